Background: an optimization exercise with open tools, aiming at small area and a short achievable clock period. Do not read the settings as production practice. At most, simulation tests tie the RTL to the original design; equivalence was not proved. Runs are listed by start time; runs that overlapped did not see each other's results, and the first one shown may already differ from the original design. The series may have gaps, and a smaller design here may also do less where the tests do not look. For runs 2 to 9, only the layout was checked, not whether the RTL still works. Power and IR drop assume default switching activity.

`design/flow/constraint.sdc`:
```
create_clock -name core_clock -period 32.0 [get_ports {clk_p_i}]
set_input_delay 6.4000 -clock core_clock [delete_from_list [all_inputs] [get_ports {clk_p_i}]]
set_output_delay 6.4000 -clock core_clock [all_outputs]
set_load 0.01 [all_outputs]
```
`design/flow/design.v`:
```
module alu(
             clk_p_i,
             reset_n_i,
             data_a_i,
             data_b_i,
             inst_i,
             data_o
             );
      input           clk_p_i;
      input           reset_n_i;
      input   [7:0]   data_a_i;
      input   [7:0]   data_b_i;
      input   [2:0]   inst_i;
      output reg  [15:0]  data_o;
      reg     [15:0]   ALU_d2_w;
      reg     [7:0]    data_a_d1_r;
      reg     [7:0]    data_b_d1_r;
      reg     [2:0]    inst_d1_r;
      always@ (*)
      begin
          case(inst_d1_r)
            3'b000:    ALU_d2_w = {{8{data_a_d1_r[7]}},data_a_d1_r}+{{8{data_b_d1_r[7]}},data_b_d1_r};
            3'b001:    ALU_d2_w = {{8{data_b_d1_r[7]}},data_b_d1_r}+~{{8{data_a_d1_r[7]}},data_a_d1_r}+1;
            3'b010:    ALU_d2_w = data_a_d1_r*data_b_d1_r;
            3'b011:    ALU_d2_w = data_a_d1_r&data_b_d1_r;
            3'b100:    ALU_d2_w = data_a_d1_r^data_b_d1_r;
            3'b101:begin 
				if(data_a_d1_r[7]) ALU_d2_w = {8'd0,~data_a_d1_r}+1;
				else ALU_d2_w = data_a_d1_r;
			end
            3'b110:    ALU_d2_w = (data_a_d1_r+data_b_d1_r)>>1;
            3'b111:begin
				if(data_a_d1_r == 8'd0) ALU_d2_w = {8'd0,data_b_d1_r};
				else ALU_d2_w = data_b_d1_r%data_a_d1_r;
			end
            default:   ALU_d2_w = 0;
          endcase
      end
      always@(posedge clk_p_i or negedge reset_n_i)
      begin
          if (reset_n_i == 1'b0)
          begin
			data_a_d1_r <= 0;
			data_b_d1_r <= 0;
			inst_d1_r <= 0;
            data_o <= 0;
          end
          else
          begin
			data_a_d1_r <= data_a_i;
			data_b_d1_r <= data_b_i;
			inst_d1_r <= inst_i;
            data_o <= ALU_d2_w;
          end
      end
endmodule
```
`design/flow/run.sh`:
```
#!/bin/bash
# synth_recipe.tcl (not shown) runs the flow's synth.tcl, then flattens the netlist and writes it again
# the make line also repeats each setting of config.mk as NAME=value (left out here)
make -C /OpenROAD-flow-scripts/flow DESIGN_CONFIG=/design/flow/config.mk WORK_HOME=/design/flow/orfs CLKGATE_MAP_FILE= SYNTH_SCRIPT=/design/flow/synth_recipe.tcl finish
```
`design/flow/config.mk`:
```
export PLATFORM = sky130hd
export DESIGN_NAME = alu
export DESIGN_NICKNAME = alu
export VERILOG_FILES = /design/flow/design.v
export SDC_FILE = /design/flow/constraint.sdc
export NUM_CORES = 4
export LEC_CHECK = 0
export CAP_MARGIN = 20
export CORE_MARGIN = 2
export CORE_UTILIZATION = 35
export SLEW_MARGIN = 20
```
==> metrics.md, run 1 <==
| Metric | Value |
|---|---|
| Core Util, Final | 0.4037 |
| Clk root buf | clkbuf_16 |
| Layout cell share with drive strength beyond 1 | 0.1255 |
| Drt wl/cell | 17.59 microns |
| Critical path launch point type | flop |
| Port buffer count | 36 |
| Die area | 31070 sq um |
| Top Layer Used | met4 |
| Most common cell on crit path | o21a_1 |
| Number of routed nets with antenna violations | 0 |
| Most frequent cell after synthesis | ha_1 |
| TritonCTS clock tree | yes |
| Top post-synthesis cells by area | ha_1 19%, dfrtp_1 8.4%, fa_1 7.7% |
| Relative slew slack | 0.4142 |
| Max Buffers Root-to-Sink | 2 |
| DR WL met3 | 1.001 mm |
| XOR/XNOR Fraction of Synth Area | 0.05818 |
| Max-Cap Viols | 0 |
| Placer Congestion | 0.9074 |
| Initial antenna violation count | 1 |
| Post-synth top cells | 155 x ha_1, 114 x nor2_1, 113 x nand2_1, 95 x inv_1, 89 x a21oi_1 |
| Total GRT Usage | 0.1971 |
| CTS Hold Buffers Added | 0 |
| Fillers | 2995 |
| GR Overflow Total | 0 |
| Most used DFF post-synth | dfrtp_1 |
| Largest family of logic cells by synthesized area | compound AO/OA/AOI/OAI gates |
| Clock-pin slew on the worst setup and hold paths | 60 ps |
| Seq cells post-synth | 35 |
| FP Rows | 63 |
| Largest net degree at the start of global routing | 36 |
| DR vias/cell | 5.679 |
| Synth Area in Compound Gates | 0.2749 |
| Period utilization | 0.9390 |
| Pre-antenna DRT Iters | 6 |
| Worst R2R Setup Slack | 1950 ps |
| RR Startpoint | data_a_d1_r[0] |
| Measured slew at the worst slew-check pin | 877.7 ps |
| Status | no timing/DRC/antenna violations |
| Remaining DRCs | 0 |
| Total CTS buffers | 5 |
| Post-Synthesis Cell Area | 10390 sq um |
| Die Y | 176.3 microns |
| Synth area leader | ha_1 |
| Highest clock rate | 0.03328 GHz |
| Hold Path Class | flop to flop |
| Synth top area share | 0.1867 |
| CP max stage delay | 520 ps |
| M1 WL | 14.63 mm |
| Clock latency reported for the late side of the worst-skew pair | 300 ps |
| Reg2reg path depth | 137 |
| Mux share of post-synthesis cell area | 0.05457 |
| Initial Util | 0.3533 |
| Starting DRT DRC Count | 647 |
| Critical Path Sink | data_o[10] |
| Slowest cell on crit path | or4_1 |
| Yosys warns | 1 |
| Reg-to-Reg End | data_o[10] |
| Min cycle time layout | 30050 ps |
| Worst EP arrival | 30230 ps |
| Simple-Gate Fraction of Synth Area | 0.2121 |
| Met2 WL | 15.12 mm |
| Final Hold Viols | 0 |
| Setup crit end kind | flop |
| First-pass GRT wire length | 49.66 mm |
| Critical-path maximum fanout | 10 |
| Number of flops mapped to enable cells by yosys | 0 |
| Total routed wirelength | 31.28 mm |
| Htree depth | 2 |
| Number of global-route vias before repair | 9519 |
| Worst setup startpoint | data_a_d1_r[0] |
| # clock sinks | 35 |
| Post-Synth Adder-Cell Area | 0.2638 |
| Crit path kind | flop to flop |
| Area of the multi-input gates | 9269 sq um |
| Vias | 10100 |
| Critical path data required time | 32180 ps |
| Slew Limit Fails | 0 |
| Synthesized instance count | 1329 |
| Worst Skew | 4.282 ps |
| Seq/Total Area, Yosys | 0.08432 |
| Final HPWL DP | 24.17 mm |
| Core area | 29400 sq um |
| Asr flop ratio synth | 1.000 |
| Die W | 176.3 microns |
| # setup viols final | 0 |
| Count of boundary I/O pins | 37 |
| Syn Area/Cell | 7.816 sq um |
| Nets | 1602 |
| FF+latch area | 880.8 sq um |
| Syn-to-layout area delta | 14.26% |
| Cell variety after synth | 98 |
## cell type report
class | instances | share of cell area
Clock inverter | 3 | 0.003900
Inverter | 95 | 0.03004
Sequential cell | 35 | 0.07421
Tap cell | 390 | 0.04111
Antenna cell | 1 | 0.0002108
Timing Repair Buffer | 82 | 0.05903
Multi-Input combinational cell | 1167 | 0.7809
Clock buffer | 5 | 0.01054
## cells in the final DEF, fill, tap and decap left out, types with 10 or more instances in the layout
cell type,Yosys,routed
fa_1,40,40
and2_1,24,24
or3_1,16,16
ha_1,155,155
o211ai_1,17,17
nand3_1,30,30
o31ai_1,25,25
or2_2,11,11
nand4_1,11,11
o21a_1,51,51
xnor2_1,47,47
nand2b_1,17,17
dfrtp_1,35,31
clkdlybuf4s50_1,0,35
nor3_1,62,57
a21o_1,27,27
inv_1,95,95
nor2b_1,12,11
mux2i_1,15,11
o21bai_1,11,10
o21ai_0,60,57
nor2_1,114,109
a21oi_1,89,80
buf_4,0,46
xor2_1,22,22
nand2_1,113,113
mux2_2,25,25
## registers in the layout, indices dropped and copies added (netlist names)
| signal | cells |
|---|---|
| inst_d1_r | 3 |
| data_o | 16 |
| data_b_d1_r | 8 |
| data_a_d1_r | 8 |
## cell families (layout without fill, tap and decap cells)
group | after synthesis | in the layout
AOI/OAI and AO/OA | 396 | 396
buffers and inverters | 135 | 185
muxes | 49 | 49
xor gates and xnor gates | 69 | 69
DFF | 35 | 35
and+or+nand+nor | 449 | 450
other | 1 | 9
adders and majority gates | 195 | 195
## what timing repair did
item | 4_1_cts | 5_1_grt
setup endpoints to repair | 16 | 16
pin swaps | 0 | 13
hold endpoints to repair | 0 | 0
gates cloned | 0 | 1
resized for setup | 3 | 58
setup buffers | 2 | 21
## metal layers
layer / vias to the layer above / GRT usage
met2: 196 / 0.3475
met5: - / 0
met3: 41 / 0.01206
li1: 4991 / -
met4: 0 / 0.04442
met1: 4870 / 0.2641
## stage by stage
step	TNS, ps	instances	hold WS (ps)	worst slack, ps	instance area (sq um)
2_1_floorplan	0	1336	635.6	2740	10410
3_3_place_gp	0	1745	803.6	314.6	11250
3_5_place_dp	-3913	1745	805.5	-379.0	11250
4_1_cts	0	1755	828.7	50.62	11450
5_1_grt	-1081	1777	840.2	-186.9	11870
6_report	0	1778	834.0	1951	11870
## critical path, delay by kind of cell (launching register included)
family,cells,cell delay [ps]
AO/OA/AOI/OAI,76,15520
adder cells (fa/ha/maj),15,4340
buffers and inverters,5,580
flip-flops,1,510
multiplexers,5,1560
AND/OR/NAND/NOR,36,7310
## how the worst min path moves through the flow
| stage | end | cells after the start | slack, ps | from |
|---|---|---|---|---|
| detailed placement | data_o[5] | 3 | 810 | data_b_d1_r[5] |
| global route | data_o[1] | 3 | 840 | data_b_d1_r[1] |
| finish | data_o[1] | 3 | 830 | data_b_d1_r[1] |
| CTS | data_o[1] | 3 | 830 | data_b_d1_r[1] |
| global placement | data_o[5] | 3 | 800 | data_b_d1_r[5] |
| floorplan | data_o[0] | 2 | 640 | data_b_d1_r[0] |
Power of run 1 is not shown: default switching activity piles up to over one toggle a cycle in this logic, so the estimate is an artifact.
==> run 2, diff against run 1 <==
==> design/flow/design.v (replaced) <==
module alu(
             clk_p_i,
             reset_n_i,
             data_a_i,
             data_b_i,
             inst_i,
             data_o
             );
      input           clk_p_i;
      input           reset_n_i;
      input   [7:0]   data_a_i;
      input   [7:0]   data_b_i;
      input   [2:0]   inst_i;
      output reg  [15:0]  data_o;
      reg     [7:0]    data_a_d1_r;
      reg     [7:0]    data_b_d1_r;
      reg     [2:0]    inst_d1_r;
      reg              valid_d1_r;
      wire    [7:0]    a = data_a_d1_r;
      wire    [7:0]    b = data_b_d1_r;
      wire    [2:0]    op = inst_d1_r;
      wire             inv_a = (op == 3'b001) | ((op == 3'b101) & a[7]);
      wire             use_b = (op != 3'b101);
      wire    [7:0]    x = a ^ {8{inv_a}};
      wire    [7:0]    y = b & {8{use_b}};
      wire    [8:0]    s = {1'b0, x} + {1'b0, y} + {8'd0, inv_a};
      wire             s8 = x[7] ^ y[7] ^ s[8];
      wire    [15:0]   prod = a * b;
      wire    [7:0]    r [0:8];
      assign r[0] = 8'd0;
      genvar k;
      generate
        for (k = 1; k <= 8; k = k + 1) begin : g_div
          wire [k-1:0] t;
          if (k == 1) begin : g_t1
            assign t = b[7];
          end else begin : g_tn
            assign t = {r[k-1][k-2:0], b[8-k]};
          end
          wire [k:0] d = {1'b0, t} - {1'b0, a[k-1:0]};
          wire hz;
          if (k == 8) begin : g_hz8
            assign hz = 1'b1;
          end else begin : g_hzn
            assign hz = ~|a[7:k];
          end
          wire ge = hz & ~d[k];
          if (k == 8) begin : g_r8
            assign r[k] = ge ? d[k-1:0] : t;
          end else begin : g_rn
            assign r[k] = {{(8-k){1'b0}}, (ge ? d[k-1:0] : t)};
          end
        end
      endgenerate
      wire    [7:0]    rem = r[8];
      reg     [15:0]   res;
      always @(*)
      begin
          case (op)
            3'b000,
            3'b001:  res = {{8{s8}}, s[7:0]};
            3'b010:  res = prod;
            3'b011:  res = {8'd0, a & b};
            3'b100:  res = {8'd0, a ^ b};
            3'b101:  res = {8'd0, s[7:0]};
            3'b110:  res = {8'd0, s[8:1]};
            default: res = {8'd0, rem};
          endcase
      end
      always @(posedge clk_p_i)
      begin
          data_a_d1_r <= data_a_i;
          data_b_d1_r <= data_b_i;
          inst_d1_r <= inst_i;
      end
      always @(posedge clk_p_i or negedge reset_n_i)
      begin
          if (reset_n_i == 1'b0)
          begin
              valid_d1_r <= 1'b0;
              data_o <= 16'd0;
          end
          else
          begin
              valid_d1_r <= 1'b1;
              data_o <= valid_d1_r ? res : 16'd0;
          end
      end
endmodule
==> metrics.md, run 2 <==
| Metric | Value |
|---|---|
| Cell variety after synth | 68 (-31%) |
| Slew Limit Fails | 0 (unchanged) |
| Critical-path maximum fanout | 13 (+3) |
| Seq cells post-synth | 36 (+2.9%) |
| Largest register FFs | 16 (unchanged) |
| Period utilization | 0.3740 (-0.5650) |
| Number of global-route vias before repair | 5015 (-47%) |
| Placed insts | 935 (-46%) |
| Nets | 880 (-45%) |
| Clock latency reported for the late side of the worst-skew pair | 300 ps (about the same) |
| Total routed wirelength | 16.33 mm (-48%) |
| Status | no timing/DRC/antenna violations |
| Final Hold Viols | 0 (unchanged) |
| Seq/Total Area, Yosys | 0.1384 (+0.05406) |
| GR Overflow Total | 0 (unchanged) |
| Worst Skew | 5.903 ps (+1.621 ps) |
| Setup WS post-layout | 20030 ps (+18080 ps) |
| Critical path data required time | 32190 ps (about the same) |
| Placer Congestion | 0.9906 (+9.2%) |
| Post-CTS Setup Inserts | 0 (-2) |
| Highest clock rate | 0.08355 GHz (+150%) |
| Max VDD drop | 33.56 uV |
| Fin cells | 943 (-47%) |
| # setup viols final | 0 (unchanged) |
| Relative slew slack | 0.3305 (-0.08372) |
| Hold depth | 1 (-2) |
| First-pass GRT wire length | 26.59 mm (-46%) |
| Number of routed nets with antenna violations | 0 (unchanged) |
| CP bufs+invs | 4 (-1) |
| Worst path depth | 42 (-69%) |
| Die W | 133.0 microns (-25%) |
| Port buffer count | 36 (unchanged) |
| # clock sinks | 36 (+2.9%) |
| CP max stage delay | 810 ps (+290 ps) |
| Die Y | 133.0 microns (-25%) |
| Starting DRT DRC Count | 311 (-52%) |
| Max Buffers Root-to-Sink | 2 (unchanged) |
| Total GRT Usage | 0.1919 (-0.005229) |
| Synth top area share | 0.1998 (+0.01313) |
| Initial antenna violation count | 0 (-1) |
| Critical path launch point type | flop |
| Yosys warns | 1 (unchanged) |
| Largest net degree at the start of global routing | 27 (-25%) |
| Post-synth top cells | 93 x ha_1, 88 x inv_1, 62 x nor2_1, 55 x nand2_1, 47 x a21oi_1 |
| Max-Cap Viols | 0 (unchanged) |
| Initial Util | 0.3549 (+0.001623) |
| Drt wl/cell | 17.31 microns (-1.6%) |
| P per Cell Area | 44.29 nW/um^2 |
| Crit path kind | flop to flop |
| Asr flop ratio synth | 0.4722 (-0.5278) |
| Post-Synthesis Cell Area | 5823 sq um (-44%) |
| Pre-antenna DRT Iters | 5 (-1) |
| Measured slew at the worst slew-check pin | 993.4 ps (+115.7 ps) |
| CTS Hold Buffers Added | 0 (unchanged) |
| Most common cell after layout, fill and taps aside | ha_1 |
| Reg2reg path depth | 42 (-69%) |
| Setup crit end kind | flop |
| Syn Area/Cell | 8.427 sq um (+7.8%) |
| Layout cell share with drive strength beyond 1 | 0.05256 (-0.07289) |
| Synthesized instance count | 691 (-48%) |
| Total CTS buffers | 5 (unchanged) |
| Placed cell area | 6422 sq um (-43%) |
| Most frequent cell after synthesis | ha_1 |
| Design area | 6573 sq um (-45%) |
| Clock-pin slew on the worst setup and hold paths | 60 ps (about the same) |
| Critical path's top delay family | compound AO/OA/AOI/OAI gates |
| Top library cells by usage in the layout, fill and taps aside | 93 x ha_1, 88 x inv_1, 62 x nor2_1 |
| # diodes | 0 (-1) |
| Hold Path Class | flop to flop |
| Core area | 16410 sq um (-44%) |
| TritonCTS clock tree | yes |
| Top post-synthesis cells by area | ha_1 20%, fa_1 15%, dfrtp_1 7.3% |
| Synth area leader | ha_1 |
| Remaining DRCs | 0 (unchanged) |
| Number of flops mapped to enable cells by yosys | 0 (unchanged) |
| Top flop regs | data_o: 16 flops, data_a_d1_r: 8 flops, data_b_d1_r: 8 flops |
| Final HPWL DP | 12.83 mm (-47%) |
| RSZ-0062 raised after global routing | false |
| Worst EP arrival | 12160 ps (-18070 ps) |
| Total negative slack | 0 ps (unchanged) |
| FP Rows | 47 (-25%) |
| DR vias/cell | 5.439 (-4.2%) |
| Count of boundary I/O pins | 37 (unchanged) |
| Slowest cell on crit path | o41ai_2 |
| Top reg by flops | data_o |
| Min cycle time layout | 11970 ps (-18080 ps) |
| Most used DFF post-synth | dfxtp_1 |
| Syn-to-layout area delta | 12.87% |
| Clk root buf | clkbuf_16 |
| Die area | 17690 sq um (-43%) |
| CTS resizes | 0 (-3) |
| Vias | 5129 (-49%) |
| Most common cell on crit path | ha_1 |
| Pre-CTS setup slack | 20250 ps (+20630 ps) |
| Htree depth | 2 (unchanged) |
| Leakage | 3.080 nW |
run 2: final cells by class:
class	instances	area (sq um)
fill	1675	9834
multi-input combinational	548	4606
sequential	36	805.8
timing repair buffer	41	397.9
inverter	90	337.8
tap	220	275.3
clock buffer	7	142.6
clock inverter	1	7.507
run 2: worst paths after layout:
check	start	to	slack [ps]
setup / recovery	data_a_d1_r[6]	data_o[2]	20030
hold / removal	valid_d1_r	data_o[2]	610
setup reg to reg	data_a_d1_r[6]	data_o[2]	20030
hold reg to reg	valid_d1_r	data_o[2]	610
max in group asynchronous	reset_n_i	data_o[12]	24880
min in group asynchronous	reset_n_i	data_o[3]	6590
run 2: cells by family (layout without fill, tap and decap cells):
| family | after synthesis | after routing | share of synthesized area |
|---|---|---|---|
| xor gates and xnor gates | 36 | 36 | 0.05415 |
| adders and majority gates | 137 | 137 | 0.3511 |
| other | 1 | 1 | 0.0006440 |
| AOI/OAI and AO/OA | 172 | 172 | 0.2084 |
| DFF | 36 | 36 | 0.1384 |
| and+or+nand+nor | 188 | 188 | 0.1502 |
| muxes | 14 | 14 | 0.02643 |
| buffers and inverters | 107 | 139 | 0.07069 |
run 2: report_power, final:
group / leakage, nW / internal (mW) / switching [mW]
logic: 2.62 / 0.0811 / 0.102
clock network: 0.0701 / 0.0311 / 0.0227
registers: 0.386 / 0.0491 / 0.00507
run 2: through the flow:
step	hold WS [ps]	power (mW)	utilization
finish	609.9	0.2911	0.4006
global route	633.1	0.3186	0.4006
CTS	605.3	0.2937	0.4006
detailed placement	601.3	0.2373	0.3914
global placement	597.2	0.2384	0.3914
floorplan	540.7	0.1912	-
run 2: layer usage:
layer / up-vias / track usage / share of wire / routed length, microns
li1: 2472 / - / - / -
met1: 2463 / 0.2501 / 0.44 / 7259
met2: 157 / 0.3210 / 0.47 / 7746
met3: 37 / 0.03065 / 0.053 / 862
met4: 0 / 0.07049 / 0.028 / 457
met5: - / 0 / 0 / 0
==> run 3, diff against run 2 <==
--- a/design/flow/config.mk
+++ b/design/flow/config.mk
@@ -7,5 +7,6 @@
 export LEC_CHECK = 0
 export CAP_MARGIN = 20
 export CORE_MARGIN = 2
-export CORE_UTILIZATION = 35
+export CORE_UTILIZATION = 65
+export PLACE_DENSITY = 0.75
 export SLEW_MARGIN = 20
==> metrics.md, run 3 <==
| Metric | Value |
|---|---|
| Status | no timing/DRC/antenna violations |
| Hold Path Class | flop to flop |
| Syn Area/Cell | 8.427 sq um (unchanged) |
| Nets | 878 (-0.23%) |
| DR vias/cell | 6.326 (+16%) |
| Core area | 8721 sq um (-47%) |
| Slew Limit Fails | 0 (unchanged) |
| # clock sinks | 36 (unchanged) |
| Top library cells by usage in the layout, fill and taps aside | 93 x ha_1, 88 x inv_1, 62 x nor2_1 |
| Most used DFF post-synth | dfxtp_1 |
| Initial Util | 0.6677 (+0.3128) |
| Clk root buf | clkbuf_8 |
| Crit path kind | flop to flop |
| Total GRT Usage | 0.3342 (+0.1423) |
| Total negative slack | 0 ps (unchanged) |
| Post-Synthesis Cell Area | 5823 sq um (unchanged) |
| Slowest cell on crit path | o41ai_2 |
| Critical path data required time | 32190 ps (about the same) |
| Number of routed nets with antenna violations | 0 (unchanged) |
| Seq cells post-synth | 36 (unchanged) |
| Critical-path maximum fanout | 11 (-2) |
| Syn-to-layout area delta | 9.239% |
| Total routed wirelength | 15.49 mm (-5.1%) |
| Simple-Gate Fraction of Synth Area | 0.1502 (unchanged) |
| M1 WL | 6.392 mm (-12%) |
| Drt wl/cell | 18.68 microns (+7.9%) |
| Top Layer Used | met4 |
| Leakage | 3.045 nW (-1.2%) |
| Relative slew slack | 0.3267 (-0.003782) |
| Most common cell on crit path | a21oi_1 |
| Total CTS buffers | 5 (unchanged) |
| Count of boundary I/O pins | 37 (unchanged) |
| Max Buffers Root-to-Sink | 2 (unchanged) |
| Total power | 277.2 uW (-4.8%) |
| # setup viols final | 0 (unchanged) |
| Die area | 9732 sq um (-45%) |
| Largest register FFs | 16 (unchanged) |
| Die Y | 98.65 microns (-26%) |
| Synth Area in Compound Gates | 0.2084 (unchanged) |
| Worst EP arrival | 12720 ps (+560 ps) |
| Clock latency reported for the late side of the worst-skew pair | 290 ps (about the same) |
| Layout cell share with drive strength beyond 1 | 0.04993 (-0.002628) |
| Synthesized instance count | 691 (unchanged) |
| Placer Congestion | 0.9318 (-5.9%) |
| Period utilization | 0.3917 (+0.01767) |
| TritonCTS clock tree | yes |
| FP Rows | 34 (-28%) |
| CTS resizes | 0 (unchanged) |
| Htree depth | 2 (unchanged) |
| # diodes | 0 (unchanged) |
| Largest net degree at the start of global routing | 27 (unchanged) |
| Fillers | 705 (-58%) |
| CTS Hold Buffers Added | 0 (unchanged) |
| P per Cell Area | 43.58 nW/um^2 (-1.6%) |
| Initial antenna violation count | 0 (unchanged) |
| Synth top area share | 0.1998 (unchanged) |
| Setup crit end kind | flop |
| RSZ-0062 raised after global routing | false |
| Min cycle time layout | 12530 ps (+565.3 ps) |
| Critical path launch point type | flop |
| Mux share of post-synthesis cell area | 0.02643 (unchanged) |
| Measured slew at the worst slew-check pin | 999.0 ps (+5.611 ps) |
| First-pass GRT wire length | 26.11 mm (-1.8%) |
| Asr flop ratio synth | 0.4722 (unchanged) |
| Largest family of logic cells by synthesized area | adder cells |
| GR Overflow Total | 0 (unchanged) |
| Top flop regs | data_o: 16 flops, data_a_d1_r: 8 flops, data_b_d1_r: 8 flops |
| Number of flops mapped to enable cells by yosys | 0 (unchanged) |
| Final Hold Viols | 0 (unchanged) |
| Port buffer count | 36 (unchanged) |
| Max-Cap Viols | 0 (unchanged) |
| Top post-synthesis cells by area | ha_1 20%, fa_1 15%, dfrtp_1 7.3% |
| Post-synth top cells | 93 x ha_1, 88 x inv_1, 62 x nor2_1, 55 x nand2_1, 47 x a21oi_1 |
| Final HPWL DP | 12.52 mm (-2.4%) |
| CP max stage delay | 810 ps (about the same) |
| Post-CTS Setup Inserts | 0 (unchanged) |
| Vias | 5244 (+2.2%) |
| Highest clock rate | 0.07978 GHz (-4.5%) |
| Pre-antenna DRT Iters | 5 (unchanged) |
| Clock-pin slew on the worst setup and hold paths | 80 ps (+20 ps) |
| XOR/XNOR Fraction of Synth Area | 0.05415 (unchanged) |
| Met2 WL | 7.582 mm (-2.1%) |
| Cell variety after synth | 68 (unchanged) |
| Synth area leader | ha_1 |
| Max VDD drop | 59.52 uV (+77%) |
| Seq/Total Area, Yosys | 0.1384 (unchanged) |
| Most frequent cell after synthesis | ha_1 |
| Most common cell after layout, fill and taps aside | ha_1 |
| Number of global-route vias before repair | 5284 (+5.4%) |
| Worst Skew | 7.520 ps (+1.617 ps) |
| Post-Synth Adder-Cell Area | 0.3511 (unchanged) |
| Remaining DRCs | 0 (unchanged) |
| Die W | 98.65 microns (-26%) |
| Yosys warns | 1 (unchanged) |
| Top reg by flops | data_o |
| DR WL met3 | 1.034 mm (+20%) |
| Starting DRT DRC Count | 445 (+43%) |
[run 3: cell counts after synthesis]
Identical to the previous run, type by type.
[run 3: cells by family (layout without fill, tap and decap cells)]
family                     count (synthesis)  after routing
AOI/OAI and AO/OA                        172            172
xor gates and xnor gates                  36             36
adders and majority gates                137            137
buffers and inverters                    107            137
DFF                                       36             36
muxes                                     14             14
other                                      1              1
and+or+nand+nor                          188            188
[run 3: worst paths after layout]
check,slack (ps),from,cells after the start,endpoint
worst max-delay path,19470,data_a_d1_r[6],43,data_o[2]
worst min-delay path,610,valid_d1_r,1,data_o[2]
worst max register to register,19470,data_a_d1_r[6],43,data_o[2]
worst min register to register,610,valid_d1_r,1,data_o[2]
max in group asynchronous,24980,reset_n_i,1,data_o[5]
min in group asynchronous,6550,reset_n_i,1,data_o[11]
[run 3: area by class of cell]
type	count	area, sq um	share of cell area
repair buffers	39	382.9	0.06019
inverters	90	337.8	0.05311
clock inverters	1	7.507	0.001180
multi-input cells	548	4606	0.7240
well taps	108	135.1	0.02124
flip-flops and latches	36	805.8	0.1267
clock buffers	7	86.33	0.01357
[run 3: power by group]
| group | internal, mW | total, mW | switching (mW) |
|---|---|---|---|
| Clock | 0.0175 | 0.0349 | 0.0174 |
| Combinational | 0.0820 | 0.188 | 0.106 |
| Sequential | 0.0490 | 0.0539 | 0.00489 |
| Total | 0.149 | 0.277 | 0.129 |
[run 3: through the flow]
stage | setup slack, ps | utilization | cell area [sq um] | hold slack, ps | std cells
after global placement | 20270 | 0.7187 | 6267 | 591.3 | 821
final | 19470 | 0.7294 | 6361 | 612.1 | 829
after detailed placement | 19790 | 0.7187 | 6267 | 594.0 | 821
after global routing | 18530 | 0.7294 | 6361 | 630.5 | 829
after floorplan | 21340 | - | 5823 | 540.7 | 691
after CTS | 19740 | 0.7294 | 6361 | 604.1 | 829
[run 3: critical path: cells and delay by family (launching register included)]
kind / cells / cell delay (ps)
AOI/OAI and AO/OA: 15 / 4030
adders and majority gates: 7 / 2730
buffers and inverters: 4 / 790
DFF: 1 / 440
muxes: 5 / 1780
and+or+nand+nor: 12 / 2630
[run 3: layer usage]
layer | global-route usage | up-vias
met3 | 0.03191 | 42
met4 | 0.1191 | 0
met1 | 0.4429 | 2499
met2 | 0.5725 | 236
li1 | - | 2467
met5 | 0 | -
==> run 4, diff against run 3 <==
==> design/flow/design.v (replaced) <==
module alu(
             clk_p_i,
             reset_n_i,
             data_a_i,
             data_b_i,
             inst_i,
             data_o
             );
      input           clk_p_i;
      input           reset_n_i;
      input   [7:0]   data_a_i;
      input   [7:0]   data_b_i;
      input   [2:0]   inst_i;
      output reg  [15:0]  data_o;
      reg     [7:0]    data_a_d1_r;
      reg     [7:0]    data_b_d1_r;
      reg     [2:0]    inst_d1_r;
      reg              valid_d1_r;
  wire [7:0] b_p = data_b_i;
  wire [0:0] p1_t = b_p[7];
  wire [1:0] p1_d1 = {1'b0, p1_t} - {1'b0, data_a_i[0:0]};
  wire p1_c1 = ~|data_a_i[7:1] & ~p1_d1[1];
  wire [0:0] p1_r = p1_c1 ? p1_d1[0:0] : p1_t;
  wire [7:0] b_store = (inst_i == 3'b111) ? {p1_r, data_b_i[6:0]} : data_b_i;
      wire    [7:0]    a = data_a_d1_r;
      wire    [7:0]    b = data_b_d1_r;
      wire    [2:0]    op = inst_d1_r;
      wire             inv_a = (op == 3'b001) | ((op == 3'b101) & a[7]);
      wire             use_b = (op != 3'b101);
      wire    [7:0]    x = a ^ {8{inv_a}};
      wire    [7:0]    y = b & {8{use_b}};
      wire    [8:0]    s = {1'b0, x} + {1'b0, y} + {8'd0, inv_a};
      wire             s8 = x[7] ^ y[7] ^ s[8];
      wire    [15:0]   prod;
      mul8 u_mul(.a(a), .b(b), .p(prod));
  wire [7:0] b_q = b;
  wire [7:0] q_x1 = a;
  wire [8:0] q_x2 = {a, 1'b0};
  wire [9:0] q_x3 = {2'b0, a} + {1'b0, a, 1'b0};
  wire [1:0] q2_t = {b[7:7], b_q[6]};
  wire [2:0] q2_d1 = {1'b0, q2_t} - {1'b0, a[1:0]};
  wire q2_c1 = ~|a[7:2] & ~q2_d1[2];
  wire [1:0] q2_r = q2_c1 ? q2_d1[1:0] : q2_t;
  wire [3:0] q3_t = {q2_r, b_q[5:4]};
  wire [4:0] q3_d1 = {1'b0, q3_t} - {1'b0, q_x1[3:0]};
  wire q3_c1 = (a < 8'd16) & ~q3_d1[4];
  wire [4:0] q3_d2 = {1'b0, q3_t} - {1'b0, q_x2[3:0]};
  wire q3_c2 = (a < 8'd8) & ~q3_d2[4];
  wire [4:0] q3_d3 = {1'b0, q3_t} - {1'b0, q_x3[3:0]};
  wire q3_c3 = (a < 8'd6) & ~q3_d3[4];
  wire [3:0] q3_r = q3_c3 ? q3_d3[3:0] : q3_c2 ? q3_d2[3:0] : q3_c1 ? q3_d1[3:0] : q3_t;
  wire [5:0] q5_t = {q3_r, b_q[3:2]};
  wire [6:0] q5_d1 = {1'b0, q5_t} - {1'b0, q_x1[5:0]};
  wire q5_c1 = (a < 8'd64) & ~q5_d1[6];
  wire [6:0] q5_d2 = {1'b0, q5_t} - {1'b0, q_x2[5:0]};
  wire q5_c2 = (a < 8'd32) & ~q5_d2[6];
  wire [6:0] q5_d3 = {1'b0, q5_t} - {1'b0, q_x3[5:0]};
  wire q5_c3 = (a < 8'd22) & ~q5_d3[6];
  wire [5:0] q5_r = q5_c3 ? q5_d3[5:0] : q5_c2 ? q5_d2[5:0] : q5_c1 ? q5_d1[5:0] : q5_t;
  wire [7:0] q7_t = {q5_r, b_q[1:0]};
  wire [8:0] q7_d1 = {1'b0, q7_t} - {1'b0, q_x1[7:0]};
  wire q7_c1 = 1'b1 & ~q7_d1[8];
  wire [8:0] q7_d2 = {1'b0, q7_t} - {1'b0, q_x2[7:0]};
  wire q7_c2 = (a < 8'd128) & ~q7_d2[8];
  wire [8:0] q7_d3 = {1'b0, q7_t} - {1'b0, q_x3[7:0]};
  wire q7_c3 = (a < 8'd86) & ~q7_d3[8];
  wire [7:0] q7_r = q7_c3 ? q7_d3[7:0] : q7_c2 ? q7_d2[7:0] : q7_c1 ? q7_d1[7:0] : q7_t;
  wire [7:0] rem = q7_r;
      reg     [15:0]   res;
      always @(*)
      begin
          case (op)
            3'b000,
            3'b001:  res = {{8{s8}}, s[7:0]};
            3'b010:  res = prod;
            3'b011:  res = {8'd0, a & b};
            3'b100:  res = {8'd0, a ^ b};
            3'b101:  res = {8'd0, s[7:0]};
            3'b110:  res = {8'd0, s[8:1]};
            default: res = {8'd0, rem};
          endcase
      end
      always @(posedge clk_p_i)
      begin
          data_a_d1_r <= data_a_i;
          data_b_d1_r <= b_store;
          inst_d1_r <= inst_i;
      end
      always @(posedge clk_p_i or negedge reset_n_i)
      begin
          if (reset_n_i == 1'b0)
          begin
              valid_d1_r <= 1'b0;
              data_o <= 16'd0;
          end
          else
          begin
              valid_d1_r <= 1'b1;
              data_o <= valid_d1_r ? res : 16'd0;
          end
      end
endmodule
module mul8(input [7:0] a, input [7:0] b, output [15:0] p);
  wire pp1;
  wire pp2;
  wire pp3;
  wire pp4;
  wire pp5;
  wire pp6;
  wire pp7;
  wire pp8;
  wire pp9;
  wire pp10;
  wire pp11;
  wire pp12;
  wire pp13;
  wire pp14;
  wire pp15;
  wire pp16;
  wire pp17;
  wire pp18;
  wire pp19;
  wire pp20;
  wire pp21;
  wire pp22;
  wire pp23;
  wire pp24;
  wire pp25;
  wire pp26;
  wire pp27;
  wire pp28;
  wire pp29;
  wire pp30;
  wire pp31;
  wire pp32;
  wire pp33;
  wire pp34;
  wire pp35;
  wire pp36;
  wire pp37;
  wire pp38;
  wire pp39;
  wire pp40;
  wire pp41;
  wire pp42;
  wire pp43;
  wire pp44;
  wire pp45;
  wire pp46;
  wire pp47;
  wire pp48;
  wire pp49;
  wire pp50;
  wire pp51;
  wire pp52;
  wire pp53;
  wire pp54;
  wire pp55;
  wire pp56;
  wire pp57;
  wire pp58;
  wire pp59;
  wire pp60;
  wire pp61;
  wire pp62;
  wire pp63;
  wire pp64;
  wire s65;
  wire c66;
  wire s67;
  wire c68;
  wire s69;
  wire c70;
  wire s71;
  wire c72;
  wire s73;
  wire c74;
  wire s75;
  wire c76;
  wire s77;
  wire c78;
  wire s79;
  wire c80;
  wire s81;
  wire c82;
  wire s83;
  wire c84;
  wire s85;
  wire c86;
  wire s87;
  wire c88;
  wire s89;
  wire c90;
  wire s91;
  wire c92;
  wire s93;
  wire c94;
  wire s95;
  wire c96;
  wire s97;
  wire c98;
  wire s99;
  wire c100;
  wire s101;
  wire c102;
  wire s103;
  wire c104;
  wire s105;
  wire c106;
  wire s107;
  wire c108;
  wire s109;
  wire c110;
  wire s111;
  wire c112;
  wire s113;
  wire c114;
  wire s115;
  wire c116;
  wire s117;
  wire c118;
  wire s119;
  wire c120;
  wire s121;
  wire c122;
  wire s123;
  wire c124;
  wire s125;
  wire c126;
  wire s127;
  wire c128;
  wire s129;
  wire c130;
  wire s131;
  wire c132;
  wire s133;
  wire c134;
  wire s135;
  wire c136;
  wire s137;
  wire c138;
  wire s139;
  wire c140;
  wire s141;
  wire c142;
  wire s143;
  wire c144;
  wire s145;
  wire c146;
  wire s147;
  wire c148;
  wire s149;
  wire c150;
  wire s151;
  wire c152;
  wire s153;
  wire c154;
  wire s155;
  wire c156;
  wire s157;
  wire c158;
  wire s159;
  wire c160;
  wire s161;
  wire c162;
  wire s163;
  wire c164;
  wire s165;
  wire c166;
  wire s167;
  wire c168;
  wire s169;
  wire c170;
  wire s171;
  wire c172;
  wire s173;
  wire c174;
  wire s175;
  wire c176;
  wire s177;
  wire c178;
  assign pp1 = a[0] & b[0];
  assign pp2 = a[1] & b[0];
  assign pp3 = a[2] & b[0];
  assign pp4 = a[3] & b[0];
  assign pp5 = a[4] & b[0];
  assign pp6 = a[5] & b[0];
  assign pp7 = a[6] & b[0];
  assign pp8 = a[7] & b[0];
  assign pp9 = a[0] & b[1];
  assign pp10 = a[1] & b[1];
  assign pp11 = a[2] & b[1];
  assign pp12 = a[3] & b[1];
  assign pp13 = a[4] & b[1];
  assign pp14 = a[5] & b[1];
  assign pp15 = a[6] & b[1];
  assign pp16 = a[7] & b[1];
  assign pp17 = a[0] & b[2];
  assign pp18 = a[1] & b[2];
  assign pp19 = a[2] & b[2];
  assign pp20 = a[3] & b[2];
  assign pp21 = a[4] & b[2];
  assign pp22 = a[5] & b[2];
  assign pp23 = a[6] & b[2];
  assign pp24 = a[7] & b[2];
  assign pp25 = a[0] & b[3];
  assign pp26 = a[1] & b[3];
  assign pp27 = a[2] & b[3];
  assign pp28 = a[3] & b[3];
  assign pp29 = a[4] & b[3];
  assign pp30 = a[5] & b[3];
  assign pp31 = a[6] & b[3];
  assign pp32 = a[7] & b[3];
  assign pp33 = a[0] & b[4];
  assign pp34 = a[1] & b[4];
  assign pp35 = a[2] & b[4];
  assign pp36 = a[3] & b[4];
  assign pp37 = a[4] & b[4];
  assign pp38 = a[5] & b[4];
  assign pp39 = a[6] & b[4];
  assign pp40 = a[7] & b[4];
  assign pp41 = a[0] & b[5];
  assign pp42 = a[1] & b[5];
  assign pp43 = a[2] & b[5];
  assign pp44 = a[3] & b[5];
  assign pp45 = a[4] & b[5];
  assign pp46 = a[5] & b[5];
  assign pp47 = a[6] & b[5];
  assign pp48 = a[7] & b[5];
  assign pp49 = a[0] & b[6];
  assign pp50 = a[1] & b[6];
  assign pp51 = a[2] & b[6];
  assign pp52 = a[3] & b[6];
  assign pp53 = a[4] & b[6];
  assign pp54 = a[5] & b[6];
  assign pp55 = a[6] & b[6];
  assign pp56 = a[7] & b[6];
  assign pp57 = a[0] & b[7];
  assign pp58 = a[1] & b[7];
  assign pp59 = a[2] & b[7];
  assign pp60 = a[3] & b[7];
  assign pp61 = a[4] & b[7];
  assign pp62 = a[5] & b[7];
  assign pp63 = a[6] & b[7];
  assign pp64 = a[7] & b[7];
  assign s65 = pp7 ^ pp14;
  assign c66 = pp7 & pp14;
  assign s67 = pp8 ^ pp15 ^ pp22;
  assign c68 = (pp8 & pp15) | (pp8 & pp22) | (pp15 & pp22);
  assign s69 = pp29 ^ pp36;
  assign c70 = pp29 & pp36;
  assign s71 = pp16 ^ pp23 ^ pp30;
  assign c72 = (pp16 & pp23) | (pp16 & pp30) | (pp23 & pp30);
  assign s73 = pp37 ^ pp44;
  assign c74 = pp37 & pp44;
  assign s75 = pp24 ^ pp31 ^ pp38;
  assign c76 = (pp24 & pp31) | (pp24 & pp38) | (pp31 & pp38);
  assign s77 = pp5 ^ pp12;
  assign c78 = pp5 & pp12;
  assign s79 = pp6 ^ pp13 ^ pp20;
  assign c80 = (pp6 & pp13) | (pp6 & pp20) | (pp13 & pp20);
  assign s81 = pp27 ^ pp34;
  assign c82 = pp27 & pp34;
  assign s83 = pp21 ^ pp28 ^ pp35;
  assign c84 = (pp21 & pp28) | (pp21 & pp35) | (pp28 & pp35);
  assign s85 = pp42 ^ pp49 ^ s65;
  assign c86 = (pp42 & pp49) | (pp42 & s65) | (pp49 & s65);
  assign s87 = pp43 ^ pp50 ^ pp57;
  assign c88 = (pp43 & pp50) | (pp43 & pp57) | (pp50 & pp57);
  assign s89 = s67 ^ s69 ^ c66;
  assign c90 = (s67 & s69) | (s67 & c66) | (s69 & c66);
  assign s91 = pp51 ^ pp58 ^ s71;
  assign c92 = (pp51 & pp58) | (pp51 & s71) | (pp58 & s71);
  assign s93 = s73 ^ c68 ^ c70;
  assign c94 = (s73 & c68) | (s73 & c70) | (c68 & c70);
  assign s95 = pp45 ^ pp52 ^ pp59;
  assign c96 = (pp45 & pp52) | (pp45 & pp59) | (pp52 & pp59);
  assign s97 = s75 ^ c72 ^ c74;
  assign c98 = (s75 & c72) | (s75 & c74) | (c72 & c74);
  assign s99 = pp32 ^ pp39 ^ pp46;
  assign c100 = (pp32 & pp39) | (pp32 & pp46) | (pp39 & pp46);
  assign s101 = pp53 ^ pp60 ^ c76;
  assign c102 = (pp53 & pp60) | (pp53 & c76) | (pp60 & c76);
  assign s103 = pp40 ^ pp47 ^ pp54;
  assign c104 = (pp40 & pp47) | (pp40 & pp54) | (pp47 & pp54);
  assign s105 = pp4 ^ pp11;
  assign c106 = pp4 & pp11;
  assign s107 = pp19 ^ pp26 ^ pp33;
  assign c108 = (pp19 & pp26) | (pp19 & pp33) | (pp26 & pp33);
  assign s109 = pp41 ^ s79 ^ s81;
  assign c110 = (pp41 & s79) | (pp41 & s81) | (s79 & s81);
  assign s111 = s83 ^ s85 ^ c80;
  assign c112 = (s83 & s85) | (s83 & c80) | (s85 & c80);
  assign s113 = s87 ^ s89 ^ c84;
  assign c114 = (s87 & s89) | (s87 & c84) | (s89 & c84);
  assign s115 = s91 ^ s93 ^ c88;
  assign c116 = (s91 & s93) | (s91 & c88) | (s93 & c88);
  assign s117 = s95 ^ s97 ^ c92;
  assign c118 = (s95 & s97) | (s95 & c92) | (s97 & c92);
  assign s119 = s99 ^ s101 ^ c96;
  assign c120 = (s99 & s101) | (s99 & c96) | (s101 & c96);
  assign s121 = pp61 ^ s103 ^ c100;
  assign c122 = (pp61 & s103) | (pp61 & c100) | (s103 & c100);
  assign s123 = pp48 ^ pp55 ^ pp62;
  assign c124 = (pp48 & pp55) | (pp48 & pp62) | (pp55 & pp62);
  assign s125 = pp3 ^ pp10;
  assign c126 = pp3 & pp10;
  assign s127 = pp18 ^ pp25 ^ s105;
  assign c128 = (pp18 & pp25) | (pp18 & s105) | (pp25 & s105);
  assign s129 = s77 ^ s107 ^ c106;
  assign c130 = (s77 & s107) | (s77 & c106) | (s107 & c106);
  assign s131 = c78 ^ s109 ^ c108;
  assign c132 = (c78 & s109) | (c78 & c108) | (s109 & c108);
  assign s133 = c82 ^ s111 ^ c110;
  assign c134 = (c82 & s111) | (c82 & c110) | (s111 & c110);
  assign s135 = c86 ^ s113 ^ c112;
  assign c136 = (c86 & s113) | (c86 & c112) | (s113 & c112);
  assign s137 = c90 ^ s115 ^ c114;
  assign c138 = (c90 & s115) | (c90 & c114) | (s115 & c114);
  assign s139 = c94 ^ s117 ^ c116;
  assign c140 = (c94 & s117) | (c94 & c116) | (s117 & c116);
  assign s141 = c98 ^ s119 ^ c118;
  assign c142 = (c98 & s119) | (c98 & c118) | (s119 & c118);
  assign s143 = c102 ^ s121 ^ c120;
  assign c144 = (c102 & s121) | (c102 & c120) | (s121 & c120);
  assign s145 = c104 ^ s123 ^ c122;
  assign c146 = (c104 & s123) | (c104 & c122) | (s123 & c122);
  assign s147 = pp56 ^ pp63 ^ c124;
  assign c148 = (pp56 & pp63) | (pp56 & c124) | (pp63 & c124);
  assign p[0] = pp1;
  assign s149 = pp2 ^ pp9;
  assign c150 = pp2 & pp9;
  assign p[1] = s149;
  assign s151 = pp17 ^ s125 ^ c150;
  assign c152 = (pp17 & s125) | (pp17 & c150) | (s125 & c150);
  assign p[2] = s151;
  assign s153 = s127 ^ c126 ^ c152;
  assign c154 = (s127 & c126) | (s127 & c152) | (c126 & c152);
  assign p[3] = s153;
  assign s155 = s129 ^ c128 ^ c154;
  assign c156 = (s129 & c128) | (s129 & c154) | (c128 & c154);
  assign p[4] = s155;
  assign s157 = s131 ^ c130 ^ c156;
  assign c158 = (s131 & c130) | (s131 & c156) | (c130 & c156);
  assign p[5] = s157;
  assign s159 = s133 ^ c132 ^ c158;
  assign c160 = (s133 & c132) | (s133 & c158) | (c132 & c158);
  assign p[6] = s159;
  assign s161 = s135 ^ c134 ^ c160;
  assign c162 = (s135 & c134) | (s135 & c160) | (c134 & c160);
  assign p[7] = s161;
  assign s163 = s137 ^ c136 ^ c162;
  assign c164 = (s137 & c136) | (s137 & c162) | (c136 & c162);
  assign p[8] = s163;
  assign s165 = s139 ^ c138 ^ c164;
  assign c166 = (s139 & c138) | (s139 & c164) | (c138 & c164);
  assign p[9] = s165;
  assign s167 = s141 ^ c140 ^ c166;
  assign c168 = (s141 & c140) | (s141 & c166) | (c140 & c166);
  assign p[10] = s167;
  assign s169 = s143 ^ c142 ^ c168;
  assign c170 = (s143 & c142) | (s143 & c168) | (c142 & c168);
  assign p[11] = s169;
  assign s171 = s145 ^ c144 ^ c170;
  assign c172 = (s145 & c144) | (s145 & c170) | (c144 & c170);
  assign p[12] = s171;
  assign s173 = s147 ^ c146 ^ c172;
  assign c174 = (s147 & c146) | (s147 & c172) | (c146 & c172);
  assign p[13] = s173;
  assign s175 = pp64 ^ c148 ^ c174;
  assign c176 = (pp64 & c148) | (pp64 & c174) | (c148 & c174);
  assign p[14] = s175;
  assign s177 = 1'b0 ^ c176;
  assign c178 = 1'b0 & c176;
  assign p[15] = s177;
endmodule
--- a/design/flow/config.mk
+++ b/design/flow/config.mk
@@ -7,6 +7,5 @@
 export LEC_CHECK = 0
 export CAP_MARGIN = 20
 export CORE_MARGIN = 2
-export CORE_UTILIZATION = 65
-export PLACE_DENSITY = 0.75
+export CORE_UTILIZATION = 35
 export SLEW_MARGIN = 20
==> metrics.md, run 4 <==
| Metric | Value |
|---|---|
| Worst R2R Setup Slack | 23780 ps (+4310 ps) |
| Synth top area share | 0.1826 (-0.01718) |
| Starting DRT DRC Count | 440 (-1.1%) |
| P_sw | 161.3 uW (+25%) |
| Number of routed nets with antenna violations | 0 (unchanged) |
| Count of boundary I/O pins | 37 (unchanged) |
| First-pass GRT wire length | 30.36 mm (+16%) |
| Setup crit end kind | flop |
| Most used DFF post-synth | dfxtp_1 |
| # clock sinks | 36 (unchanged) |
| Slowest cell on crit path | dfxtp_1 |
| Fillers | 1902 (+170%) |
| Placer Congestion | 0.8936 (-4.1%) |
| GR Overflow Total | 0 (unchanged) |
| Layout cell share with drive strength beyond 1 | 0.04364 (-0.006294) |
| Most common cell on crit path | ha_1 |
| # diodes | 0 (unchanged) |
| Core area | 18580 sq um (+110%) |
| RR Startpoint | data_a_d1_r[1] |
| Worst EP arrival | 8450 ps (-4270 ps) |
| Critical path launch point type | flop |
| Pre-CTS setup slack | 23840 ps (+4051 ps) |
| Worst Skew | 23.17 ps (+15.65 ps) |
| Syn-to-layout area delta | 11.51% |
| Highest clock rate | 0.1216 GHz (+52%) |
| Origin of the worst min-delay path | valid_d1_r |
| Htree depth | 2 (unchanged) |
| Port buffer count | 36 (unchanged) |
| Clock-pin slew on the worst setup and hold paths | 80 ps (about the same) |
| Die area | 19900 sq um (+100%) |
| Switching share of total power | 0.4794 (+0.01516) |
| Top flop regs | data_o: 16 flops, data_a_d1_r: 8 flops, data_b_d1_r: 8 flops |
| P per Cell Area | 45.87 nW/um^2 (+5.3%) |
| Leakage | 3.335 nW (+9.5%) |
| CTS Hold Buffers Added | 0 (unchanged) |
| Top library cells by usage in the layout, fill and taps aside | 102 x inv_1, 95 x ha_1, 87 x nor2_1 |
| Initial antenna violation count | 0 (unchanged) |
| Cell variety after synth | 74 (+8.8%) |
| Critical-path maximum fanout | 16 (+5) |
| FP Rows | 50 (+47%) |
| Crit path kind | flop to flop |
| Number of flops mapped to enable cells by yosys | 0 (unchanged) |
| Most frequent cell after synthesis | inv_1 |
| Slew Limit Fails | 0 (unchanged) |
| Syn Area/Cell | 8.303 sq um (-1.5%) |
| Max VDD drop | 22.93 uV (-61%) |
| CTS resizes | 0 (unchanged) |
| Die W | 141.1 microns (+43%) |
| Nets | 1000 (+14%) |
| Final Hold Viols | 0 (unchanged) |
| Final HPWL DP | 14.77 mm (+18%) |
| Measured slew at the worst slew-check pin | 930.2 ps (-68.85 ps) |
| Synth area leader | fa_1 |
| Drt wl/cell | 17.72 microns (-5.2%) |
| Vias | 5786 (+10%) |
| Clk root buf | clkbuf_16 |
| Min cycle time layout | 8225 ps (-4309 ps) |
| Reg power frac | 0.160 (-0.034) |
| Worst setup startpoint | data_a_d1_r[1] |
| CP max stage delay | 750 ps (-60 ps) |
| TritonCTS clock tree | yes |
| Clock latency reported for the late side of the worst-skew pair | 320 ps (+30 ps) |
| Remaining DRCs | 0 (unchanged) |
| Total CTS buffers | 5 (unchanged) |
| Post-Synthesis Cell Area | 6576 sq um (+13%) |
| Number of global-route vias before repair | 5592 (+5.8%) |
| Clock Power Share | 0.157 (+0.031) |
| Seq cells post-synth | 36 (unchanged) |
| Cell internal pwr | 175.1 uW (+18%) |
| Relative slew slack | 0.3799 (+0.05318) |
| Post-synth top cells | 102 x inv_1, 95 x ha_1, 87 x nor2_1, 65 x a21oi_1, 60 x fa_1 |
| RSZ-0062 raised after global routing | false |
| Most common cell after layout, fill and taps aside | inv_1 |
| Critical path data required time | 32220 ps (+30 ps) |
| DR vias/cell | 5.464 (-14%) |
| Max Buffers Root-to-Sink | 2 (unchanged) |
| Largest net degree at the start of global routing | 27 (unchanged) |
| Hold Path Class | flop to flop |
| Synthesized instance count | 792 (+15%) |
| Total negative slack | 0 ps (unchanged) |
| Post-CTS Setup Inserts | 0 (unchanged) |
| Yosys warns | 1 (unchanged) |
| Top post-synthesis cells by area | fa_1 18%, ha_1 18%, dfrtp_1 6.5% |
| Initial Util | 0.3539 (-0.3138) |
| Status | no timing/DRC/antenna violations |
| Asr flop ratio synth | 0.4722 (unchanged) |
| Die Y | 141.1 microns (+43%) |
| Seq/Total Area, Yosys | 0.1225 (-0.01585) |
| Total GRT Usage | 0.1947 (-0.1395) |
| Period utilization | 0.2570 (-0.1346) |
| Top reg by flops | data_o |
| Pre-antenna DRT Iters | 6 (+1) |
| Total routed wirelength | 18.76 mm (+21%) |
| Largest register FFs | 16 (unchanged) |
| # setup viols final | 0 (unchanged) |
| Setup WS post-layout | 23780 ps (+4309 ps) |
| Max-Cap Viols | 0 (unchanged) |
| Comb power frac | 0.683 (+0.004) |
==> run 4: cell types whose count changed after synthesis, sizes merged, moves of 7 or more <==
| cell | delta |
|---|---|
| a211oi | -15 |
| a21oi | +19 |
| buf | +7 |
| clkbuf | -9 |
| fa | +16 |
| inv | +17 |
| nor2 | +25 |
| o21ai | +10 |
| o31a | +8 |
==> run 4: stage by stage <==
stage	cells	hold slack, ps	instance area [sq um]	total power, mW	utilization
floorplan	792	637.8	6576	0.2242	-
global placement	1051	637.9	7189	0.2823	0.3869
detailed placement	1051	641.2	7189	0.2819	0.3869
CTS	1059	651.2	7333	0.3373	0.3947
global route	1059	693.2	7333	0.3679	0.3947
finish	1059	659.9	7333	0.3364	0.3947
==> run 4: worst paths after layout <==
path | cells after the start | endpoint
max in group asynchronous | 1 | data_o[10]
hold reg to reg | 2 | data_o[0]
setup / recovery | 29 | data_o[7]
hold / removal | 2 | data_o[0]
min in group asynchronous | 1 | data_o[2]
setup reg to reg | 29 | data_o[7]
==> run 4: cells by family (layout without fill, tap and decap cells) <==
group                    after synthesis  after routing  synth area share
buffers and inverters                123            156           0.07230
flip-flops                            36             36            0.1225
AND/OR/NAND/NOR                      229            229            0.1631
other                                  1              1         0.0005702
XOR/XNOR                              31             31           0.04129
multiplexers                          14             14           0.02264
AO/OA/AOI/OAI                        203            203            0.2142
adder cells (fa/ha/maj)              155            155            0.3634
==> run 4: layout make-up <==
type	count	area (sq um)	area share
well taps	234	292.8	0.03992
inverters	108	405.4	0.05528
flip-flops and latches	36	805.8	0.1099
multi-input cells	633	5295	0.7221
clock buffers	5	125.1	0.01706
repair buffers	40	390.4	0.05323
clock inverters	3	18.77	0.002559
==> run 4: power groups by stage <==
stage	Combinational (mW)	Sequential, mW	Clock, mW
5_1_grt	0.257	0.0544	0.0560
3_5_place_dp	0.227	0.0546	0
2_1_floorplan	0.170	0.0542	0
6_report	0.230	0.0537	0.0529
3_3_place_gp	0.228	0.0548	0
4_1_cts	0.229	0.0538	0.0541
==> run 4: worst max-delay path: cells and delay by family, from the launching register on <==
family,cells,cell delay (ps)
buffers and inverters,3,870
AO/OA/AOI/OAI,16,3660
multiplexers,2,720
flip-flops,1,750
AND/OR/NAND/NOR,4,490
adder cells (fa/ha/maj),4,1610
==> run 4: metal layers <==
layer	global-route usage	share of wire	vias to the layer above
li1	-	-	2795
met1	0.2794	0.47	2775
met2	0.3051	0.45	178
met3	0.02853	0.061	38
met4	0.05474	0.024	0
met5	0	0	-
==> run 5, diff against run 4 <==
--- a/design/flow/design.v
+++ b/design/flow/design.v
@@ -17,11 +17,18 @@
       reg     [2:0]    inst_d1_r;
       reg              valid_d1_r;
   wire [7:0] b_p = data_b_i;
-  wire [0:0] p1_t = b_p[7];
-  wire [1:0] p1_d1 = {1'b0, p1_t} - {1'b0, data_a_i[0:0]};
-  wire p1_c1 = ~|data_a_i[7:1] & ~p1_d1[1];
-  wire [0:0] p1_r = p1_c1 ? p1_d1[0:0] : p1_t;
-  wire [7:0] b_store = (inst_i == 3'b111) ? {p1_r, data_b_i[6:0]} : data_b_i;
+  wire [7:0] p_x1 = data_a_i;
+  wire [8:0] p_x2 = {data_a_i, 1'b0};
+  wire [9:0] p_x3 = {2'b0, data_a_i} + {1'b0, data_a_i, 1'b0};
+  wire [1:0] p1_t = b_p[7:6];
+  wire [2:0] p1_d1 = {1'b0, p1_t} - {1'b0, p_x1[1:0]};
+  wire p1_c1 = (data_a_i < 8'd4) & ~p1_d1[2];
+  wire [2:0] p1_d2 = {1'b0, p1_t} - {1'b0, p_x2[1:0]};
+  wire p1_c2 = (data_a_i < 8'd2) & ~p1_d2[2];
+  wire [2:0] p1_d3 = {1'b0, p1_t} - {1'b0, p_x3[1:0]};
+  wire p1_c3 = (data_a_i < 8'd2) & ~p1_d3[2];
+  wire [1:0] p1_r = p1_c3 ? p1_d3[1:0] : p1_c2 ? p1_d2[1:0] : p1_c1 ? p1_d1[1:0] : p1_t;
+  wire [7:0] b_store = (inst_i == 3'b111) ? {p1_r, data_b_i[5:0]} : data_b_i;
       wire    [7:0]    a = data_a_d1_r;
       wire    [7:0]    b = data_b_d1_r;
       wire    [2:0]    op = inst_d1_r;
@@ -37,11 +44,7 @@
   wire [7:0] q_x1 = a;
   wire [8:0] q_x2 = {a, 1'b0};
   wire [9:0] q_x3 = {2'b0, a} + {1'b0, a, 1'b0};
-  wire [1:0] q2_t = {b[7:7], b_q[6]};
-  wire [2:0] q2_d1 = {1'b0, q2_t} - {1'b0, a[1:0]};
-  wire q2_c1 = ~|a[7:2] & ~q2_d1[2];
-  wire [1:0] q2_r = q2_c1 ? q2_d1[1:0] : q2_t;
-  wire [3:0] q3_t = {q2_r, b_q[5:4]};
+  wire [3:0] q3_t = {b[7:6], b_q[5:4]};
   wire [4:0] q3_d1 = {1'b0, q3_t} - {1'b0, q_x1[3:0]};
   wire q3_c1 = (a < 8'd16) & ~q3_d1[4];
   wire [4:0] q3_d2 = {1'b0, q3_t} - {1'b0, q_x2[3:0]};
==> metrics.md, run 5 <==
| Metric | Value |
|---|---|
| Placed insts | 1050 (-0.095%) |
| Cell variety after synth | 66 (-11%) |
| GR Overflow Total | 0 (unchanged) |
| Clock Power Share | 0.150 (-0.007) |
| Setup WS post-layout | 23820 ps (+41.30 ps) |
| Htree depth | 2 (unchanged) |
| Leakage | 3.323 nW (-0.37%) |
| P_sw | 153.5 uW (-4.8%) |
| Core area | 18520 sq um (-0.34%) |
| Die area | 19850 sq um (-0.28%) |
| Critical path data required time | 32220 ps (about the same) |
| Placed cell area | 7172 sq um (-0.24%) |
| Total CTS buffers | 5 (unchanged) |
| Initial antenna violation count | 0 (unchanged) |
| Nets | 1002 (+0.20%) |
| Highest clock rate | 0.1222 GHz (+0.51%) |
| WHS | 683.0 ps (+23.07 ps) |
| Measured slew at the worst slew-check pin | 902.0 ps (-28.23 ps) |
| Reg2reg path depth | 23 (-21%) |
| Largest net degree at the start of global routing | 25 (-7.4%) |
| Most common cell after layout, fill and taps aside | inv_1 |
| Max VDD drop | 22.62 uV (-1.4%) |
| Max Buffers Root-to-Sink | 2 (unchanged) |
| Worst Skew | 6.964 ps (-16.21 ps) |
| Top post-synthesis cells by area | fa_1 19%, ha_1 19%, dfrtp_1 6.5% |
| Clk root buf | clkbuf_16 |
| Setup crit end kind | flop |
| Switching share of total power | 0.4700 (-0.009408) |
| FP Rows | 50 (unchanged) |
| Max-Cap Viols | 0 (unchanged) |
| Hold depth | 1 (-1) |
| Asr flop ratio synth | 0.4722 (unchanged) |
| Drt wl/cell | 17.40 microns (-1.8%) |
| Top flop regs | data_o: 16 flops, data_a_d1_r: 8 flops, data_b_d1_r: 8 flops |
| Comb power frac | 0.681 (-0.002) |
| Min cycle time layout | 8184 ps (-41.30 ps) |
| Seq/Total Area, Yosys | 0.1229 (+0.0003507) |
| Number of global-route vias before repair | 5870 (+5.0%) |
| # setup viols final | 0 (unchanged) |
| Final Hold Viols | 0 (unchanged) |
| Reg power frac | 0.169 (+0.009) |
| Initial Util | 0.3541 (about the same) |
| Post-Synthesis Cell Area | 6558 sq um (-0.29%) |
| RSZ-0062 raised after global routing | false |
| # clock sinks | 36 (unchanged) |
| # diodes | 0 (unchanged) |
| Critical path launch point type | primary input |
| Design area | 7313 sq um (-0.27%) |
| Syn-to-layout area delta | 11.52% (about the same) |
| Total routed wirelength | 18.40 mm (-1.9%) |
| TritonCTS clock tree | yes |
| CTS Hold Buffers Added | 0 (unchanged) |
| Synth top area share | 0.1862 (+0.003576) |
| Fin cells | 1058 (-0.094%) |
| Clock latency reported for the late side of the worst-skew pair | 290 ps (-30 ps) |
| Yosys warns | 1 (unchanged) |
| Vias | 5809 (+0.40%) |
| Layout cell share with drive strength beyond 1 | 0.02913 (-0.01451) |
| Synthesized instance count | 791 (-0.13%) |
| Relative slew slack | 0.3965 (+0.01660) |
| Die Y | 140.9 microns (-0.14%) |
| Largest register FFs | 16 (unchanged) |
| Hold Path End | data_o[0] |
| Worst EP arrival | 8400 ps (-50 ps) |
| Hold Path Class | flop to flop |
| Worst R2R Setup Slack | 24200 ps (+430 ps) |
| DR vias/cell | 5.491 (+0.49%) |
| Clock-pin slew on the worst setup and hold paths | 60 ps (-20 ps) |
| Syn Area/Cell | 8.290 sq um (-0.16%) |
| Starting DRT DRC Count | 313 (-29%) |
| Die W | 140.9 microns (-0.14%) |
| Number of flops mapped to enable cells by yosys | 0 (unchanged) |
| Post-CTS Setup Inserts | 0 (unchanged) |
| RR Startpoint | data_a_d1_r[3] |
| Post-synth top cells | 98 x inv_1, 97 x ha_1, 80 x nor2_1, 62 x a21oi_1, 61 x fa_1 |
| Top reg by flops | data_o |
| Status | no timing/DRC/antenna violations |
| Cell internal pwr | 173.2 uW (-1.1%) |
| Period utilization | 0.2557 (-0.001291) |
| CTS resizes | 0 (unchanged) |
| P per Cell Area | 44.67 nW/um^2 (-2.6%) |
| Crit path kind | primary input to flop |
| Most frequent cell after synthesis | inv_1 |
| Synth area leader | fa_1 |
| Slew Limit Fails | 0 (unchanged) |
| Port buffer count | 36 (unchanged) |
| Pre-antenna DRT Iters | 5 (-1) |
| First-pass GRT wire length | 30.77 mm (+1.4%) |
| Count of boundary I/O pins | 37 (unchanged) |
| Final HPWL DP | 14.45 mm (-2.2%) |
| Reg-to-Reg End | data_o[7] |
| Number of routed nets with antenna violations | 0 (unchanged) |
| Total GRT Usage | 0.1954 (+0.0006944) |
| Top library cells by usage in the layout, fill and taps aside | 98 x inv_1, 97 x ha_1, 80 x nor2_1 |
| Total negative slack | 0 ps (unchanged) |
| Most used DFF post-synth | dfxtp_1 |
| Seq cells post-synth | 36 (unchanged) |
| Origin of the worst min-delay path | valid_d1_r |
| Critical-path maximum fanout | 4 (-12) |
| Remaining DRCs | 0 (unchanged) |
| Placer Congestion | 0.9223 (+3.2%) |
| Pre-CTS setup slack | 23520 ps (-325.2 ps) |
## run 5: cell types whose count changed after synthesis, sizes merged, moves of 5 or more
cell / delta
a21boi: -5
inv: -7
o31a: -6
o21ai: +10
a211oi: +11
xnor2: +5
a31oi: +5
nor2: -7
## run 5: final cells by class
cell class,instances,area (sq um)
fill,1922,11200
multi-input combinational,639,5308
sequential,36,805.8
timing repair buffer,39,382.9
inverter,102,382.9
tap,234,292.8
clock buffer,7,132.6
clock inverter,1,8.758
## run 5: worst max-delay path: stages
cell	delay, ps
clkdlybuf4s50_1	490
ha_1	270
fa_1	460
o311ai_0	340
a21oi_1	100
a21oi_1	120
o21ai_0	80
o21ai_0	130
## run 5: cells by family after synthesis
group	synth area share
XOR/XNOR	0.04808
buffers and inverters	0.06774
other	0.0005719
flip-flops	0.1229
AND/OR/NAND/NOR	0.1519
adder cells (fa/ha/maj)	0.3713
multiplexers	0.01736
AO/OA/AOI/OAI	0.2202
## run 5: how the worst max path moves through the flow
| stage | cells after the start | slack [ps] | startpoint | endpoint |
|---|---|---|---|---|
| final | 8 | 23820 | data_a_i[0] | data_b_d1_r[7] |
| after global routing | 9 | 23590 | data_a_i[0] | data_b_d1_r[7] |
| after CTS | 8 | 23810 | data_a_i[0] | data_b_d1_r[7] |
| after detailed placement | 8 | 23520 | data_a_i[0] | data_b_d1_r[7] |
| after global placement | 8 | 23530 | data_a_i[0] | data_b_d1_r[7] |
| after floorplan | 8 | 24170 | data_b_i[6] | data_b_d1_r[7] |
## run 5: power by group through the flow
stage / sequential [mW] / clock (mW) / combinational, mW
6_report: 0.0553 / 0.0489 / 0.223
5_1_grt: 0.0558 / 0.0522 / 0.255
4_1_cts: 0.0553 / 0.0496 / 0.222
3_5_place_dp: 0.0561 / 0 / 0.220
3_3_place_gp: 0.0560 / 0 / 0.220
2_1_floorplan: 0.0549 / 0 / 0.167
## run 5: layer usage
layer  track usage  part of all wire
met1        0.2756              0.47
met2        0.3209              0.46
met3       0.02446             0.050
met4       0.04474             0.023
met5             0                 0
## run 5: per-stage QoR
step | power, mW | utilization
after detailed placement | 0.2766 | 0.3873
after CTS | 0.3271 | 0.3949
final | 0.3267 | 0.3949
after global placement | 0.2757 | 0.3873
after floorplan | 0.2221 | -
after global routing | 0.3626 | 0.3949
==> run 6, diff against run 5 <==
==> design/flow/flow/run.sh (new file) <==
#!/bin/bash
set -euo pipefail
bash standard.sh BUFFER_PORTS_ARGS="-buffer_cell sky130_fd_sc_hd__buf_2" SETUP_SLACK_MARGIN=24 TNS_END_PERCENT=0 finish > make_finish.log 2>&1
==> design/flow/standard.sh (new file) <==
#!/bin/bash
# synth_recipe.tcl (not shown) runs the flow's synth.tcl, then flattens the netlist and writes it again
# the make line also repeats each setting of config.mk as NAME=value (left out here)
make -C /OpenROAD-flow-scripts/flow DESIGN_CONFIG=/design/flow/config.mk WORK_HOME=/design/flow/orfs CLKGATE_MAP_FILE= SYNTH_SCRIPT=/design/flow/synth_recipe.tcl "${@:-finish}"
removed: design/flow/run.sh
==> metrics.md, run 6 <==
| Metric | Value |
|---|---|
| Status | no timing/DRC/antenna violations |
| Total GRT Usage | 0.1883 (-0.007026) |
| Number of flops mapped to enable cells by yosys | 0 (unchanged) |
| Number of routed nets with antenna violations | 0 (unchanged) |
| Fin cells | 1061 (+0.28%) |
| Most used DFF post-synth | dfxtp_1 |
| Top library cells by usage in the layout, fill and taps aside | 97 x inv_1, 97 x ha_1, 80 x nor2_1 |
| Seq/Total Area, Yosys | 0.1229 (unchanged) |
| Pre-CTS setup slack | 23940 ps (+423.2 ps) |
| Pre-antenna DRT Iters | 5 (unchanged) |
| Relative slew slack | 0.4069 (+0.01043) |
| Final Hold Viols | 0 (unchanged) |
| Met2 WL | 8.163 mm (-3.3%) |
| Highest clock rate | 0.1285 GHz (+5.2%) |
| Largest register FFs | 16 (unchanged) |
| Htree depth | 2 (unchanged) |
| Max Buffers Root-to-Sink | 2 (unchanged) |
| Top flop regs | data_o: 16 flops, data_a_d1_r: 8 flops, data_b_d1_r: 8 flops |
| Remaining DRCs | 0 (unchanged) |
| Drt wl/cell | 17.23 microns (-0.97%) |
| Measured slew at the worst slew-check pin | 886.4 ps (-15.59 ps) |
| Design area | 7162 sq um (-2.1%) |
| Fillers | 1919 (-0.16%) |
| Post-Synthesis Cell Area | 6558 sq um (unchanged) |
| Synth top area share | 0.1862 (unchanged) |
| CTS Hold Buffers Added | 0 (unchanged) |
| Critical path launch point type | primary input |
| Area of the multi-input gates | 5308 sq um (unchanged) |
| Total power | 324.3 uW (-0.74%) |
| # setup viols final | 0 (unchanged) |
| Hold Path Class | flop to flop |
| Port buffer count | 36 (unchanged) |
| Max-Cap Viols | 0 (unchanged) |
| Total CTS buffers | 5 (unchanged) |
| TritonCTS clock tree | yes |
| Initial Util | 0.3541 (unchanged) |
| Largest net degree at the start of global routing | 25 (unchanged) |
| RSZ-0062 raised after global routing | false |
| Critical path data required time | 32220 ps (about the same) |
| Placed cell area | 6992 sq um (-2.5%) |
| Count of boundary I/O pins | 37 (unchanged) |
| Asr flop ratio synth | 0.4722 (unchanged) |
| Die area | 19850 sq um (unchanged) |
| Placed insts | 1050 (unchanged) |
| Comb power frac | 0.681 (about the same) |
| WHS | 680.2 ps (-2.811 ps) |
| Setup crit end kind | flop |
| Critical-path maximum fanout | 4 (unchanged) |
| Post-synth top cells | 98 x inv_1, 97 x ha_1, 80 x nor2_1, 62 x a21oi_1, 61 x fa_1 |
| Clk root buf | clkbuf_16 |
| Clock latency reported for the late side of the worst-skew pair | 290 ps (about the same) |
| Core Util, Final | 0.3868 (-0.008175) |
| M1 WL | 8.774 mm (+1.7%) |
| Period utilization | 0.2432 (-0.01255) |
| Syn-to-layout area delta | 9.216% |
| Crit path kind | primary input to flop |
| Nets | 1005 (+0.30%) |
| Leakage | 3.363 nW (+1.2%) |
| Min cycle time layout | 7782 ps (-401.6 ps) |
| # diodes | 0 (unchanged) |
| Vias | 5793 (-0.28%) |
| First-pass GRT wire length | 29.79 mm (-3.2%) |
| Clock Power Share | 0.150 (about the same) |
| GR Overflow Total | 0 (unchanged) |
| Syn Area/Cell | 8.290 sq um (unchanged) |
| Reg power frac | 0.169 (about the same) |
| DR WL met3 | 923 microns (+0.54%) |
| Most frequent cell after synthesis | inv_1 |
| Top Layer Used | met4 |
| Max VDD drop | 32.99 uV (+46%) |
| Cell internal pwr | 169.9 uW (-1.9%) |
| FF+latch area | 805.8 sq um (unchanged) |
| Setup WS post-layout | 24220 ps (+401.6 ps) |
| Synth area leader | fa_1 |
| Synthesized instance count | 791 (unchanged) |
| Total routed wirelength | 18.28 mm (-0.69%) |
| Starting DRT DRC Count | 381 (+22%) |
| Worst EP arrival | 8000 ps (-400 ps) |
| DR vias/cell | 5.460 (-0.56%) |
| Top reg by flops | data_o |
| Seq cells post-synth | 36 (unchanged) |
| Layout cell share with drive strength beyond 1 | 0.07981 (+0.05068) |
| Die W | 140.9 microns (unchanged) |
| FP Rows | 50 (unchanged) |
| P per Cell Area | 45.28 nW/um^2 (+1.4%) |
| Total negative slack | 0 ps (unchanged) |
| Die Y | 140.9 microns (unchanged) |
| Top post-synthesis cells by area | fa_1 19%, ha_1 19%, dfrtp_1 6.5% |
| Core area | 18520 sq um (unchanged) |
| Final HPWL DP | 14.34 mm (-0.79%) |
| Worst Skew | 4.452 ps (-2.512 ps) |
| Worst R2R Setup Slack | 24590 ps (+390 ps) |
| Yosys warns | 1 (unchanged) |
| Switching share of total power | 0.4760 (+0.005993) |
| Slew Limit Fails | 0 (unchanged) |
| Clock-pin slew on the worst setup and hold paths | 60 ps (about the same) |
| # clock sinks | 36 (unchanged) |
| Number of global-route vias before repair | 5798 (-1.2%) |
| Initial antenna violation count | 0 (unchanged) |
| Cell variety after synth | 66 (unchanged) |
| Placer Congestion | 0.9257 (+0.37%) |
| P_sw | 154.4 uW (+0.52%) |
-- run 6: cell counts after synthesis --
No cell type changed its count.
-- run 6: layout make-up --
class	count	share of cell area
multi-input cells	639	0.7411
flip-flops and latches	36	0.1125
inverters	102	0.05398
well taps	234	0.04088
repair buffers	42	0.03145
clock buffers	5	0.01747
clock inverters	3	0.002621
-- run 6: kinds of logic (layout without fill, tap and decap cells) --
group,count (synthesis),after routing,share of synthesized area
XOR/XNOR,36,36,0.04808
flip-flops,36,36,0.1229
AO/OA/AOI/OAI,215,215,0.2202
adder cells (fa/ha/maj),158,158,0.3713
buffers and inverters,116,152,0.06774
multiplexers,11,11,0.01736
other,1,1,0.0005719
AND/OR/NAND/NOR,218,218,0.1519
-- run 6: worst max-delay path, stage by stage --
cell	delay [ps]
buf_2	130
ha_1	220
fa_1	450
o311ai_0	350
a21oi_1	110
a21oi_1	120
o21ai_0	80
o21ai_0	130
-- run 6: path summary, 6_finish.rpt --
path,startpoint,to,cells past startpoint
max,data_a_i[0],data_b_d1_r[7],8
max reg2reg,data_a_d1_r[3],data_o[4],26
max in group asynchronous,reset_n_i,data_o[5],1
min in group asynchronous,reset_n_i,data_o[15],1
min reg2reg,valid_d1_r,data_o[0],1
min,valid_d1_r,data_o[0],1
-- run 6: power by group through the flow --
stage	combinational, mW	clock (mW)	sequential [mW]
after floorplan	0.167	0	0.0549
after global placement	0.216	0	0.0559
after detailed placement	0.218	0	0.0557
after CTS	0.220	0.0490	0.0549
after global routing	0.250	0.0511	0.0555
final	0.221	0.0485	0.0549
-- run 6: routing by layer --
metal	GRT usage	vias up
met1	0.2680	2800
met5	0	-
met3	0.02140	34
met2	0.3086	157
li1	-	2802
met4	0.04211	0
-- run 6: what timing repair did --
item / CTS / global route
buffers inserted: 0 / 3
resized for setup: 0 / 2
endpoints found under the setup margin: 0 / 3
endpoints found under the hold margin: 0 / 0
==> run 7, diff against run 6 <==
==> design/flow/flow/run.sh (replaced) <==
#!/bin/bash
set -euo pipefail
bash standard.sh BUFFER_PORTS_ARGS="-buffer_cell sky130_fd_sc_hd__buf_2" SETUP_SLACK_MARGIN=25 TNS_END_PERCENT=0 finish > make_finish.log 2>&1
==> metrics.md, run 7 <==
| Metric | Value |
|---|---|
| Status | no timing/DRC/antenna violations |
| Most used DFF post-synth | dfxtp_1 |
| Worst-path cell chain | buf_8, inv_12, ha_4, fa_2, o21ai_2, o311ai_2, a21oi_1, a21oi_1, o21ai_1, o21ai_1 |
| # diodes | 0 (unchanged) |
| Clk root buf | clkbuf_16 |
| TritonCTS clock tree | yes |
| Critical path launch point type | primary input |
| Drt wl/cell | 17.32 microns (+0.53%) |
| Fillers | 1918 (-0.052%) |
| Final HPWL DP | 14.35 mm (about the same) |
| CP max stage delay | 400 ps (-50 ps) |
| Nets | 1009 (+0.40%) |
| Hold depth | 1 (unchanged) |
| Fin cells | 1065 (+0.38%) |
| Top Layer Used | met4 |
| Placed insts | 1050 (unchanged) |
| Seq/Total Area, Yosys | 0.1229 (unchanged) |
| DR WL met3 | 1.101 mm (+19%) |
| Max VDD drop | 20.46 uV (-38%) |
| Number of flops mapped to enable cells by yosys | 0 (unchanged) |
| Cell variety after synth | 66 (unchanged) |
| Placer Congestion | 0.9418 (+1.7%) |
| Post-Synthesis Cell Area | 6558 sq um (unchanged) |
| M1 WL | 8.602 mm (-2.0%) |
| Setup WS post-layout | 24460 ps (+246.2 ps) |
| Total GRT Usage | 0.1914 (+0.003031) |
| Crit path kind | primary input to flop |
| CP bufs+invs | 2 (+1) |
| P per Cell Area | 44.73 nW/um^2 (-1.2%) |
| Setup crit end kind | flop |
| Post-synth top cells | 98 x inv_1, 97 x ha_1, 80 x nor2_1, 62 x a21oi_1, 61 x fa_1 |
| WHS | 674.0 ps (-6.195 ps) |
| Max-Cap Viols | 0 (unchanged) |
| Slowest cell on crit path | fa_2 |
| Pre-CTS setup slack | 24060 ps (+119.8 ps) |
| Worst R2R Setup Slack | 24800 ps (+210 ps) |
| Syn-to-layout area delta | 10.88% |
| RSZ-0062 raised after global routing | true |
| FP Rows | 50 (unchanged) |
| Port buffer count | 36 (unchanged) |
| Slew Limit Fails | 0 (unchanged) |
| # clock sinks | 36 (unchanged) |
| Worst path depth | 10 (+2) |
| # setup viols final | 0 (unchanged) |
| Most frequent cell after synthesis | inv_1 |
| Yosys warns | 1 (unchanged) |
| Die Y | 140.9 microns (unchanged) |
| Worst Skew | 4.919 ps (+0.4672 ps) |
| Top post-synthesis cells by area | fa_1 19%, ha_1 19%, dfrtp_1 6.5% |
| Critical path data required time | 32170 ps (-50 ps) |
| Layout cell share with drive strength beyond 1 | 0.09868 (+0.01887) |
| Highest clock rate | 0.1327 GHz (+3.3%) |
| Total negative slack | 0 ps (unchanged) |
| Clock-pin slew on the worst setup and hold paths | 60 ps (about the same) |
| Met2 WL | 8.455 mm (+3.6%) |
| Initial antenna violation count | 0 (unchanged) |
| Min cycle time layout | 7536 ps (-246.2 ps) |
| Htree depth | 2 (unchanged) |
| Initial Util | 0.3541 (unchanged) |
| Largest register FFs | 16 (unchanged) |
| Hold Path Class | flop to flop |
| Critical path's top delay family | compound AO/OA/AOI/OAI gates |
| Asr flop ratio synth | 0.4722 (unchanged) |
| Pre-antenna DRT Iters | 5 (unchanged) |
| Top library cells by usage in the layout, fill and taps aside | 96 x ha_1, 94 x inv_1, 80 x nor2_1 |
| Remaining DRCs | 0 (unchanged) |
| Largest net degree at the start of global routing | 25 (unchanged) |
| Total routed wirelength | 18.44 mm (+0.91%) |
| Top flop regs | data_o: 16 flops, data_a_d1_r: 8 flops, data_b_d1_r: 8 flops |
| Clock latency reported for the late side of the worst-skew pair | 290 ps (about the same) |
| Starting DRT DRC Count | 341 (-10%) |
| Most common cell after layout, fill and taps aside | ha_1 |
| GR Overflow Total | 0 (unchanged) |
| Total power | 325.2 uW (+0.28%) |
| Measured slew at the worst slew-check pin | 943.0 ps (+56.65 ps) |
| Vias | 5821 (+0.48%) |
| Number of routed nets with antenna violations | 0 (unchanged) |
| Leakage | 3.380 nW (+0.49%) |
| Critical-path maximum fanout | 4 (unchanged) |
| DR vias/cell | 5.466 (+0.11%) |
| Top reg by flops | data_o |
| Seq cells post-synth | 36 (unchanged) |
| Reg2reg path depth | 21 (-19%) |
| Period utilization | 0.2355 (-0.007694) |
| Die area | 19850 sq um (unchanged) |
| Die W | 140.9 microns (unchanged) |
| Total CTS buffers | 5 (unchanged) |
| Synth top area share | 0.1862 (unchanged) |
| Syn Area/Cell | 8.290 sq um (unchanged) |
| Final Hold Viols | 0 (unchanged) |
| Core area | 18520 sq um (unchanged) |
| Worst EP arrival | 7710 ps (-290 ps) |
| Synthesized instance count | 791 (unchanged) |
| First-pass GRT wire length | 30.06 mm (+0.88%) |
| Number of global-route vias before repair | 5691 (-1.8%) |
| Relative slew slack | 0.3690 (-0.03791) |
| Count of boundary I/O pins | 37 (unchanged) |
| Synth area leader | fa_1 |
| Max Buffers Root-to-Sink | 2 (unchanged) |
## run 7: worst reg2reg max path: stages (launching register included)
cell and delay, ps:
dfxtp_1 770, clkinvlp_4 330, buf_4 250, nor2_1 110, ha_1 250, fa_1 470, fa_1 450, fa_1 380
fa_1 390, fa_1 390, fa_1 390, fa_1 390, fa_1 390, fa_1 380, fa_1 400, fa_1 380
inv_1 90, fa_1 160, inv_1 50, fa_1 480, nand2_1 50, a21oi_1 170
## run 7: worst paths after layout
check                            endpoint            from
setup / recovery           data_b_d1_r[7]     data_b_i[6]
hold / removal                  data_o[0]      valid_d1_r
setup reg to reg               data_o[14]  data_a_d1_r[2]
hold reg to reg                 data_o[0]      valid_d1_r
max in group asynchronous       data_o[2]       reset_n_i
min in group asynchronous      data_o[13]       reset_n_i
## run 7: layout make-up
class | instances | area [sq um] | share of cell area
Tap cell | 234 | 292.8 | 0.04027
Clock inverter | 3 | 18.77 | 0.002581
Multi-Input combinational cell | 639 | 5351 | 0.7360
Sequential cell | 36 | 808.3 | 0.1112
Inverter | 102 | 402.9 | 0.05541
Timing Repair Buffer | 46 | 271.5 | 0.03734
Clock buffer | 5 | 125.1 | 0.01721
## run 7: metal layers
layer / track usage / vias to the layer above
met5: 0 / -
met4: 0.03526 / 0
met3: 0.02921 / 26
met2: 0.3163 / 161
met1: 0.2684 / 2816
li1: - / 2818
## run 7: cell families (layout without fill, tap and decap cells)
kind of cell / Yosys count / count (layout) / share of synthesized area
compound gates: 215 / 215 / 0.2202
xor+xnor: 36 / 36 / 0.04808
fa+ha+maj: 158 / 158 / 0.3713
buf+inv: 116 / 156 / 0.06774
flops: 36 / 36 / 0.1229
mux: 11 / 11 / 0.01736
other cells: 1 / 1 / 0.0005719
simple gates: 218 / 218 / 0.1519
## run 7: metrics by stage
stage,util,instance area (sq um)
after global placement,0.3791,7019
final,0.3926,7271
after detailed placement,0.3791,7019
after floorplan,-,6585
after CTS,0.3883,7191
after global routing,0.3926,7271
## run 7: report_power, final
| group | internal (mW) | switching [mW] | total (mW) | leakage [nW] |
|---|---|---|---|---|
| clock | 0.0287 | 0.0194 | 0.0481 | 0.0736 |
| sequential | 0.0493 | 0.00581 | 0.0551 | 0.386 |
| combinational | 0.0929 | 0.129 | 0.222 | 2.92 |
| total | 0.171 | 0.154 | 0.325 | 3.38 |
## run 7: timing repair
| action | 4_1_cts | 5_1_grt |
|---|---|---|
| resized for setup | 8 | 8 |
| hold buffers | 0 | 0 |
| pin swaps | 5 | 2 |
| setup buffers | 0 | 7 |
| endpoints found under the setup margin | 29 | 29 |
==> run 8, diff against run 7 <==
--- a/design/flow/config.mk
+++ b/design/flow/config.mk
@@ -7,5 +7,5 @@
 export LEC_CHECK = 0
 export CAP_MARGIN = 20
 export CORE_MARGIN = 2
-export CORE_UTILIZATION = 35
+export CORE_UTILIZATION = 60
 export SLEW_MARGIN = 20
==> metrics.md, run 8 <==
| Metric | Value |
|---|---|
| Met2 WL | 8.617 mm (+1.9%) |
| Clock latency reported for the late side of the worst-skew pair | 310 ps (+20 ps) |
| Core Util, Final | 0.6646 (+0.2720) |
| Reg-to-Reg End | data_o[0] |
| Initial antenna violation count | 0 (unchanged) |
| Reg power frac | 0.177 (+0.008) |
| Port buffer count | 36 (unchanged) |
| Pre-CTS setup slack | 23930 ps (-130.7 ps) |
| Worst EP arrival | 7810 ps (+100 ps) |
| Drt wl/cell | 18.59 microns (+7.3%) |
| Placer Congestion | 0.9717 (+3.2%) |
| RSZ-0062 raised after global routing | true |
| Die area | 11780 sq um (-41%) |
| Clock-pin slew on the worst setup and hold paths | 80 ps (+20 ps) |
| Top library cells by usage in the layout, fill and taps aside | 96 x ha_1, 94 x inv_1, 80 x nor2_1 |
| Most used DFF post-synth | dfxtp_1 |
| Period utilization | 0.2364 (+0.0008656) |
| Initial Util | 0.6103 (+0.2561) |
| Pre-antenna DRT Iters | 5 (unchanged) |
| Worst-path cell chain | buf_8, inv_12, ha_4, fa_2, o311ai_4, a21oi_2, a21oi_2, o21ai_1, o21ai_1 |
| Asr flop ratio synth | 0.4722 (unchanged) |
| M1 WL | 8.211 mm (-4.5%) |
| Max Buffers Root-to-Sink | 2 (unchanged) |
| Htree depth | 2 (unchanged) |
| Count of boundary I/O pins | 37 (unchanged) |
| Final HPWL DP | 14.10 mm (-1.7%) |
| Critical Path Sink | data_b_d1_r[7] |
| Critical path data required time | 32250 ps (+80 ps) |
| Post-synth top cells | 98 x inv_1, 97 x ha_1, 80 x nor2_1, 62 x a21oi_1, 61 x fa_1 |
| Largest net degree at the start of global routing | 25 (unchanged) |
| Worst Skew | 8.236 ps (+3.316 ps) |
| DR WL met3 | 997 microns (-9.4%) |
| # setup viols final | 0 (unchanged) |
| Leakage | 3.365 nW (-0.43%) |
| Post-Synthesis Cell Area | 6558 sq um (unchanged) |
| Synth top area share | 0.1862 (unchanged) |
| P per Cell Area | 43.59 nW/um^2 (-2.5%) |
| CP max stage delay | 480 ps (+80 ps) |
| Max VDD drop | 22.83 uV (+12%) |
| Total power | 311.3 uW (-4.3%) |
| Syn Area/Cell | 8.290 sq um (unchanged) |
| Total GRT Usage | 0.3263 (+0.1350) |
| Crit path kind | primary input to flop |
| Critical path launch point type | primary input |
| Syn-to-layout area delta | 8.911% |
| Total negative slack | 0 ps (unchanged) |
| Hold Path Class | flop to flop |
| Total CTS buffers | 5 (unchanged) |
| Origin of the worst min-delay path | valid_d1_r |
| Die Y | 108.5 microns (-23%) |
| DR vias/cell | 6.120 (+12%) |
| Highest clock rate | 0.1322 GHz (-0.37%) |
| RR Startpoint | data_a_d1_r[1] |
| Core area | 10750 sq um (-42%) |
| Synth area leader | fa_1 |
| Top post-synthesis cells by area | fa_1 19%, ha_1 19%, dfrtp_1 6.5% |
| Most common cell after layout, fill and taps aside | ha_1 |
| Critical-path maximum fanout | 2 (-2) |
| Worst setup startpoint | data_b_i[6] |
| Vias | 5949 (+2.2%) |
| Synthesized instance count | 791 (unchanged) |
| Clk root buf | clkbuf_8 |
| Status | no timing/DRC/antenna violations |
| Most frequent cell after synthesis | inv_1 |
| Top reg by flops | data_o |
| Reg2reg path depth | 25 (+19%) |
| Number of routed nets with antenna violations | 0 (unchanged) |
| P_sw | 153.7 uW (-0.40%) |
| Yosys warns | 1 (unchanged) |
| Seq cells post-synth | 36 (unchanged) |
| Setup WS post-layout | 24440 ps (-27.70 ps) |
| Total routed wirelength | 18.07 mm (-2.0%) |
| First-pass GRT wire length | 29.44 mm (-2.0%) |
| Cell internal pwr | 157.6 uW (-7.8%) |
| Seq/Total Area, Yosys | 0.1229 (unchanged) |
| Starting DRT DRC Count | 401 (+18%) |
| Max-Cap Viols | 0 (unchanged) |
| Worst R2R Setup Slack | 24790 ps (about the same) |
| Cell variety after synth | 66 (unchanged) |
| FP Rows | 38 (-24%) |
| Final Hold Viols | 0 (unchanged) |
| # diodes | 0 (unchanged) |
| Comb power frac | 0.713 (+0.030) |
| Setup crit end kind | flop |
| Largest register FFs | 16 (unchanged) |
| GR Overflow Total | 0 (unchanged) |
| Relative slew slack | 0.4270 (+0.05804) |
| Measured slew at the worst slew-check pin | 856.3 ps (-86.74 ps) |
| Clock Power Share | 0.110 (-0.038) |
| Layout cell share with drive strength beyond 1 | 0.1022 (+0.003487) |
| Remaining DRCs | 0 (unchanged) |
| Top Layer Used | met4 |
| Slowest cell on crit path | fa_2 |
| Number of global-route vias before repair | 5858 (+2.9%) |
| Min cycle time layout | 7564 ps (+27.70 ps) |
| Slew Limit Fails | 0 (unchanged) |
| Nets | 1010 (+0.099%) |
| Die W | 108.5 microns (-23%) |
| Switching share of total power | 0.4938 (+0.01917) |
| Top flop regs | data_o: 16 flops, data_a_d1_r: 8 flops, data_b_d1_r: 8 flops |
| # clock sinks | 36 (unchanged) |
| Number of flops mapped to enable cells by yosys | 0 (unchanged) |
| TritonCTS clock tree | yes |
run 8: cell counts after synthesis:
Identical to the previous run, type by type.
run 8: kinds of logic (layout without fill, tap and decap cells):
logic type,count (synthesis),after routing,synth area share
muxes,11,11,0.01736
and+or+nand+nor,218,218,0.1519
buffers and inverters,116,157,0.06774
other,1,1,0.0005719
DFF,36,36,0.1229
AOI/OAI and AO/OA,215,215,0.2202
adders and majority gates,158,158,0.3713
xor gates and xnor gates,36,36,0.04808
run 8: worst max-delay path: cells and delay by family:
kind            cells  cell delay, ps
buf+inv             2             120
compound gates      5             660
fa+ha+maj           2             630
run 8: timing repair:
action / CTS / global route
endpoints found under the hold margin: 0 / 0
pin swaps: 7 / 3
gates resized for setup: 13 / 10
hold buffers: 0 / 0
endpoints found under the setup margin: 29 / 29
buffers inserted: 4 / 6
run 8: area by class of cell:
cell class	count	area (sq um)
fill	958	3603
clock inverter	3	18.77
tap	140	175.2
inverter	102	402.9
timing repair buffer	47	281.5
multi-input combinational	639	5388
clock buffer	5	68.82
sequential	36	807.0
run 8: how the worst min path moves through the flow:
stage / to / slack, ps / cells past startpoint
global route: data_o[0] / 700 / 1
global placement: data_o[0] / 670 / 1
floorplan: data_o[0] / 540 / 1
CTS: data_o[0] / 680 / 1
detailed placement: data_o[0] / 670 / 1
finish: data_o[0] / 680 / 1
run 8: power groups by stage:
stage / clock network, mW / logic [mW] / registers (mW)
after detailed placement: 0 / 0.215 / 0.0561
after global routing: 0.0361 / 0.252 / 0.0559
after CTS: 0.0342 / 0.218 / 0.0551
after floorplan: 0 / 0.167 / 0.0549
after global placement: 0 / 0.211 / 0.0560
final: 0.0343 / 0.222 / 0.0552
run 8: metrics by stage:
step / cells / hold WS, ps / cell area [sq um]
global placement: 954 / 673.5 / 6887
finish: 972 / 683.9 / 7142
CTS: 966 / 680.0 / 7062
floorplan: 791 / 542.1 / 6585
global route: 972 / 699.2 / 7142
detailed placement: 954 / 668.3 / 6887
run 8: metal layers:
layer  vias to the layer above  global-route usage
met5                         -                   0
met4                         0             0.07784
met3                        21             0.03737
met2                       180              0.5402
met1                      2934              0.4567
li1                       2814                   -
==> run 9, diff against run 8 <==
==> design/flow/flow/run.sh (replaced) <==
#!/bin/bash
set -euo pipefail
bash standard.sh BUFFER_PORTS_ARGS="-buffer_cell sky130_fd_sc_hd__buf_2" SETUP_SLACK_MARGIN=26 TNS_END_PERCENT=0 finish > make_finish.log 2>&1
--- a/design/flow/config.mk
+++ b/design/flow/config.mk
@@ -7,5 +7,5 @@
 export LEC_CHECK = 0
 export CAP_MARGIN = 20
 export CORE_MARGIN = 2
-export CORE_UTILIZATION = 60
+export CORE_UTILIZATION = 35
 export SLEW_MARGIN = 20
==> metrics.md, run 9 <==
| Metric | Value |
|---|---|
| Status | no timing/DRC/antenna violations |
| Largest net degree at the start of global routing | 25 (unchanged) |
| Slew Limit Fails | 0 (unchanged) |
| Syn-to-layout area delta | 10.88% |
| Critical path data required time | 32170 ps (-80 ps) |
| Count of boundary I/O pins | 37 (unchanged) |
| DR WL met3 | 1.101 mm (+10%) |
| Worst R2R Setup Slack | 24800 ps (about the same) |
| Htree depth | 2 (unchanged) |
| Final HPWL DP | 14.35 mm (+1.7%) |
| Die Y | 140.9 microns (+30%) |
| Total CTS buffers | 5 (unchanged) |
| Origin of the worst min-delay path | valid_d1_r |
| M1 WL | 8.602 mm (+4.8%) |
| Die W | 140.9 microns (+30%) |
| Clock latency reported for the late side of the worst-skew pair | 290 ps (-20 ps) |
| Max-Cap Viols | 0 (unchanged) |
| Placed cell area | 7019 sq um (+1.9%) |
| Post-Synthesis Cell Area | 6558 sq um (unchanged) |
| Max Buffers Root-to-Sink | 2 (unchanged) |
| Asr flop ratio synth | 0.4722 (unchanged) |
| Placer Congestion | 0.9418 (-3.1%) |
| # diodes | 0 (unchanged) |
| Post-synth top cells | 98 x inv_1, 97 x ha_1, 80 x nor2_1, 62 x a21oi_1, 61 x fa_1 |
| Core Util, Final | 0.3926 (-0.2720) |
| GR Overflow Total | 0 (unchanged) |
| Initial antenna violation count | 0 (unchanged) |
| Setup WS post-layout | 24460 ps (+27.70 ps) |
| Number of routed nets with antenna violations | 0 (unchanged) |
| Top post-synthesis cells by area | fa_1 19%, ha_1 19%, dfrtp_1 6.5% |
| Core area | 18520 sq um (+72%) |
| DR vias/cell | 5.466 (-11%) |
| Period utilization | 0.2355 (-0.0008656) |
| Reg-to-Reg End | data_o[14] |
| Top Layer Used | met4 |
| Hold depth | 1 (unchanged) |
| # setup viols final | 0 (unchanged) |
| Most used DFF post-synth | dfxtp_1 |
| Most frequent cell after synthesis | inv_1 |
| Drt wl/cell | 17.32 microns (-6.8%) |
| # clock sinks | 36 (unchanged) |
| Top reg by flops | data_o |
| Die area | 19850 sq um (+68%) |
| Met2 WL | 8.455 mm (-1.9%) |
| Measured slew at the worst slew-check pin | 943.0 ps (+86.74 ps) |
| TritonCTS clock tree | yes |
| Crit path kind | primary input to flop |
| Reg2reg path depth | 21 (-16%) |
| Vias | 5821 (-2.2%) |
| Min cycle time layout | 7536 ps (-27.70 ps) |
| Largest register FFs | 16 (unchanged) |
| Total negative slack | 0 ps (unchanged) |
| Syn Area/Cell | 8.290 sq um (unchanged) |
| Clock-pin slew on the worst setup and hold paths | 60 ps (-20 ps) |
| Leakage | 3.380 nW (+0.44%) |
| RSZ-0062 raised after global routing | true |
| Pre-CTS setup slack | 24060 ps (+130.7 ps) |
| Setup crit end kind | flop |
| Final Hold Viols | 0 (unchanged) |
| Initial Util | 0.3541 (-0.2561) |
| Number of flops mapped to enable cells by yosys | 0 (unchanged) |
| Critical-path maximum fanout | 4 (+2) |
| P per Cell Area | 44.73 nW/um^2 (+2.6%) |
| Port buffer count | 36 (unchanged) |
| Pre-antenna DRT Iters | 5 (unchanged) |
| Hold Path Class | flop to flop |
| Starting DRT DRC Count | 341 (-15%) |
| Max VDD drop | 20.46 uV (-10%) |
| Top library cells by usage in the layout, fill and taps aside | 96 x ha_1, 94 x inv_1, 80 x nor2_1 |
| Synth area leader | fa_1 |
| Seq/Total Area, Yosys | 0.1229 (unchanged) |
| Synthesized instance count | 791 (unchanged) |
| Top flop regs | data_o: 16 flops, data_a_d1_r: 8 flops, data_b_d1_r: 8 flops |
| Most common cell after layout, fill and taps aside | ha_1 |
| Worst Skew | 4.919 ps (-3.316 ps) |
| First-pass GRT wire length | 30.06 mm (+2.1%) |
| Layout cell share with drive strength beyond 1 | 0.09868 (-0.003487) |
| Highest clock rate | 0.1327 GHz (+0.37%) |
| Relative slew slack | 0.3690 (-0.05804) |
| Critical path launch point type | primary input |
| Remaining DRCs | 0 (unchanged) |
| CTS Hold Buffers Added | 0 (unchanged) |
| Clk root buf | clkbuf_16 |
| Total routed wirelength | 18.44 mm (+2.1%) |
| Worst EP arrival | 7710 ps (-100 ps) |
| Hold Path End | data_o[0] |
| Seq cells post-synth | 36 (unchanged) |
| Number of global-route vias before repair | 5691 (-2.9%) |
| Nets | 1009 (-0.099%) |
| Yosys warns | 1 (unchanged) |
| Cell variety after synth | 66 (unchanged) |
| Total GRT Usage | 0.1914 (-0.1350) |
| Design area | 7271 sq um (+1.8%) |
| Synth top area share | 0.1862 (unchanged) |
| FP Rows | 50 (+32%) |
| RR Startpoint | data_a_d1_r[2] |
==> run 9: area by class of cell <==
class / count / area (sq um)
fill: 1918 / 11250
inverter: 102 / 402.9
timing repair buffer: 46 / 271.5
multi-input combinational: 639 / 5351
sequential: 36 / 808.3
tap: 234 / 292.8
clock buffer: 5 / 125.1
clock inverter: 3 / 18.77
==> run 9: where the power goes <==
group          internal [mW]  switching [mW]
registers             0.0493         0.00581
clock network         0.0287          0.0194
logic                 0.0929           0.129
total                  0.171           0.154
==> run 9: how the worst max path moves through the flow <==
stage / startpoint / to / cells past startpoint
floorplan: data_b_i[6] / data_b_d1_r[7] / 8
global placement: data_b_i[6] / data_b_d1_r[7] / 9
detailed placement: data_b_i[6] / data_b_d1_r[7] / 9
CTS: data_b_i[6] / data_b_d1_r[7] / 9
global route: data_b_i[6] / data_b_d1_r[7] / 9
finish: data_b_i[6] / data_b_d1_r[7] / 10
==> run 9: per-layer routing <==
layer | track usage | vias to the layer above
met3 | 0.02921 | 26
met2 | 0.3163 | 161
li1 | - | 2818
met1 | 0.2684 | 2816
met4 | 0.03526 | 0
met5 | 0 | -
==> run 9: kinds of logic (layout without fill, tap and decap cells) <==
logic type / count (synthesis) / count (layout) / share of synthesized area
AOI/OAI and AO/OA: 215 / 215 / 0.2202
xor gates and xnor gates: 36 / 36 / 0.04808
adders and majority gates: 158 / 158 / 0.3713
buffers and inverters: 116 / 156 / 0.06774
DFF: 36 / 36 / 0.1229
muxes: 11 / 11 / 0.01736
other: 1 / 1 / 0.0005719
and+or+nand+nor: 218 / 218 / 0.1519
==> run 9: per-stage QoR <==
| step | hold WS, ps | power (mW) | std cells |
|---|---|---|---|
| after floorplan | 542.1 | 0.2224 | 791 |
| after global placement | 654.1 | 0.2727 | 1050 |
| after detailed placement | 659.1 | 0.2730 | 1050 |
| after CTS | 664.2 | 0.3243 | 1058 |
| after global routing | 682.3 | 0.3596 | 1065 |
| final | 674.0 | 0.3252 | 1065 |
==> run 9: critical path, stage by stage <==
cell,delay [ps]
buf_8,90
inv_12,30
ha_4,150
fa_2,400
o21ai_2,190
o311ai_2,120
a21oi_1,140
a21oi_1,50
o21ai_1,70
o21ai_1,60
==> run 9: repair_timing <==
item / 4_1_cts / 5_1_grt
setup endpoints to repair: 65 / 66
gates resized for setup: 8 / 8
pin swaps: 5 / 2
buffers inserted: 0 / 7

port drivers added, routing unchanged:
The results above use ideal ports. As a check the final layouts listed here were re-extracted and re-timed, cells and wires unchanged.
Step 1 sets driving cells, clkbuf_16 on the clock port and buf_2 on the other inputs (assumed; they add their load-dependent delay and slew).
Step 2 times the ports against the registers' clock, not the clock port: input delays grow and output delays shrink by t, the midpoint of the rising clock arrivals with the driver on.
a / b / c = no drivers / after step 1 / after step 2; a / b = the first two.
| run | shift t [ns] | setup slack, ns | worst setup path after step 2 |
|---|---|---|---|
| run 1 | 0.332 | 1.951 / 1.951 / 1.951 | register to register |
| run 2 | 0.338 | 20.031 / 20.031 / 20.031 | register to register |
| run 3 | 0.323 | 19.466 / 19.466 / 19.466 | register to register |
| run 4 | 0.349 | 23.775 / 23.775 / 23.775 | register to register |
| run 5 | 0.326 | 23.816 / 23.828 / 23.503 | input to register |
| run 6 | 0.319 | 24.218 / 24.230 / 23.911 | input to register |
| run 7 | 0.324 | 24.464 / 24.456 / 24.133 | input to register |
| run 8 | 0.342 | 24.436 / 24.417 / 24.075 | input to register |
| run 9 | 0.324 | 24.464 / 24.456 / 24.133 | input to register |
After both steps setup and hold are still met in every run listed. The setup slack of run 8, which loses most, moves by -0.019 ns with the drivers and by -0.361 ns with both steps.
